Background: an optimization exercise with open tools, aiming at small area. Do not read the settings as production practice. Only simulation tests tie the RTL to the original design; equivalence was not proved. The runs stand in the order in which they began. Some may have run side by side, so a run need not build on the results above it, and the first need not be the original design. Some runs may be left out. An edit can pass the tests and still lose a function that they never use. No activity file was given, so power comes from the tool's default toggle rates.

==> flow/design.v <==
module adder #(parameter WIDTH = 32) (
    input       [WIDTH-1:0] a, b,
    output      [WIDTH-1:0] sum
);
assign sum = a + b;
endmodule
module mux2 #(parameter WIDTH = 32) (
    input       [WIDTH-1:0] d0, d1,
    input       sel,
    output      [WIDTH-1:0] y
);
assign y = sel ? d1 : d0;
endmodule
module mux4 #(parameter WIDTH = 8) (
    input       [WIDTH-1:0] d0, d1, d2, d3,
    input       [1:0] sel,
    output      [WIDTH-1:0] y
);
assign y = sel[1] ? (sel[0] ? d3 : d2) : (sel[0] ? d1 : d0);
endmodule
module mux5 #(parameter WIDTH = 8) (
    input  [WIDTH-1:0] d0, d1, d2, d3, d4,
    input  [2:0]       sel,         
    output [WIDTH-1:0] y
);
assign y = (sel == 3'b000) ? d0 :
           (sel == 3'b001) ? d1 :
           (sel == 3'b010) ? d2 :
           (sel == 3'b011) ? d3 :
           (sel == 3'b100) ? d4 :
           {WIDTH{1'b0}};  
endmodule
module reset_ff #(parameter WIDTH = 32) (
    input       clk, rst,
    input       [WIDTH-1:0] d,
    output reg  [WIDTH-1:0] q
);
always @(posedge clk or posedge rst) begin
    if (rst) q <= 0;
    else     q <= d;
end
endmodule
module instr_fetch(
    input clk,
    input rst,FlushD,
    input  PCSrcE,
    input [31:0] PCTargetE,
    input  [31:0] InstrF,
    output [31:0] PCF_out,
    output  [31:0] InstrD,
    output  [31:0] PCD,
    output [31:0] PCPlus4D
);
  wire [31:0] PCPlus4F, PCF_1, PCF;
  reg  [31:0] PCF_reg, PCPlus4F_reg, InstrF_reg;
  adder pc_adder (
    .a(PCF), 
    .b(32'd4), 
    .sum(PCPlus4F)
  );
  mux2 pc_mux (
    .d0(PCPlus4F), 
    .d1(PCTargetE), 
    .sel(PCSrcE), 
    .y(PCF_1)
  );
  assign PCF_out = PCF;
reset_ff PC_update (
    .clk(clk),
    .rst(rst),
    .d(PCF_1),
    .q(PCF)
);
  always @(posedge clk or posedge rst) begin
    if (rst) begin
      PCF_reg <= 32'b0;
      PCPlus4F_reg <= 32'b0;
      InstrF_reg <= 32'b0;
    end else if(FlushD) begin
      InstrF_reg <= 32'b0;
      PCF_reg <= 32'b0; 
      PCPlus4F_reg <= 32'b0;
    end else begin
      PCF_reg <= PCF;
      PCPlus4F_reg <= PCPlus4F;
      InstrF_reg <= InstrF;
    end
  end
assign PCD       = PCF_reg;
assign PCPlus4D  =  PCPlus4F_reg;
assign InstrD    =  InstrF_reg;
endmodule
module main_decoder (
    input  [6:0] op,
    output [2:0] ResultSrc,
    output       MemWrite, Branch, ALUSrc,
    output       RegWrite,
    output [2:0] ImmSrc,
    output [1:0] ALUOp,
    output [1:0] Jump
);
reg [13:0] controls;  
always @(*) begin
    casez (op)
        7'b0000011: controls = 14'b1_000_1_0_001_00_00_0;  
        7'b0100011: controls = 14'b0_001_1_1_000_00_00_0;  
        7'b0110011: controls = 14'b1_000_0_0_000_10_00_0;  
        7'b0010011: controls = 14'b1_000_1_0_000_10_00_0;  
        7'b1100011: controls = 14'b0_010_0_0_000_01_00_1;  
        7'b0110111: controls = 14'b1_100_1_0_011_00_00_0;  
        7'b0010111: controls = 14'b1_100_1_0_011_00_00_0;  
        7'b1101111: controls = 14'b1_011_0_0_010_00_01_0;  
        7'b1100111: controls = 14'b1_000_1_0_010_00_10_0;  
        7'b1110011: controls = 14'b1_000_1_0_100_00_00_0;  
        default:    controls = 14'b0_000_0_0_000_00_00_0;  
    endcase
end
assign {RegWrite, ImmSrc, ALUSrc, MemWrite, ResultSrc, ALUOp, Jump, Branch} = controls;
endmodule
module alu_decoder (
    input            opb5,
    input [2:0]      funct3,
    input            funct7b5,
    input [1:0]      ALUOp,
    output reg [2:0] ALUControl
);
always @(*) begin
    case (ALUOp)
        2'b00: ALUControl = 3'b000;              
        2'b01: ALUControl = 3'b001;              
        default:
            case (funct3)  
                3'b000: begin
                    if   (funct7b5 & opb5) ALUControl = 3'b001;  
                    else ALUControl = 3'b000;  
                end
                3'b001:  ALUControl = 3'b100; 
                3'b010:  ALUControl = 3'b101;  
					 3'b011:  ALUControl = 3'b101;  
                3'b100:  ALUControl = 3'b111; 
					 3'b101:  ALUControl = 3'b110;  
                3'b110:  ALUControl = 3'b011;  
                3'b111:  ALUControl = 3'b010;  
                default: ALUControl = 3'b000;  
            endcase
    endcase
end
endmodule
module controller (
    input [6:0]  op,
    input [2:0]  funct3,
    input        funct7b5,
    output       [2:0] ResultSrc,
    output       MemWrite,
    output     ALUSrc,
    output       RegWrite,Branch,
    output [1:0] Jump,
    output [2:0] ALUControl,ImmSrc
);
wire [1:0] ALUOp;
main_decoder    md (.op(op),.ResultSrc(ResultSrc), .MemWrite(MemWrite),.Branch(Branch),
                    .ALUSrc(ALUSrc), .RegWrite(RegWrite), .Jump(Jump), .ImmSrc(ImmSrc), .ALUOp(ALUOp));
alu_decoder     ad (op[5], funct3, funct7b5, ALUOp, ALUControl);
endmodule
module reg_file #(parameter DATA_WIDTH = 32) (
    input       clk,
    input       wr_en,
    input       [4:0] rd_addr1, rd_addr2, wr_addr,
    input       [DATA_WIDTH-1:0] wr_data,
    output      [DATA_WIDTH-1:0] rd_data1, rd_data2
);
reg [DATA_WIDTH-1:0] reg_file_arr [0:31];
always @(posedge clk) begin
    if (wr_en) reg_file_arr[wr_addr] <= wr_data;
end
assign rd_data1 = ( rd_addr1 == 0 ) ? 0 : (wr_en && wr_addr == rd_addr1) ? wr_data : reg_file_arr[rd_addr1];
assign rd_data2 = ( rd_addr2 == 0 ) ? 0 : (wr_en && wr_addr == rd_addr2) ? wr_data : reg_file_arr[rd_addr2];
endmodule
module imm_extend (
    input  [31:0]  instr,      
    input  [2:0]   immsrc,
    output reg [31:0] immext
);
always @(*) begin
    case(immsrc)
        3'b000: immext = {{21{instr[31]}}, instr[30:20]};
        3'b001: immext = {{21{instr[31]}}, instr[30:25], instr[11:7]};
        3'b010: immext = {{20{instr[31]}}, instr[7], instr[30:25], instr[11:8], 1'b0};
        3'b011: immext = {{12{instr[31]}}, instr[19:12], instr[20], instr[30:21], 1'b0};
        3'b100: immext = {instr[31:12], 12'b0};
        3'b101:immext={27'b0,instr[19:15]};
        default: immext = 32'b0;  
    endcase
end
endmodule
module decode_cycle(
    input clk,rst,RegWriteW,FlushE,
    input [31:0] ResultW,
    input [4:0] RDW,
    input [31:0] InstrD,PCD,PCPlus4D,
    output RegWriteE,MemWriteE,BranchE,ALUSrcE,luiE,
    output [2:0] ALUControlE,ResultSrcE,
    output [1:0] JumpE,
    output [4:0] RdE,RS1E,RS2E,
    output [31:0] RD1E,RD2E,PCE,PCPlus4E,ImmExtE,InstrE
);
wire [2:0]ImmSrcD;
wire [1:0]JumpD;
wire [2:0]ResultSrcD;
reg [2:0] ResultSrc_r;
wire ALUSrcD,BranchD,MemWriteD;
reg RegWrite_r,MemWrite_r,Branch_r,ALUSrc_r;
wire lui_control_bit,Final_RegWrite,RegWriteD;
reg [1:0] Jump_r;
wire [31:0] RD1,RD2;
reg [31:0] RD1_r,RD2_r,InstrD_r;
wire [2:0] ALUControlD;
reg [2:0]ALUControl_r;
wire [4:0] RdD;
reg [4:0] Rd_r,RS1_r,RS2_r;
wire [31:0] ImmExtD;
reg [31:0] ImmExt_r;
reg lui_r;
reg [31:0]PC_r,PCPlus4_r;
assign RdD=InstrD[11:7];
assign Final_RegWrite=RdD!=5'b00000 ? RegWriteD : 1'b0;  
assign lui_control_bit=InstrD[5];
controller c(
 .op(InstrD[6:0]),
 .funct3(InstrD[14:12]),
 .funct7b5(InstrD[30]),
  .ResultSrc(ResultSrcD),
  .MemWrite(MemWriteD),
  .ALUSrc(ALUSrcD),
  .Branch(BranchD),
  .RegWrite(RegWriteD),
  .Jump(JumpD),
  .ImmSrc(ImmSrcD),
  .ALUControl(ALUControlD));
reg_file reg1(.clk(clk),.wr_en(RegWriteW),
              .rd_addr1(InstrD[19:15]),
              .rd_addr2(InstrD[24:20]),
               .wr_addr(RDW),
               .wr_data(ResultW),
               .rd_data1(RD1),
               .rd_data2(RD2));
imm_extend ext(InstrD,
               ImmSrcD,
               ImmExtD);
always @(posedge clk or posedge rst)begin
  if(rst)begin 
    RegWrite_r<=1'b0;
    ALUSrc_r<=1'b0;
    MemWrite_r<=1'b0;
    ResultSrc_r<=3'b0;
    Jump_r<=2'b0;
    Branch_r<=1'b0;
    RD1_r<=32'h00000000;
    RD2_r<=32'h00000000;
    Rd_r<=32'h00000000;
    ImmExt_r<=32'h00000000;
    PC_r<=32'h00000000;
    PCPlus4_r<=32'h00000000;
    ALUControl_r<=2'b0;
    ImmExt_r<=32'h00000000;
    InstrD_r<=32'h00000000;
    RS1_r<=5'b00000;
    RS2_r<=5'b00000;
    lui_r<=1'b0;
 end else if (FlushE) begin
    RegWrite_r   <= 1'b0;
    ALUSrc_r     <= 1'b0;
    MemWrite_r   <= 1'b0;
    ResultSrc_r  <= 3'b0;
    Jump_r       <= 2'b0;
    Branch_r     <= 1'b0;
    RD1_r        <= 32'h00000000;
    RD2_r        <= 32'h00000000;
    Rd_r         <= 5'b00000;
    ImmExt_r     <= 32'h00000000;
    ALUControl_r <= 3'b000;
    InstrD_r     <= 32'h00000000;  
    RS1_r        <= 5'b00000;
    RS2_r        <= 5'b00000;
    lui_r        <= 1'b0;
    PC_r<=32'b0;
    PCPlus4_r<=32'b0;
  end
 else begin 
    RegWrite_r<=Final_RegWrite;
    ALUSrc_r<=ALUSrcD;
    MemWrite_r<=MemWriteD;
    ResultSrc_r<=ResultSrcD;
    Jump_r<=JumpD;
    Branch_r<=BranchD;
    RD1_r<=RD1;
    RD2_r<=RD2;
    Rd_r<=RdD;
    PC_r<=PCD;
    PCPlus4_r<=PCPlus4D;
    ALUControl_r<=ALUControlD;
    ImmExt_r<=ImmExtD;
    InstrD_r<=InstrD;
    RS1_r<=InstrD[19:15];
    RS2_r<=InstrD[24:20];
    lui_r<=lui_control_bit;
 end
  end 
assign RegWriteE =RegWrite_r;
assign ALUSrcE =ALUSrc_r;
assign MemWriteE =MemWrite_r;
assign ResultSrcE =ResultSrc_r;
assign JumpE =Jump_r;
assign BranchE=Branch_r;
assign RD1E=RD1_r;
assign RD2E=RD2_r;
assign RdE=Rd_r;
assign PCE =PC_r;
assign PCPlus4E=PCPlus4_r;
assign ALUControlE=ALUControl_r;
assign ImmExtE=ImmExt_r;
assign InstrE=InstrD_r;
assign RS1E=RS1_r;
assign RS2E=RS2_r;
assign luiE=lui_r;
endmodule 
module hazard_detection_unit(
   input rst,RegWriteM,RegWriteW,Branch_or_Jump,
   input [4:0] RD_M,RD_W,Rs1_E,Rs2_E,
   output [1:0] ForwardOp1,ForwardOp2,
   output FlushD,FlushE     
);
assign ForwardOp1 = (RegWriteM && (RD_M != 0) && (RD_M == Rs1_E)) ? 2'b10 : 
                    (RegWriteW && (RD_W != 0) && (RD_W == Rs1_E)) ? 2'b01 : 2'b00;
assign ForwardOp2 = (RegWriteM && (RD_M != 0) && (RD_M == Rs2_E)) ? 2'b10 : 
                    (RegWriteW && (RD_W != 0) && (RD_W == Rs2_E)) ? 2'b01 : 2'b00;
assign FlushE=Branch_or_Jump;
assign FlushD= Branch_or_Jump;                                                                               
endmodule 
module alu #(parameter WIDTH = 32) (
    input [WIDTH-1:0] a, b,
    input [2:0] alu_ctrl,
    output reg [WIDTH-1:0] alu_out,
    output zero,
    input op7bit, funct3_bit
);
wire signed [31:0] a_s;
always @(*) begin
    case (alu_ctrl)
        3'b000: alu_out <= a + b;  
        3'b001: alu_out <= a - b;  
        3'b010: alu_out <= a & b;  
        3'b011: alu_out <= a | b;  
		  3'b100: alu_out <= a << b[4:0];  
        3'b101: begin 
            case (funct3_bit)
                1'b0: begin
                    if (a[31] != b[31])
                        alu_out <= a[31] ? 1 : 0; 
                    else
                        alu_out <= (a < b) ? 1 : 0; 
                end
                1'b1: alu_out <= (a < b) ? 1 : 0;  
            endcase
        end
        3'b110: begin  
            if (op7bit == 1'b0)
                alu_out <= (a >> b[4:0]);  
            else
                alu_out <= (a_s >>> b[4:0]);  
        end
        3'b111: alu_out <= a ^ b; 
        default: alu_out <= 0;
    endcase
end
assign zero = (alu_out == 0) ? 1'b1 : 1'b0;
assign a_s = a;
endmodule
module branching_unit (
    input  [2:0] funct3,
    input        zero,    
    input        lt,      
    input        ltu,     
    output reg   Branch   
); 
    always @(*) begin
        case (funct3)
            3'b000: Branch =  zero;      
            3'b001: Branch = !zero;      
            3'b100: Branch =  lt;        
            3'b101: Branch = !lt;        
            3'b110: Branch =  ltu;       
            3'b111: Branch = !ltu;       
            default: Branch = 0;
        endcase
    end
endmodule
module jump_mux (
    input  [31:0] pc,        
    input  [31:0] imm,       
    input  [31:0] rs1,       
    input  [1:0]  Jump,      
    output reg [31:0] next_pc
);
always @(*) begin
    case (Jump)
        2'b00: next_pc = pc + 4;                  
        2'b01: next_pc = pc + imm;                
        2'b10: next_pc = (rs1 + imm) & ~32'h1;    
        default: next_pc = 32'b0;                 
    endcase
end
endmodule
module csr_exec
(
  input  [31:0] csr_old,     
  input  [31:0] csr_wdata,   
  input  [2:0]  funct3,      
  output reg [31:0] csr_data,   
  output reg [31:0] csr_new     
);
always @(*) begin
  case(funct3)
    3'b001: begin  
      csr_data = csr_old;      
      csr_new  = csr_wdata;    
    end
    3'b010: begin  
      csr_data = csr_old;
      csr_new  = csr_old | csr_wdata;
    end
    3'b011: begin  
      csr_data = csr_old;
      csr_new  = csr_old & ~csr_wdata;
    end
    3'b101: begin  
      csr_data = csr_old;
      csr_new  = csr_wdata;
    end
    3'b110: begin  
      csr_data = csr_old;
      csr_new  = csr_old | csr_wdata;
    end
    3'b111: begin  
      csr_data = csr_old;
      csr_new  = csr_old & ~csr_wdata;
    end
    default: begin
      csr_data = 32'b0;
      csr_new  = csr_old;   
    end
  endcase
end
endmodule
module csr_reg_file (
    input         clk,
    input         reset,
    input  [11:0] csr_addr,    
    input  [31:0] wdata,       
    input         we,          
    output reg [31:0] rdata    
);
    reg [31:0] mrTEVi0, mrTEVi1, mrTEVi2, mrTEVi3;
    reg [31:0] mrWDEVi0, mrWDEVi1, mrWDEVi2, mrWDEVi3;
    reg [31:0] mrD1EVi0, mrD1EVi1, mrD1EVi2, mrD1EVi3;
    reg [31:0] mrD2EVi0, mrD2EVi1, mrD2EVi2, mrD2EVi3;
    reg [31:0] crTR0,crTR1,crTR2,crTR3;
    always @(*) begin
        case (csr_addr)
            12'h7E0: rdata = mrTEVi0;
            12'h7E1: rdata = mrWDEVi0;
            12'h7E2: rdata = mrD1EVi0;
            12'h7E3: rdata = mrD2EVi0;
            12'h7E4: rdata= crTR0;
            12'h7E5: rdata=32'b0;
            12'h7E6: rdata=32'b0;
            12'h7E7: rdata=32'b0;
            12'h7F0: rdata = mrTEVi1;
            12'h7F1: rdata = mrWDEVi1;
            12'h7F2: rdata = mrD1EVi1;
            12'h7F3: rdata = mrD2EVi1;
            12'h7F4: rdata = crTR1;
            12'h7F5: rdata = 32'b0;
            12'h7F6: rdata = 32'b0;
            12'h7F7: rdata = 32'b0;
            12'h800: rdata = mrTEVi2;
            12'h801: rdata = mrWDEVi2;
            12'h802: rdata = mrD1EVi2;
            12'h803: rdata = mrD2EVi2;
            12'h804: rdata = crTR2;
            12'h805: rdata = 32'b0;
            12'h806: rdata = 32'b0;
            12'h807: rdata = 32'b0;
            12'h900: rdata = mrTEVi3;
            12'h901: rdata = mrWDEVi3;
            12'h902: rdata = mrD1EVi3;
            12'h903: rdata = mrD2EVi3;
            12'h904: rdata = crTR3;
            12'h905: rdata = 32'b0;
            12'h906: rdata = 32'b0;
            12'h907: rdata = 32'b0;
            default: rdata = 32'b0;
        endcase
    end
    always @(posedge clk or posedge reset) begin
        if (reset) begin
            mrTEVi0  <= 32'b0; mrWDEVi0 <= 32'b0; mrD1EVi0 <= 32'b0; mrD2EVi0 <= 32'b0;
            mrTEVi1  <= 32'b0; mrWDEVi1 <= 32'b0; mrD1EVi1 <= 32'b0; mrD2EVi1 <= 32'b0;
            mrTEVi2  <= 32'b0; mrWDEVi2 <= 32'b0; mrD1EVi2 <= 32'b0; mrD2EVi2 <= 32'b0;
            mrTEVi3  <= 32'b0; mrWDEVi3 <= 32'b0; mrD1EVi3 <= 32'b0; mrD2EVi3 <= 32'b0;
            crTR0    <= 32'b0; crTR1    <= 32'b0; crTR2    <= 32'b0; crTR3    <= 32'b0;
        end else if (we) begin
            case (csr_addr)
                12'h7E0: mrTEVi0  <= wdata;
                12'h7E1: mrWDEVi0 <= wdata;
                12'h7E2: mrD1EVi0 <= wdata;
                12'h7E3: mrD2EVi0 <= wdata;
                12'h7E4: crTR0    <= wdata;
                12'h7F0: mrTEVi1  <= wdata;
                12'h7F1: mrWDEVi1 <= wdata;
                12'h7F2: mrD1EVi1 <= wdata;
                12'h7F3: mrD2EVi1 <= wdata;
                12'h7F4: crTR1    <= wdata;
                12'h800: mrTEVi2  <= wdata;
                12'h801: mrWDEVi2 <= wdata;
                12'h802: mrD1EVi2 <= wdata;
                12'h803: mrD2EVi2 <= wdata;
                12'h804: crTR2    <= wdata;
                12'h900: mrTEVi3  <= wdata;
                12'h901: mrWDEVi3 <= wdata;
                12'h902: mrD1EVi3 <= wdata;
                12'h903: mrD2EVi3 <= wdata;
                12'h904: crTR3    <= wdata;
                default: ;
            endcase
        end
    end
endmodule
module execute_cycle(
input clk,rst,
input RegWriteE, MemWriteE, BranchE, ALUSrcE, op7bit, luiE,
input [2:0] ALUControlE,funct3,ResultSrcE,
input [31:0]InstrE,
input [1:0] JumpE,ForwardOp1,ForwardOp2,
input [4:0] RdE,
input [31:0] RD1E, RD2E, PCE, PCPlus4E, ImmExtE,ResultW,
output PCSrcE,RegWriteM,MemWriteM,Branch_or_Jump,
output [2:0] ResultSrcM,
output [4:0] RdM,
output [31:0] PCTargetE,WriteDataM,ALUResultM,PCPlus4M,luAuiPCM,InstrM
);
wire [31:0] Result_Final;
reg RegWrite_mr,MemWrite_mr;
wire is_lui,is_auipc,is_csr;
reg [2:0] ResultSrc_mr;
wire [31:0] SrcA,SrcB,SrcB_Final,ALUResultE,csr_operand,new_csr,CSR_ResultE;
wire ZeroE, LtE, LtuE, Branch_type;
wire [31:0] BranchAddr,JumpTarget,WriteDataE,Auipc,lAuiPC;
assign WriteDataE=SrcB;
assign Branch_or_Jump=((JumpE!=2'b00)|BranchE)?1'b1:1'b0;
reg [31:0] WriteData_mr,PCPlus4_mr,ALUResult_mr,lAuiPC_r,InstrE_r;
reg[4:0] Rd_mr;
assign is_lui=(InstrE[6:0]==7'b0110111)?1'b1:1'b0;
assign is_auipc=(InstrE[6:0]==7'b0010111)?1'b1:1'b0;
assign is_csr=(ResultSrcE==3'b100)?1'b1:1'b0;
always @(posedge clk or posedge rst)begin
if(rst)begin
RegWrite_mr<=1'b0;
MemWrite_mr<=1'b0;
ResultSrc_mr<=3'b0;
WriteData_mr<=32'b0;
Rd_mr<=5'b0;
PCPlus4_mr<=32'b0;
ALUResult_mr<=32'b0;
lAuiPC_r<=32'b0;
InstrE_r<=32'b0;
end else begin
RegWrite_mr<=RegWriteE;
MemWrite_mr<=MemWriteE;
ResultSrc_mr<=ResultSrcE;
WriteData_mr<=WriteDataE;
Rd_mr<=RdE;
PCPlus4_mr<=PCPlus4E;
ALUResult_mr<=Result_Final;
lAuiPC_r<=lAuiPC;
InstrE_r<=InstrE;
end
end
mux4 #(32) ForwardOperand_1 (
.d0(RD1E),  
.d1(ResultW),  
.d2(ALUResultM),  
.d3(32'b0),  
.sel(ForwardOp1),
.y(SrcA)
);
mux4 #(32) ForwardOperand_2 (
.d0(RD2E),  
.d1(ResultW),  
.d2(ALUResultM),  
.d3(32'b0),
.sel(ForwardOp2),
.y(SrcB)
);
mux2 operand_select(
.d0(SrcB),
.d1(ImmExtE),
.sel(ALUSrcE),
.y(SrcB_Final)
);
adder#(32) auipcadder(PCE,ImmExtE,Auipc);
mux2 #(32) luipcmux( Auipc,ImmExtE, luiE,lAuiPC);
alu alu_unit(
.a(SrcA),
.b(SrcB_Final),
.alu_ctrl(ALUControlE),
.alu_out(ALUResultE),
.zero(ZeroE),
.op7bit(op7bit),
.funct3_bit(funct3[0])
);
assign Result_Final = (is_auipc|is_lui) ? lAuiPC :
                      (ResultSrcE==3'b010) ? PCPlus4E :
                      is_csr ? CSR_ResultE : ALUResultE;
assign LtE  = ($signed(SrcA) < $signed(SrcB_Final)) ? 1'b1 : 1'b0;
assign LtuE = (SrcA < SrcB_Final) ? 1'b1 : 1'b0;
branching_unit branch(
.zero(ZeroE),
.funct3(funct3),
.lt(LtE),
.ltu(LtuE),
.Branch(Branch_type)
);
adder#(32) pcaddbranch(PCE, ImmExtE, BranchAddr);
assign PCTargetE = (JumpE != 2'b00) ? JumpTarget : BranchAddr;
assign PCSrcE = (Branch_type & BranchE) | (JumpE!=2'b00) ;
jump_mux jump_selector (
.pc(PCE),
.imm(ImmExtE),
.rs1(SrcA),
.Jump(JumpE),
.next_pc(JumpTarget)
);
mux2 #(32) op_csr_select(.d0(SrcA),
                         .d1({27'b0,InstrE[19:15]}),
                         .sel(InstrE[14]),
                         .y(csr_operand));
csr_reg_file csr_reg(
    .clk(clk),
    .reset(rst),
    .csr_addr(InstrE[31:20]),
    .we(is_csr),
    .wdata(new_csr),
    .rdata(CSR_ResultE)
);
csr_exec csr_unit(
    .csr_old(CSR_ResultE),
    .csr_wdata(csr_operand),
    .funct3(InstrE[14:12]),
    .csr_data(),
    .csr_new(new_csr)
);
assign RegWriteM = RegWrite_mr;
assign ResultSrcM = ResultSrc_mr;
assign WriteDataM = WriteData_mr;
assign ALUResultM =  ALUResult_mr;
assign RdM =  Rd_mr;
assign PCPlus4M = PCPlus4_mr;
assign luAuiPCM =lAuiPC_r;
assign InstrM=InstrE_r;
assign MemWriteM=MemWrite_mr;
endmodule
module data_mem #(
    parameter DATA_WIDTH = 32,
    parameter ADDR_WIDTH = 32
) (
    input wire wr_en,
    input wire [2:0] funct3,
    input wire [ADDR_WIDTH-1:0] wr_addr,
    input wire [DATA_WIDTH-1:0] wr_data,
    input wire [DATA_WIDTH-1:0] mem_word,       
    output reg [3:0] mem_wstrb,                 
    output reg [DATA_WIDTH-1:0] mem_wdata,      
    output reg [DATA_WIDTH-1:0] rd_data_mem
);
    always @(*) begin
        mem_wstrb = 4'b0000;
        mem_wdata = wr_data;
        if (wr_en) begin
            case (funct3)
                3'b000: begin  
                    mem_wdata = {4{wr_data[7:0]}};
                    case (wr_addr[1:0])
                        2'b00: mem_wstrb = 4'b0001;
                        2'b01: mem_wstrb = 4'b0010;
                        2'b10: mem_wstrb = 4'b0100;
                        2'b11: mem_wstrb = 4'b1000;
                    endcase
                end
                3'b001: begin  
                    mem_wdata = {2{wr_data[15:0]}};
                    case (wr_addr[1:0])
                        2'b00: mem_wstrb = 4'b0011;  
                        2'b10: mem_wstrb = 4'b1100;  
                        default: mem_wstrb = 4'b0000;
                    endcase
                end
                3'b010: begin  
                    mem_wstrb = 4'b1111;
                end
                default: begin
                    mem_wstrb = 4'b0000;
                end
            endcase
        end
    end
    always @(*) begin
        rd_data_mem = 32'b0;
        case (funct3)
            3'b000: begin  
                case (wr_addr[1:0])
                    2'b00: rd_data_mem = {{24{mem_word[7]}}, mem_word[7:0]};
                    2'b01: rd_data_mem = {{24{mem_word[15]}}, mem_word[15:8]};
                    2'b10: rd_data_mem = {{24{mem_word[23]}}, mem_word[23:16]};
                    2'b11: rd_data_mem = {{24{mem_word[31]}}, mem_word[31:24]};
                endcase
            end
            3'b100: begin  
                case (wr_addr[1:0])
                    2'b00: rd_data_mem = {24'b0, mem_word[7:0]};
                    2'b01: rd_data_mem = {24'b0, mem_word[15:8]};
                    2'b10: rd_data_mem = {24'b0, mem_word[23:16]};
                    2'b11: rd_data_mem = {24'b0, mem_word[31:24]};
                endcase
            end
            3'b010: begin  
                rd_data_mem = mem_word;
            end
            3'b001: begin  
                case (wr_addr[1:0])
                    2'b00: rd_data_mem = {{16{mem_word[15]}}, mem_word[15:0]};  
                    2'b10: rd_data_mem = {{16{mem_word[31]}}, mem_word[31:16]};  
                    default: rd_data_mem = 32'b0;
                endcase
            end
            3'b101: begin  
                case (wr_addr[1:0])
                    2'b00: rd_data_mem = {16'b0, mem_word[15:0]};  
                    2'b10: rd_data_mem = {16'b0, mem_word[31:16]};  
                    default: rd_data_mem = 32'b0;
                endcase
            end
            default: begin
                rd_data_mem = 32'b0;
            end
        endcase
    end
endmodule
module memory_cycle(
input clk,rst,RegWriteM,MemWriteM,
input [2:0] ResultSrcM,funct3,
input [31:0] ALUResultM,WriteDataM,PCPlus4M,luAuiPCM,InstrM,
input [4:0] RdM,
output [31:0] mem_addr,mem_wdata,
output [3:0] mem_wstrb,
output mem_re,
input [31:0] mem_rdata,
output [4:0] RdW,
output [31:0]PCPlus4W,
output RegWriteW,
output [31:0] ReadDataW,ALUResultW,luAuiPCW,InstrW,
output [2:0] ResultSrcW
);
wire [31:0] ReadDataM;
reg [31:0] ReadDataw_r,PCPlus4W_r,ALUResultw_r,luAuiPCw_r,Instrw_r;
reg [4:0] Rdw_r;
reg RegWritew_r;
reg [2:0]ResultSrcw_r;
data_mem dmem( .wr_en(MemWriteM),
              .funct3(funct3),
              .wr_addr(ALUResultM),
              .wr_data(WriteDataM),
              .mem_word(mem_rdata),
              .mem_wstrb(mem_wstrb),
              .mem_wdata(mem_wdata),
              .rd_data_mem(ReadDataM));
assign mem_addr = ALUResultM;
assign mem_re = (ResultSrcM==3'b001) ? 1'b1 : 1'b0;
always @(posedge clk or posedge rst)begin
  if(rst)begin
    ReadDataw_r<=32'b0;
    PCPlus4W_r<=32'b0;
    Rdw_r<=5'b0;
    RegWritew_r<=1'b0;
    ResultSrcw_r<=3'b0;
    ALUResultw_r<=32'b0;
    luAuiPCw_r<=32'b0;
    Instrw_r<=32'b0;
  end else begin
    RegWritew_r<=RegWriteM;
    ReadDataw_r<=ReadDataM;
    ResultSrcw_r<=ResultSrcM;
    Rdw_r<=RdM;
    PCPlus4W_r<=PCPlus4M;
    ALUResultw_r<=ALUResultM;
    luAuiPCw_r<=luAuiPCM;
    Instrw_r<=InstrM;
  end
end 
assign ReadDataW=(rst==1'b1)?32'b0:ReadDataw_r;
assign PCPlus4W=(rst==1'b1)?32'b0:PCPlus4W_r;
assign RdW=(rst==1'b1)?5'b0:Rdw_r;
assign RegWriteW=(rst==1'b1)?1'b0: RegWritew_r;
assign ResultSrcW=(rst==1'b1)?3'b0:ResultSrcw_r;
assign ALUResultW=ALUResultw_r;
assign luAuiPCW=luAuiPCw_r;
assign InstrW=Instrw_r;
endmodule
module writeback_cycle(
  input [31:0]InstrM,
   input [2:0] ResultSrcW,
   input [31:0]ReadDataW,
   input [31:0]PCPlus4W,
   input [31:0]ALUResultW,
   input [31:0]luAuiPCW,
   output [31:0]ResultW);
mux5 #(32) resultmux (
        .d0(ALUResultW),
        .d1(ReadDataW),
        .d2(PCPlus4W),
        .d3(luAuiPCW),
        .d4(ALUResultW),  
        .sel(ResultSrcW),
        .y(ResultW)
    );
endmodule
module t1c_riscv_cpu(
    input clk,
    input rst,
    output [31:0] imem_addr,
    input  [31:0] imem_rdata,
    output [31:0] dmem_addr,
    output [31:0] dmem_wdata,
    output [3:0]  dmem_wstrb,
    output        dmem_re,
    input  [31:0] dmem_rdata,
    output        wb_we,
    output [4:0]  wb_rd,
    output [31:0] wb_data
);
    wire PCSrcE;
    wire FlushD,FlushE,Branch_or_Jump;
    wire [31:0] InstrD, PCD, PCPlus4D;
    wire RegWriteE, MemWriteE, BranchE, ALUSrcE, luiE;
    wire [2:0] ALUControlE,ResultSrcE;
    wire [1:0] JumpE;
    wire [4:0] RdE,RS1E,RS2E;
    wire [31:0] RD1E, RD2E, PCE, PCPlus4E, ImmExtE,InstrE;
    wire RegWriteM, MemWriteM;
    wire [1:0] ForwardOp1,ForwardOp2;
    wire [2:0] ResultSrcM;
    wire [4:0] RdM;
    wire [31:0] WriteDataM, ALUResultM, PCPlus4M, PCTargetE;
    wire [31:0] luAuiPCM,InstrM;
    wire RegWriteW;
    wire [2:0] ResultSrcW;
    wire [4:0] RdW;
    wire [31:0] ReadDataW, PCPlus4W, ALUResultW, luAuiPCW, ResultW,InstrW;
    instr_fetch fetch_stage (
        .clk(clk),
        .rst(rst),
        .PCSrcE(PCSrcE),
        .PCTargetE(PCTargetE),
        .InstrF(imem_rdata),
        .PCF_out(imem_addr),
        .InstrD(InstrD),
        .PCD(PCD),
        .PCPlus4D(PCPlus4D),
        .FlushD(FlushD)
    );
    decode_cycle decode_stage (
        .clk(clk),
        .rst(rst),
        .RegWriteW(RegWriteW),
        .RDW(RdW),
        .ResultW(ResultW),
        .InstrD(InstrD),
        .PCD(PCD),
        .PCPlus4D(PCPlus4D),
        .RegWriteE(RegWriteE),
        .MemWriteE(MemWriteE),
        .BranchE(BranchE),
        .ALUSrcE(ALUSrcE),
        .ALUControlE(ALUControlE),
        .JumpE(JumpE),
        .ResultSrcE(ResultSrcE),
        .RdE(RdE),
        .RD1E(RD1E),
        .RD2E(RD2E),
        .PCE(PCE),
        .PCPlus4E(PCPlus4E),
        .ImmExtE(ImmExtE),
        .InstrE(InstrE),
        .RS1E(RS1E),
        .RS2E(RS2E),
        .luiE(luiE),
        .FlushE(FlushE)
    );
    execute_cycle execute_stage (
        .clk(clk),
        .rst(rst),
        .InstrE(InstrE),
        .RegWriteE(RegWriteE),
        .MemWriteE(MemWriteE),
        .BranchE(BranchE),
        .ALUSrcE(ALUSrcE),
        .op7bit(InstrE[30]),
        .funct3(InstrE[14:12]),
        .ALUControlE(ALUControlE),
        .JumpE(JumpE),
        .ResultSrcE(ResultSrcE),
        .RdE(RdE),
        .RD1E(RD1E),
        .RD2E(RD2E),
        .PCE(PCE),
        .PCPlus4E(PCPlus4E),
        .ImmExtE(ImmExtE),
        .PCSrcE(PCSrcE),
        .PCTargetE(PCTargetE),
        .RegWriteM(RegWriteM),
        .ResultSrcM(ResultSrcM),
        .RdM(RdM),
        .luAuiPCM(luAuiPCM),
        .WriteDataM(WriteDataM),
        .ALUResultM(ALUResultM),
        .PCPlus4M(PCPlus4M),
        .InstrM(InstrM),
        .MemWriteM(MemWriteM),
        .ForwardOp1(ForwardOp1),
        .ForwardOp2(ForwardOp2),
        .ResultW(ResultW),
        .luiE(luiE),
        .Branch_or_Jump(Branch_or_Jump)
    );
    memory_cycle mem_cycle_inst (
        .InstrM(InstrM),
        .clk(clk),
        .rst(rst),
        .RegWriteM(RegWriteM),
        .MemWriteM(MemWriteM),
        .ResultSrcM(ResultSrcM),
        .funct3(InstrM[14:12]),
        .ALUResultM(ALUResultM),
        .WriteDataM(WriteDataM),
        .PCPlus4M(PCPlus4M),
        .luAuiPCM(luAuiPCM),
        .RdM(RdM),
        .mem_addr(dmem_addr),
        .mem_wdata(dmem_wdata),
        .mem_wstrb(dmem_wstrb),
        .mem_re(dmem_re),
        .mem_rdata(dmem_rdata),
        .RdW(RdW),
        .PCPlus4W(PCPlus4W),
        .RegWriteW(RegWriteW),
        .ReadDataW(ReadDataW),
        .ALUResultW(ALUResultW),
        .luAuiPCW(luAuiPCW),
        .ResultSrcW(ResultSrcW),
        .InstrW(InstrW)
    );
    writeback_cycle wb_stage (
        .ResultSrcW(ResultSrcW),
        .ReadDataW(ReadDataW),
        .PCPlus4W(PCPlus4W),
        .ALUResultW(ALUResultW),
        .luAuiPCW(luAuiPCW),
        .ResultW(ResultW),
        .InstrM(InstrW)
    );
    hazard_detection_unit hdu (
        .rst(rst),
        .RegWriteM(RegWriteM),
        .RegWriteW(RegWriteW),
        .RD_M(RdM),
        .RD_W(RdW),
        .Rs1_E(RS1E),
        .Rs2_E(RS2E),
        .Branch_or_Jump(PCSrcE),
        .ForwardOp1(ForwardOp1),
        .ForwardOp2(ForwardOp2),
        .FlushD(FlushD),
        .FlushE(FlushE)
    );
    assign wb_we   = RegWriteW;
    assign wb_rd   = RdW;
    assign wb_data = ResultW;
endmodule
==> flow/run.sh <==
#!/bin/bash
# synth_recipe.tcl (not shown) runs the flow's synth.tcl, then flattens the netlist and writes it again
# the make line also repeats each setting of config.mk as NAME=value (left out here)
make -C /OpenROAD-flow-scripts/flow DESIGN_CONFIG=/design/flow/config.mk WORK_HOME=/design/flow/orfs CLKGATE_MAP_FILE= SYNTH_SCRIPT=/design/flow/synth_recipe.tcl finish
==> flow/config.mk <==
export PLATFORM = sky130hd
export DESIGN_NAME = t1c_riscv_cpu
export DESIGN_NICKNAME = t1c_riscv_cpu
export VERILOG_FILES = /design/flow/design.v
export SDC_FILE = /design/flow/constraint.sdc
export NUM_CORES = 4
export LEC_CHECK = 0
export CAP_MARGIN = 20
export CORE_MARGIN = 2
export CORE_UTILIZATION = 40
export SLEW_MARGIN = 20
==> flow/constraint.sdc <==
create_clock -name core_clock -period 10.0 [get_ports {clk}]
set_input_delay 2.0000 -clock core_clock [delete_from_list [all_inputs] [get_ports {clk}]]
set_output_delay 2.0000 -clock core_clock [all_outputs]
set_load 0.01 [all_outputs]
==> results of run 1 <==
-- per-stage QoR --
step	total power [mW]	instance area (sq um)	util, %	cells	setup WS, ns
finish	28.09	126000	45.68	12820	1.243
global route	28.92	126000	45.68	12820	0.9496
CTS	27.95	125900	45.64	12810	1.501
detailed placement	18.97	118100	42.81	12380	0.6326
global placement	18.93	118000	42.80	12370	0.5852
floorplan	15.54	110600	-	8853	-18.88
-- cells in the final DEF, fill, tap and decap left out, types with 58 or more instances in the layout --
cell type	n
xnor2_1	81
clkbuf_16	244
inv_1	115
nor3_1	166
nor2_1	399
buf_4	306
and2_1	177
clkbuf_1	61
a22oi_1	150
a21oi_1	328
ha_1	159
o21ai_0	939
a222oi_1	64
nand2_1	1110
edfxtp_1	1024
mux2i_1	282
clkdlybuf4s50_1	203
nand3_1	89
mux2_2	58
nor2b_1	59
mux4_2	641
a221oi_1	97
dfrtp_1	1232
-- critical path: cells and delay by family --
family | cells | cell delay [ns]
compound gates | 11 | 2.47
mux | 3 | 0.83
buf+inv | 5 | 1.12
fa+ha+maj | 1 | 0.35
simple gates | 9 | 2.69
-- power groups by stage --
stage / Combinational [mW] / Sequential [mW] / Clock (mW)
floorplan: 3.71 / 11.8 / 0
CTS: 6.77 / 12.1 / 9.08
finish: 6.96 / 12.1 / 8.98
global placement: 6.66 / 12.3 / 0
detailed placement: 6.73 / 12.2 / 0
global route: 7.30 / 12.2 / 9.46
-- kinds of logic (layout without fill, tap and decap cells) --
family | Yosys count | in the layout | synth area share (%)
AND/OR/NAND/NOR | 2347 | 2347 | 9.597
AO/OA/AOI/OAI | 2115 | 2115 | 12.04
multiplexers | 987 | 987 | 16.26
adder cells (fa/ha/maj) | 163 | 163 | 1.871
other | 0 | 7 | 0
flip-flops | 2270 | 2270 | 55.99
XOR/XNOR | 137 | 137 | 1.085
buffers and inverters | 834 | 1091 | 3.155
-- layer usage --
| layer | track usage (%) | wire length (um) | vias up |
|---|---|---|---|
| met5 | 0 | 35 | - |
| met4 | 13.71 | 22400 | 6 |
| met3 | 6.581 | 43280 | 917 |
| met2 | 45.19 | 189400 | 4564 |
| met1 | 39.98 | 165000 | 41570 |
| li1 | - | - | 33470 |
-- Yosys cell counts (54+ instances only) --
cell	number	share of area (%)
and2_1	178	1.0
a21oi_1	328	1.5
a221oi_1	97	0.77
nand4_1	54	0.31
xnor2_1	81	0.64
a22oi_1	150	1.0
a222oi_1	64	0.58
ha_1	159	1.8
mux4_2	641	13
xor2_1	56	0.44
mux2_2	58	0.59
dfrtp_1	1246	28
nand3_1	91	0.41
clkbuf_1	538	1.8
edfxtp_1	1024	28
nor2_1	457	1.6
nand2_1	1132	3.8
nor3_1	169	0.76
inv_1	116	0.39
o21ai_0	947	4.3
buf_1	67	0.23
nor2b_1	62	0.35
mux2i_1	282	2.6
buf_2	61	0.28
-- worst paths after layout --
check,to,startpoint
min reg2reg,mem_cycle_inst.PCPlus4W_r[22],execute_stage.PCPlus4_mr[22]
min in group asynchronous,execute_stage.RegWrite_mr,rst
max reg2reg,fetch_stage.PC_update.q[8],mem_cycle_inst.ResultSrcw_r[2]
min,mem_cycle_inst.PCPlus4W_r[22],execute_stage.PCPlus4_mr[22]
max in group asynchronous,execute_stage.csr_reg.mrTEVi3[26],rst
max,fetch_stage.PC_update.q[8],rst
-- final cells by class --
| cell class | instances | area share (%) |
|---|---|---|
| Antenna cell | 7 | 0.01390 |
| Sequential cell | 2270 | 49.19 |
| Clock inverter | 111 | 0.9346 |
| Inverter | 121 | 0.3734 |
| Multi-Input combinational cell | 5749 | 36.78 |
| Timing Repair Buffer | 533 | 3.768 |
| Tap cell | 3705 | 3.680 |
| Clock buffer | 326 | 5.258 |
==> flow_summary.json, run 1 <==
{
  "cts_made_buffers": 242,
  "endpoint_kind": "register",
  "die_w_um": 529.8,
  "drc_errors": 0,
  "status": "no timing/DRC/antenna violations",
  "slowest_stage": "or4b_1",
  "multiInputGateArea_sq_mm": 0.04633,
  "top_register": "decode_stage.reg1.reg_file_arr",
  "hold_ws_ns": 0.2641,
  "hold_class": "reg -> reg",
  "post_cts_resize_count": 0,
  "fin_crit_ns": 8.757,
  "cts_tree": "yes",
  "syn_area_sq_mm": 0.1106,
  "pwr-share-clk_pct": 32.0,
  "cp_max_fo": 31,
  "num_io_pins": 205,
  "gr-total-overflow": 0,
  "period_share_pct": 87.57,
  "r2r_cells": 30,
  "start_util_pct": 40.11,
  "p_per_area_mw_per_mm2": 223.0,
  "antenna_found_initial": 22,
  "cts_max_level": 4,
  "grt_pass1_vias": 79770,
  "whs_path_depth": 0,
  "area_growth_pct": 13.90,
  "ys_ff_latch": 2270,
  "clockBufferDepth": 4,
  "final_nets": 9146,
  "clock.fmax_mhz": 114.2,
  "drtAntennaViolNets": 0,
  "skew_ns": 0.1134,
  "rsz0062_at_grt": "false",
  "routabilityCongestion": 1.066,
  "cap_violations": 0,
  "r2r_setup_slack_ns": 1.32,
  "largest_register_ffs": 1024,
  "slowest_delay_ns": 0.61,
  "grt_use_total_pct": 29.51,
  "synth_cell_type_count": 104,
  "yosys_warnings": 15,
  "vias": 80530,
  "switching_share_pct": 33.13,
  "hold_violations": 0,
  "tightest_slew_ns": 1.302,
  "power.switching_mw": 9.305,
  "grt_max_degree": 186,
  "worstPathArrival_ns": 9.53,
  "wirelength_um": 420100,
  "pwr-share-comb_pct": 24.8,
  "hpwl_um": 268700,
  "tns_ns": 0,
  "vias_per_cell": 6.281,
  "route.detailed.wl_per_inst_um": 32.76,
  "postCtsHoldBufs": 0,
  "cts_setup_buffers": 0,
  "power.internal_mw": 18.78,
  "synth_seq_area_share_pct": 55.99,
  "max-vdd-ir-drop_v": 0.0001573,
  "core_area_sq_mm": 0.2758,
  "worstSkewPairLatency_ns": 0.96,
  "ff_latch_area_sq_mm": 0.06197,
  "die_h_um": 529.8,
  "setup_viol_count_final": 0,
  "fill_cells": 24680,
  "drtIter0Drc": 10600,
  "synth_edf_count": 1024,
  "startpoint_type": "input port",
  "required_ns": 10.77,
  "grt_pass1_wl_um": 594500,
  "detail_route.first_pass.iterations": 10,
  "rows": 193,
  "clock-sinks": 2270,
  "seqPwrFrac_pct": 43.2,
  "leakage_nw": 48.48,
  "max_slew_margin_pct": 12.27,
  "async_flop_share_pct": 54.89,
  "netlist_instances": 8853,
  "syn_avg_cell_area_sq_um": 12.49,
  "path_clk_slew_ns": 0.07,
  "die_area_sq_mm": 0.2807,
  "synth-main-ff-cell": "dfrtp_1",
  "drive_above_1_share_pct": 17.38,
  "ctsRootBufferMaster": "clkbuf_16",
  "drv_slew": 0,
  "port-buffer-count": 204,
  "path_class": "in -> reg"
}
==> inputs of run 2 (changes only) <==
==> flow/design.v (replaced) <==
module t1c_riscv_cpu(
    input clk,
    input rst,
    output [31:0] imem_addr,
    input  [31:0] imem_rdata,
    output [31:0] dmem_addr,
    output [31:0] dmem_wdata,
    output [3:0]  dmem_wstrb,
    output        dmem_re,
    input  [31:0] dmem_rdata,
    output        wb_we,
    output [4:0]  wb_rd,
    output [31:0] wb_data
);
    localparam [3:0] C_NONE  = 4'd0,
                     C_LOAD  = 4'd1,
                     C_STORE = 4'd2,
                     C_BR    = 4'd3,
                     C_R     = 4'd4,
                     C_I     = 4'd5,
                     C_LUI   = 4'd6,
                     C_AUIPC = 4'd7,
                     C_JAL   = 4'd8,
                     C_JALR  = 4'd9,
                     C_CSR   = 4'd10;
    reg  [31:1] pc;
    wire        take;             
    wire [31:1] target;
    assign imem_addr = {pc, 1'b0};
    always @(posedge clk or posedge rst)
        if (rst) pc <= 31'd0;
        else     pc <= take ? target : pc + 31'd2;
    reg [3:0] fclass;
    always @(*) begin
        case (imem_rdata[6:0])
            7'b0000011: fclass = C_LOAD;
            7'b0100011: fclass = C_STORE;
            7'b1100011: fclass = C_BR;
            7'b0110011: fclass = C_R;
            7'b0010011: fclass = C_I;
            7'b0110111: fclass = C_LUI;
            7'b0010111: fclass = C_AUIPC;
            7'b1101111: fclass = C_JAL;
            7'b1100111: fclass = C_JALR;
            7'b1110011: fclass = C_CSR;
            default:    fclass = C_NONE;
        endcase
    end
    reg [3:0]  dclass;
    reg [31:7] dinstr;
    always @(posedge clk or posedge rst)
        if (rst)       dclass <= C_NONE;
        else if (take) dclass <= C_NONE;
        else           dclass <= fclass;
    always @(posedge clk) dinstr <= imem_rdata[31:7];
    reg [3:0]  eclass;
    reg [31:7] ei;
    always @(posedge clk or posedge rst)
        if (rst)       eclass <= C_NONE;
        else if (take) eclass <= C_NONE;
        else           eclass <= dclass;
    always @(posedge clk) ei <= dinstr;
    wire e_load  = eclass == C_LOAD;
    wire e_store = eclass == C_STORE;
    wire e_br    = eclass == C_BR;
    wire e_r     = eclass == C_R;
    wire e_i     = eclass == C_I;
    wire e_lui   = eclass == C_LUI;
    wire e_auipc = eclass == C_AUIPC;
    wire e_jal   = eclass == C_JAL;
    wire e_jalr  = eclass == C_JALR;
    wire e_csr   = eclass == C_CSR;
    wire [4:0] e_rd  = ei[11:7];
    wire [2:0] e_f3  = ei[14:12];
    wire [4:0] e_rs1 = ei[19:15];
    wire [4:0] e_rs2 = ei[24:20];
    wire e_wr = (e_load | e_r | e_i | e_lui | e_auipc | e_jal | e_jalr | e_csr) & (e_rd != 5'd0);
    reg  [31:0] m_res, m_wd;
    reg  [4:0]  m_rd;
    reg  [2:0]  m_f3;
    reg         m_wr, m_ld, m_st;
    reg  [31:0] w_res;
    reg  [4:0]  w_rd;
    reg         w_wr;
    wire fa_m = m_wr & (m_rd == e_rs1);
    wire fa_w = w_wr & (w_rd == e_rs1);
    wire fb_m = m_wr & (m_rd == e_rs2);
    wire fb_w = w_wr & (w_rd == e_rs2);
    wire [31:0] ra [0:31];
    wire [31:0] rb [0:31];
    assign ra[0] = ({32{fa_m}} & m_res) | ({32{~fa_m & fa_w}} & w_res);
    assign rb[0] = ({32{fb_m}} & m_res) | ({32{~fb_m & fb_w}} & w_res);
    genvar g;
    generate
        for (g = 1; g < 32; g = g + 1) begin : rf
            reg [31:0] q;
            always @(posedge clk)
                if (w_wr & (w_rd == g)) q <= w_res;
            assign ra[g] = ra[g-1] | ({32{~fa_m & ~fa_w & (e_rs1 == g)}} & q);
            assign rb[g] = rb[g-1] | ({32{~fb_m & ~fb_w & (e_rs2 == g)}} & q);
        end
    endgenerate
    wire [31:0] srca = ra[31];
    wire [31:0] srcb = rb[31];
    wire [31:0] imm_i = {{21{ei[31]}}, ei[30:20]};
    wire [31:0] imm_s = {{21{ei[31]}}, ei[30:25], ei[11:7]};
    wire [31:0] imm_b = {{20{ei[31]}}, ei[7], ei[30:25], ei[11:8], 1'b0};
    wire [31:0] imm_j = {{12{ei[31]}}, ei[19:12], ei[20], ei[30:21], 1'b0};
    wire [31:0] imm_u = {ei[31:12], 12'b0};
    wire [31:0] alu_imm = e_store ? imm_s : imm_i;
    wire [31:0] opb     = (e_r | e_br) ? srcb : alu_imm;
    wire        is_sub = e_br | ((e_r | e_i) & ((e_f3 == 3'b000 & e_r & ei[30]) | (e_f3[2:1] == 2'b01)));
    wire [32:0] sum    = {1'b0, srca} + {1'b0, opb ^ {32{is_sub}}} + {32'd0, is_sub};
    wire        ltu    = ~sum[32];
    wire        lts    = (srca[31] ^ opb[31]) ? srca[31] : sum[31];
    wire        eq     = (srca == opb);
    wire        sh_left = ~e_f3[2];
    reg  [31:0] sh_in, sh_rev;
    integer j;
    always @(*)
        for (j = 0; j < 32; j = j + 1)
            sh_in[j] = sh_left ? srca[31-j] : srca[j];
    wire        sh_fill = ei[30] & srca[31] & ~sh_left;
    wire [31:0] sh_out  = $signed({sh_fill, sh_in}) >>> opb[4:0];
    always @(*)
        for (j = 0; j < 32; j = j + 1)
            sh_rev[j] = sh_left ? sh_out[31-j] : sh_out[j];
    reg [31:0] alu;
    always @(*) begin
        if (e_r | e_i)
            case (e_f3)
                3'b000:  alu = sum[31:0];
                3'b001:  alu = sh_rev;
                3'b010:  alu = {31'd0, lts};
                3'b011:  alu = {31'd0, ltu};
                3'b100:  alu = srca ^ opb;
                3'b101:  alu = sh_rev;
                3'b110:  alu = srca | opb;
                default: alu = srca & opb;
            endcase
        else
            alu = sum[31:0];
    end
    reg cond;
    always @(*)
        case (e_f3)
            3'b000:  cond = eq;
            3'b001:  cond = ~eq;
            3'b100:  cond = lts;
            3'b101:  cond = ~lts;
            3'b110:  cond = ltu;
            3'b111:  cond = ~ltu;
            default: cond = 1'b0;
        endcase
    assign take = e_jal | e_jalr | (e_br & cond);
    wire [31:1] pc_e  = {pc[31:3] - 29'd1, pc[2:1]};
    wire [31:1] pc_e4 = {pc[31:2] - 30'd1, pc[1]};
    wire [31:0] tgt_imm = e_br ? imm_b : e_jal ? imm_j : imm_u;
    wire [31:0] tgt     = ({32{~e_lui}} & {pc_e, 1'b0}) + tgt_imm;
    assign target = e_jalr ? sum[31:1] : tgt[31:1];
    wire [11:0] csr_addr = ei[31:20];
    reg  [19:0] csr_sel;
    always @(*) begin
        csr_sel = 20'd0;
        case (csr_addr)
            12'h7E0: csr_sel[0]  = 1'b1;
            12'h7E1: csr_sel[1]  = 1'b1;
            12'h7E2: csr_sel[2]  = 1'b1;
            12'h7E3: csr_sel[3]  = 1'b1;
            12'h7E4: csr_sel[4]  = 1'b1;
            12'h7F0: csr_sel[5]  = 1'b1;
            12'h7F1: csr_sel[6]  = 1'b1;
            12'h7F2: csr_sel[7]  = 1'b1;
            12'h7F3: csr_sel[8]  = 1'b1;
            12'h7F4: csr_sel[9]  = 1'b1;
            12'h800: csr_sel[10] = 1'b1;
            12'h801: csr_sel[11] = 1'b1;
            12'h802: csr_sel[12] = 1'b1;
            12'h803: csr_sel[13] = 1'b1;
            12'h804: csr_sel[14] = 1'b1;
            12'h900: csr_sel[15] = 1'b1;
            12'h901: csr_sel[16] = 1'b1;
            12'h902: csr_sel[17] = 1'b1;
            12'h903: csr_sel[18] = 1'b1;
            12'h904: csr_sel[19] = 1'b1;
            default: ;
        endcase
    end
    reg  [19:0] csr_v;
    wire [31:0] cr [0:20];
    assign cr[0] = 32'd0;
    wire [31:0] csr_old = cr[20];
    reg  [31:0] csr_new;
    generate
        for (g = 0; g < 20; g = g + 1) begin : csrs
            reg [31:0] q;
            always @(posedge clk)
                if (e_csr & csr_sel[g]) q <= csr_new;
            assign cr[g+1] = cr[g] | ({32{csr_sel[g] & csr_v[g]}} & q);
        end
    endgenerate
    wire [31:0] csr_op = e_f3[2] ? {27'd0, e_rs1} : srca;
    always @(*)
        case (e_f3[1:0])
            2'b01:   csr_new = csr_op;
            2'b10:   csr_new = csr_old | csr_op;
            2'b11:   csr_new = csr_old & ~csr_op;
            default: csr_new = csr_old;
        endcase
    always @(posedge clk or posedge rst)
        if (rst)        csr_v <= 20'd0;
        else if (e_csr) csr_v <= csr_v | csr_sel;
    wire [31:0] e_res = (e_lui | e_auipc) ? tgt :
                        (e_jal | e_jalr)  ? {pc_e4, 1'b0} :
                        e_csr             ? csr_old : alu;
    always @(posedge clk or posedge rst)
        if (rst) begin
            m_wr <= 1'b0;
            m_ld <= 1'b0;
            m_st <= 1'b0;
        end else begin
            m_wr <= e_wr;
            m_ld <= e_load;
            m_st <= e_store;
        end
    always @(posedge clk) begin
        m_res <= e_res;
        m_wd  <= srcb;
        m_rd  <= e_rd;
        m_f3  <= e_f3;
    end
    assign dmem_addr = m_res;
    assign dmem_re   = m_ld;
    wire [1:0] ma = m_res[1:0];
    reg  [3:0] wstrb;
    always @(*) begin
        wstrb = 4'b0000;
        if (m_st)
            case (m_f3)
                3'b000:  wstrb = 4'b0001 << ma;
                3'b001:  wstrb = (ma == 2'b00) ? 4'b0011 : (ma == 2'b10) ? 4'b1100 : 4'b0000;
                3'b010:  wstrb = 4'b1111;
                default: wstrb = 4'b0000;
            endcase
    end
    assign dmem_wstrb = wstrb;
    assign dmem_wdata[7:0]   = m_wd[7:0];
    assign dmem_wdata[15:8]  = (m_f3[1:0] == 2'b00) ? m_wd[7:0] : m_wd[15:8];
    assign dmem_wdata[23:16] = m_f3[1] ? m_wd[23:16] : m_wd[7:0];
    assign dmem_wdata[31:24] = m_f3[1] ? m_wd[31:24] : m_f3[0] ? m_wd[15:8] : m_wd[7:0];
    reg [31:0] ld;
    reg [7:0]  lb;
    reg [15:0] lh;
    always @(*) begin
        case (ma)
            2'b00: lb = dmem_rdata[7:0];
            2'b01: lb = dmem_rdata[15:8];
            2'b10: lb = dmem_rdata[23:16];
            default: lb = dmem_rdata[31:24];
        endcase
        lh = ma[1] ? dmem_rdata[31:16] : dmem_rdata[15:0];
        case (m_f3)
            3'b000:  ld = {{24{lb[7]}}, lb};
            3'b100:  ld = {24'd0, lb};
            3'b010:  ld = dmem_rdata;
            3'b001:  ld = ma[0] ? 32'd0 : {{16{lh[15]}}, lh};
            3'b101:  ld = ma[0] ? 32'd0 : {16'd0, lh};
            default: ld = 32'd0;
        endcase
    end
    always @(posedge clk or posedge rst)
        if (rst) w_wr <= 1'b0;
        else     w_wr <= m_wr;
    always @(posedge clk) begin
        w_res <= m_ld ? ld : m_res;
        w_rd  <= m_rd;
    end
    assign wb_we   = w_wr;
    assign wb_rd   = w_rd;
    assign wb_data = w_res;
endmodule
==> run 2 against run 1 <==
Compared with the run above:
- final cell count shrank 17%
- routed wire length rose by 25%
- still clean on timing, DRC and antenna
- critical path type is now reg -> reg
- core utilization rose by 1.3 points
- via count fell by 0.96%
- clock skew up 0.011 ns
==> flow_summary.json, run 2 <==
{
  "status": "no timing/DRC/antenna violations",
  "leakage_nw": 36.30,
  "layout_common_cells": "1632 x edfxtp_1, 472 x a22oi_1, 456 x buf_4, 432 x nor2_1, 376 x nand2_1",
  "multiInputGateArea_sq_mm": 0.03332,
  "seqPwrFrac_pct": 43.0,
  "synth_top_area_share_pct": 55.06,
  "power.total_mw": 22.49,
  "die_w_um": 475.7,
  "cts_made_buffers": 196,
  "max_slew_margin_pct": 9.465,
  "worstPathArrival_ns": 9.46,
  "post-place-ws_ns": 1.673,
  "worstSkewPairLatency_ns": 0.95,
  "clockBufferDepth": 3,
  "largest_register_ffs": 992,
  "skew_ns": 0.1244,
  "startpoint_type": "register",
  "hold_ws_ns": 0.3254,
  "synth_cell_type_count": 112,
  "synthMuxAreaShare_pct": 4.730,
  "tightest_slew_ns": 1.348,
  "start_util_pct": 40.16,
  "fin_ws_ns": 1.285,
  "fin_crit_ns": 8.715,
  "synth-simple-area-share_pct": 10.25,
  "drc_errors": 0,
  "hold_class": "reg -> reg",
  "ys_ff_latch": 1854,
  "netlist_instances": 7143,
  "synth-compound-area-share_pct": 17.47,
  "vias": 79760,
  "cts_max_level": 4,
  "synth_xor_area_share_pct": 1.830,
  "ff_latch_area_sq_mm": 0.05380,
  "pwr-share-clk_pct": 34.6,
  "cts_tree": "yes",
  "max-vdd-ir-drop_v": 0.0001813,
  "post_cts_resize_count": 0,
  "synth_common_cells": "1632 x edfxtp_1, 518 x nor2_1, 472 x a22oi_1",
  "rsz0062_at_grt": "false",
  "cp_common_cell": "nor2_1",
  "path_class": "reg -> reg",
  "gr-total-overflow": 0,
  "detail_route.first_pass.iterations": 13,
  "top_register": "rf.q",
  "endpoint_kind": "register",
  "drtIter0Drc": 17300,
  "switching_share_pct": 32.89,
  "routabilityCongestion": 1.125,
  "power.switching_mw": 7.397,
  "final_nets": 7657,
  "reg_top3": "rf.q: 992 flops, csrs.q: 640 flops",
  "grt_max_degree": 64,
  "antenna_found_initial": 72,
  "grt_pass1_wl_um": 679100,
  "core_area_sq_mm": 0.2217,
  "drv_slew": 0,
  "tns_ns": 0,
  "synth_seq_area_share_pct": 60.40,
  "fill_cells": 19720,
  "setup_viol_count_final": 0,
  "ctsRootBufferMaster": "clkbuf_16",
  "slowest_delay_ns": 1.13,
  "power.internal_mw": 15.10,
  "port-buffer-count": 203,
  "rows": 173,
  "mostFrequentLayoutCell": "edfxtp_1",
  "syn_avg_cell_area_sq_um": 12.46,
  "cp_max_fo": 20,
  "async_flop_share_pct": 3.398,
  "yosys_warnings": 1,
  "grt_pass1_vias": 71030,
  "synth-main-ff-cell": "edfxtp_1",
  "grt_use_total_pct": 45.07,
  "synthAdderAreaFrac_pct": 1.872,
  "period_share_pct": 87.15,
  "drive_above_1_share_pct": 15.62,
  "synth.area.top_cells": "edfxtp_1 55%, a22oi_1 4.0%, dfxtp_1 3.6%",
  "required_ns": 10.74,
  "pwr-share-comb_pct": 22.4,
  "area_growth_pct": 16.95,
  "die_area_sq_mm": 0.2263,
  "die_h_um": 475.7,
  "postCtsHoldBufs": 0,
  "clock.fmax_mhz": 114.7,
  "route.detailed.wl_per_inst_um": 49.24,
  "cts_setup_buffers": 0,
  "synth_edf_count": 1632,
  "syn_area_sq_mm": 0.08901,
  "synth.most_common_cell": "edfxtp_1",
  "vias_per_cell": 7.473,
  "clock-sinks": 1854,
  "synth_top_family_by_area": "compound AO/OA/AOI/OAI gates",
  "hpwl_um": 348000,
  "path_clk_slew_ns": 0.06,
  "wirelength_um": 525500,
  "slowest_stage": "nor2_4",
  "drtAntennaViolNets": 0,
  "yosys.area.top_type": "edfxtp_1",
  "hold_violations": 0,
  "p_per_area_mw_per_mm2": 216.1,
  "num_io_pins": 205,
  "cap_violations": 0
}
[run 2: layer usage]
metal	vias up	GRT usage (%)	share of wire [%]
met3	2100	22.64	17
met5	-	0.7676	0.11
met2	8181	58.53	38
met4	48	29.15	8.2
li1	29220	-	-
met1	40200	58.36	37
[run 2: cells by family after synthesis]
logic type	after synthesis
other cells	1
xor+xnor	186
buf+inv	691
fa+ha+maj	132
compound gates	2092
mux	372
simple gates	1815
flops	1854
[run 2: path summary, 6_finish.rpt]
path,slack (ns),from,depth (start not counted),end
hold / removal,0.33,dinstr[30],0,ei[30]
setup / recovery,1.29,w_rd[4],30,pc[11]
setup reg to reg,1.29,w_rd[4],30,pc[11]
hold reg to reg,0.33,dinstr[30],0,ei[30]
max in group asynchronous,7.54,rst,3,pc[3]
min in group asynchronous,1.74,rst,3,eclass[3]
[run 2: stage by stage]
step | area [sq um] | cells | util (%)
2_1_floorplan | 89010 | 7143 | -
3_3_place_gp | 96890 | 10230 | 43.71
3_5_place_dp | 96970 | 10230 | 43.75
4_1_cts | 103800 | 10600 | 46.84
5_1_grt | 103900 | 10610 | 46.89
6_report | 104100 | 10670 | 46.97
[run 2: power by group through the flow]
| stage | combinational, mW | sequential [mW] | clock (mW) |
|---|---|---|---|
| 6_report | 5.04 | 9.68 | 7.77 |
| 5_1_grt | 5.10 | 9.67 | 8.07 |
| 4_1_cts | 4.76 | 9.64 | 7.78 |
| 3_5_place_dp | 4.74 | 9.80 | 0 |
| 3_3_place_gp | 4.75 | 9.80 | 0 |
| 2_1_floorplan | 1.95 | 9.89 | 0 |
[run 2: final cells by class]
type / count / area share [%]
well taps: 2975 / 3.576
inverters: 135 / 0.4880
multi-input cells: 4598 / 32.00
repair buffers: 674 / 5.507
flip-flops and latches: 1854 / 51.69
diodes: 70 / 0.1683
clock buffers: 233 / 4.974
clock inverters: 133 / 1.599
[run 2: critical path: cells and delay by family, from the launching register on]
kind | cells | cell delay, ns
AO/OA/AOI/OAI | 11 | 2.61
XOR/XNOR | 2 | 0.24
adder cells (fa/ha/maj) | 1 | 0.41
AND/OR/NAND/NOR | 12 | 3.72
buffers and inverters | 4 | 1.04
flip-flops | 1 | 0.52
==> inputs of run 3 (changes only) <==
--- a/flow/design.v
+++ b/flow/design.v
@@ -25,11 +25,11 @@
                      C_CSR   = 4'd10;
     reg  [31:1] pc;
     wire        take;             
-    wire [31:1] target;
+    wire [31:1] target;           
     assign imem_addr = {pc, 1'b0};
     always @(posedge clk or posedge rst)
         if (rst) pc <= 31'd0;
-        else     pc <= take ? target : pc + 31'd2;
+        else     pc <= target;
     reg [3:0] fclass;
     always @(*) begin
         case (imem_rdata[6:0])
@@ -82,65 +82,137 @@
     reg  [31:0] w_res;
     reg  [4:0]  w_rd;
     reg         w_wr;
+    wire [11:0] csr_addr = ei[31:20];
+    reg  [19:0] csr_sel;
+    always @(*) begin
+        csr_sel = 20'd0;
+        case (csr_addr)
+            12'h7E0: csr_sel[0]  = 1'b1;
+            12'h7E1: csr_sel[1]  = 1'b1;
+            12'h7E2: csr_sel[2]  = 1'b1;
+            12'h7E3: csr_sel[3]  = 1'b1;
+            12'h7E4: csr_sel[4]  = 1'b1;
+            12'h7F0: csr_sel[5]  = 1'b1;
+            12'h7F1: csr_sel[6]  = 1'b1;
+            12'h7F2: csr_sel[7]  = 1'b1;
+            12'h7F3: csr_sel[8]  = 1'b1;
+            12'h7F4: csr_sel[9]  = 1'b1;
+            12'h800: csr_sel[10] = 1'b1;
+            12'h801: csr_sel[11] = 1'b1;
+            12'h802: csr_sel[12] = 1'b1;
+            12'h803: csr_sel[13] = 1'b1;
+            12'h804: csr_sel[14] = 1'b1;
+            12'h900: csr_sel[15] = 1'b1;
+            12'h901: csr_sel[16] = 1'b1;
+            12'h902: csr_sel[17] = 1'b1;
+            12'h903: csr_sel[18] = 1'b1;
+            12'h904: csr_sel[19] = 1'b1;
+            default: ;
+        endcase
+    end
+    reg  [19:0] csr_v;
+    wire [31:0] lu;                  
+    always @(posedge clk or posedge rst)
+        if (rst)        csr_v <= 20'd0;
+        else if (e_csr) csr_v <= csr_v | csr_sel;
+    wire [639:0] csrq;
+    genvar g;
+    generate
+        for (g = 0; g < 20; g = g + 1) begin : csrs
+            reg  [31:0] q;
+            wire [31:0] nq;
+            wire        we = e_csr & csr_sel[g];
+            hold_mux hm (.d(lu), .q(q), .we(we), .wen(~we), .y(nq));
+            always @(posedge clk) q <= nq;
+            assign csrq[g*32 +: 32] = q;
+        end
+    endgenerate
+    wire zsel = e_csr & e_f3[2];
     wire fa_m = m_wr & (m_rd == e_rs1);
     wire fa_w = w_wr & (w_rd == e_rs1);
     wire fb_m = m_wr & (m_rd == e_rs2);
     wire fb_w = w_wr & (w_rd == e_rs2);
-    wire [31:0] ra [0:31];
-    wire [31:0] rb [0:31];
-    assign ra[0] = ({32{fa_m}} & m_res) | ({32{~fa_m & fa_w}} & w_res);
-    assign rb[0] = ({32{fb_m}} & m_res) | ({32{~fb_m & fb_w}} & w_res);
-    genvar g;
+    wire ra_rf = ~zsel & ~fa_m & ~fa_w;
+    wire rb_rf = ~e_csr & ~fb_m & ~fb_w;
+    wire [30:0]  sela, selb;
+    wire [991:0] rfq;
     generate
         for (g = 1; g < 32; g = g + 1) begin : rf
-            reg [31:0] q;
-            always @(posedge clk)
-                if (w_wr & (w_rd == g)) q <= w_res;
-            assign ra[g] = ra[g-1] | ({32{~fa_m & ~fa_w & (e_rs1 == g)}} & q);
-            assign rb[g] = rb[g-1] | ({32{~fb_m & ~fb_w & (e_rs2 == g)}} & q);
+            reg  [31:0] q;
+            wire [31:0] nq;
+            wire        we = w_wr & (w_rd == g);
+            hold_mux hm (.d(w_res), .q(q), .we(we), .wen(~we), .y(nq));
+            always @(posedge clk) q <= nq;
+            assign rfq[(g-1)*32 +: 32] = q;
+            assign sela[g-1] = ra_rf & (e_rs1 == g);
+            assign selb[g-1] = rb_rf & (e_rs2 == g);
         end
     endgenerate
-    wire [31:0] srca = ra[31];
-    wire [31:0] srcb = rb[31];
+    wire [31:0] rda, srcb;
+    sel_or #(.N(33)) rd_a (
+        .d({w_res, m_res, rfq}),
+        .sel({~zsel & ~fa_m & fa_w, ~zsel & fa_m, sela}),
+        .y(rda));
+    sel_or #(.N(53)) rd_b (
+        .d({csrq, w_res, m_res, rfq}),
+        .sel({csr_sel & csr_v & {20{e_csr}}, ~e_csr & ~fb_m & fb_w, ~e_csr & fb_m, selb}),
+        .y(srcb));
+    wire [31:0] srca = {rda[31:5], rda[4:0] | ({5{zsel}} & e_rs1)};
     wire [31:0] imm_i = {{21{ei[31]}}, ei[30:20]};
     wire [31:0] imm_s = {{21{ei[31]}}, ei[30:25], ei[11:7]};
     wire [31:0] imm_b = {{20{ei[31]}}, ei[7], ei[30:25], ei[11:8], 1'b0};
     wire [31:0] imm_j = {{12{ei[31]}}, ei[19:12], ei[20], ei[30:21], 1'b0};
     wire [31:0] imm_u = {ei[31:12], 12'b0};
     wire [31:0] alu_imm = e_store ? imm_s : imm_i;
-    wire [31:0] opb     = (e_r | e_br) ? srcb : alu_imm;
-    wire        is_sub = e_br | ((e_r | e_i) & ((e_f3 == 3'b000 & e_r & ei[30]) | (e_f3[2:1] == 2'b01)));
+    wire [31:0] nopb;
+    mux2iw #(.W(32)) opb_mux (.a(alu_imm), .b(srcb), .s(e_r | e_br | e_csr), .y(nopb));
+    wire [31:0] opb = ~nopb;
+    wire e_alu = e_r | e_i;
+    wire        is_sub = e_br | (e_alu & ((e_f3 == 3'b000 & e_r & ei[30]) | (e_f3[2:1] == 2'b01)));
     wire [32:0] sum    = {1'b0, srca} + {1'b0, opb ^ {32{is_sub}}} + {32'd0, is_sub};
     wire        ltu    = ~sum[32];
     wire        lts    = (srca[31] ^ opb[31]) ? srca[31] : sum[31];
-    wire        eq     = (srca == opb);
-    wire        sh_left = ~e_f3[2];
-    reg  [31:0] sh_in, sh_rev;
-    integer j;
-    always @(*)
-        for (j = 0; j < 32; j = j + 1)
-            sh_in[j] = sh_left ? srca[31-j] : srca[j];
-    wire        sh_fill = ei[30] & srca[31] & ~sh_left;
-    wire [31:0] sh_out  = $signed({sh_fill, sh_in}) >>> opb[4:0];
-    always @(*)
-        for (j = 0; j < 32; j = j + 1)
-            sh_rev[j] = sh_left ? sh_out[31-j] : sh_out[j];
-    reg [31:0] alu;
+    reg lt1, lt2, lt3;
     always @(*) begin
-        if (e_r | e_i)
-            case (e_f3)
-                3'b000:  alu = sum[31:0];
-                3'b001:  alu = sh_rev;
-                3'b010:  alu = {31'd0, lts};
-                3'b011:  alu = {31'd0, ltu};
-                3'b100:  alu = srca ^ opb;
-                3'b101:  alu = sh_rev;
-                3'b110:  alu = srca | opb;
-                default: alu = srca & opb;
+        if (e_csr)
+            case (e_f3[1:0])
+                2'b01:   {lt1, lt2, lt3} = 3'b011;
+                2'b10:   {lt1, lt2, lt3} = 3'b111;
+                2'b11:   {lt1, lt2, lt3} = 3'b100;
+                default: {lt1, lt2, lt3} = 3'b101;
             endcase
         else
-            alu = sum[31:0];
+            case (e_f3[1:0])
+                2'b10:   {lt1, lt2, lt3} = 3'b111;
+                2'b11:   {lt1, lt2, lt3} = 3'b001;
+                default: {lt1, lt2, lt3} = 3'b110;
+            endcase
     end
+    assign lu = (~srca & opb & {32{lt1}}) | (srca & ~opb & {32{lt2}}) | (srca & opb & {32{lt3}});
+    wire eq = ~|lu;
+    wire        sh_left = ~e_f3[2];
+    wire [31:0] srca_rev;
+    wire [31:0] sh0, sh1, sh2, sh3, sh4, sh5;
+    genvar b;
+    generate
+        for (b = 0; b < 32; b = b + 1) begin : rev
+            assign srca_rev[b] = srca[31-b];
+        end
+    endgenerate
+    wire sh_fill = ei[30] & srca[31] & ~sh_left;
+    wire nfill = ~sh_fill;
+    mux2iw #(.W(32)) sh_m0 (.a(srca), .b(srca_rev), .s(sh_left), .y(sh0));
+    mux2iw #(.W(32)) sh_m1 (.a(sh0), .b({nfill, sh0[31:1]}),            .s(opb[0]), .y(sh1));
+    mux2iw #(.W(32)) sh_m2 (.a(sh1), .b({{2{sh_fill}}, sh1[31:2]}),     .s(opb[1]), .y(sh2));
+    mux2iw #(.W(32)) sh_m3 (.a(sh2), .b({{4{nfill}}, sh2[31:4]}),       .s(opb[2]), .y(sh3));
+    mux2iw #(.W(32)) sh_m4 (.a(sh3), .b({{8{sh_fill}}, sh3[31:8]}),     .s(opb[3]), .y(sh4));
+    mux2iw #(.W(32)) sh_m5 (.a(sh4), .b({{16{nfill}}, sh4[31:16]}),     .s(opb[4]), .y(sh5));
+    wire [31:0] shl;
+    generate
+        for (b = 0; b < 32; b = b + 1) begin : revo
+            assign shl[b] = sh5[31-b];
+        end
+    endgenerate
     reg cond;
     always @(*)
         case (e_f3)
@@ -154,65 +226,28 @@
         endcase
     assign take = e_jal | e_jalr | (e_br & cond);
     wire [31:1] pc_e  = {pc[31:3] - 29'd1, pc[2:1]};
-    wire [31:1] pc_e4 = {pc[31:2] - 30'd1, pc[1]};
     wire [31:0] tgt_imm = e_br ? imm_b : e_jal ? imm_j : imm_u;
     wire [31:0] tgt     = ({32{~e_lui}} & {pc_e, 1'b0}) + tgt_imm;
-    assign target = e_jalr ? sum[31:1] : tgt[31:1];
-    wire [11:0] csr_addr = ei[31:20];
-    reg  [19:0] csr_sel;
-    always @(*) begin
-        csr_sel = 20'd0;
-        case (csr_addr)
-            12'h7E0: csr_sel[0]  = 1'b1;
-            12'h7E1: csr_sel[1]  = 1'b1;
-            12'h7E2: csr_sel[2]  = 1'b1;
-            12'h7E3: csr_sel[3]  = 1'b1;
-            12'h7E4: csr_sel[4]  = 1'b1;
-            12'h7F0: csr_sel[5]  = 1'b1;
-            12'h7F1: csr_sel[6]  = 1'b1;
-            12'h7F2: csr_sel[7]  = 1'b1;
-            12'h7F3: csr_sel[8]  = 1'b1;
-            12'h7F4: csr_sel[9]  = 1'b1;
-            12'h800: csr_sel[10] = 1'b1;
-            12'h801: csr_sel[11] = 1'b1;
-            12'h802: csr_sel[12] = 1'b1;
-            12'h803: csr_sel[13] = 1'b1;
-            12'h804: csr_sel[14] = 1'b1;
-            12'h900: csr_sel[15] = 1'b1;
-            12'h901: csr_sel[16] = 1'b1;
-            12'h902: csr_sel[17] = 1'b1;
-            12'h903: csr_sel[18] = 1'b1;
-            12'h904: csr_sel[19] = 1'b1;
-            default: ;
-        endcase
-    end
-    reg  [19:0] csr_v;
-    wire [31:0] cr [0:20];
-    assign cr[0] = 32'd0;
-    wire [31:0] csr_old = cr[20];
-    reg  [31:0] csr_new;
-    generate
-        for (g = 0; g < 20; g = g + 1) begin : csrs
-            reg [31:0] q;
-            always @(posedge clk)
-                if (e_csr & csr_sel[g]) q <= csr_new;
-            assign cr[g+1] = cr[g] | ({32{csr_sel[g] & csr_v[g]}} & q);
-        end
-    endgenerate
-    wire [31:0] csr_op = e_f3[2] ? {27'd0, e_rs1} : srca;
-    always @(*)
-        case (e_f3[1:0])
-            2'b01:   csr_new = csr_op;
-            2'b10:   csr_new = csr_old | csr_op;
-            2'b11:   csr_new = csr_old & ~csr_op;
-            default: csr_new = csr_old;
-        endcase
-    always @(posedge clk or posedge rst)
-        if (rst)        csr_v <= 20'd0;
-        else if (e_csr) csr_v <= csr_v | csr_sel;
-    wire [31:0] e_res = (e_lui | e_auipc) ? tgt :
-                        (e_jal | e_jalr)  ? {pc_e4, 1'b0} :
-                        e_csr             ? csr_old : alu;
+    wire [31:0] next_pc;
+    sel_or #(.N(3)) pc_mux (
+        .d({pc + 31'd2, 1'b0, tgt, sum[31:0]}),
+        .sel({~take, take & ~e_jalr, e_jalr}),
+        .y(next_pc));
+    assign target = next_pc[31:1];
+    wire r_lu   = e_alu & (e_f3 == 3'b100 | e_f3[2:1] == 2'b11);
+    wire r_shr  = e_alu & (e_f3 == 3'b101);
+    wire r_shl  = e_alu & (e_f3 == 3'b001);
+    wire r_tgt  = e_lui | e_auipc;
+    wire r_link = e_jal | e_jalr;
+    wire r_sum  = ~(r_lu | r_shr | r_shl | r_tgt | r_link | e_csr | (e_alu & e_f3[2:1] == 2'b01));
+    wire [31:0] res_w;
+    sel_or #(.N(8)) res_mux (
+        .d({srcb, pc[31:3], 1'b0, pc[1], 1'b0, pc_e[31:3], 1'b1, pc[1], 1'b0,
+            tgt, shl, sh5, lu, sum[31:0]}),
+        .sel({e_csr, r_link & pc[2], r_link & ~pc[2], r_tgt, r_shl, r_shr, r_lu, r_sum}),
+        .y(res_w));
+    wire slt = e_alu & (e_f3[2:1] == 2'b01) & (e_f3[0] ? ltu : lts);
+    wire [31:0] e_res = {res_w[31:1], res_w[0] | slt};
     always @(posedge clk or posedge rst)
         if (rst) begin
             m_wr <= 1'b0;
@@ -279,3 +314,95 @@
     assign wb_rd   = w_rd;
     assign wb_data = w_res;
 endmodule
+module sel_or #(parameter N = 2) (
+    input  [N*32-1:0] d,
+    input  [N-1:0]    sel,
+    output [31:0]     y
+);
+    localparam G3 = N / 3;
+    localparam R  = N - 3 * G3;
+    localparam G  = G3 + R;
+    localparam H  = (G + 3) / 4;        
+    localparam L2 = (H + 2) / 3;        
+    genvar i, k;
+    generate
+        for (i = 0; i < 32; i = i + 1) begin : gb
+            wire [G-1:0] lo;
+            for (k = 0; k < G; k = k + 1) begin : ga
+                localparam W = (k < G3) ? 3 : 1;
+                localparam B = (k < G3) ? 3 * k : 3 * G3 + (k - G3);
+                wire [W-1:0] dd, ss;
+                genvar j;
+                for (j = 0; j < W; j = j + 1) begin : gj
+                    assign dd[j] = d[(B+j)*32 + i];
+                    assign ss[j] = sel[B+j];
+                end
+                aoi_n #(.W(W)) u (.a(dd), .b(ss), .y(lo[k]));
+            end
+            if (H == 1) begin : h1
+                nand_n #(.W(G)) u (.a(lo), .y(y[i]));
+            end else begin : hn
+                wire [H-1:0] hi;
+                for (k = 0; k < H; k = k + 1) begin : gn
+                    localparam W = (4 * k + 4 <= G) ? 4 : G - 4 * k;
+                    nand_n #(.W(W)) u (.a(lo[4*k +: W]), .y(hi[k]));
+                end
+                if (H <= 4) begin : h4
+                    or_n #(.W(H)) u (.a(hi), .y(y[i]));
+                end else begin : h9
+                    wire [L2-1:0] l2;
+                    for (k = 0; k < L2; k = k + 1) begin : gr
+                        localparam W = (3 * k + 3 <= H) ? 3 : H - 3 * k;
+                        nor_n #(.W(W)) u (.a(hi[3*k +: W]), .y(l2[k]));
+                    end
+                    nand_n #(.W(L2)) u (.a(l2), .y(y[i]));
+                end
+            end
+        end
+    endgenerate
+endmodule
+module aoi_n #(parameter W = 3) (
+    input  [W-1:0] a, b,
+    output         y
+);
+    assign y = ~|(a & b);
+endmodule
+module nand_n #(parameter W = 4) (
+    input  [W-1:0] a,
+    output         y
+);
+    assign y = ~&a;
+endmodule
+module nor_n #(parameter W = 4) (
+    input  [W-1:0] a,
+    output         y
+);
+    assign y = ~|a;
+endmodule
+module or_n #(parameter W = 4) (
+    input  [W-1:0] a,
+    output         y
+);
+    assign y = |a;
+endmodule
+module mux2w #(parameter W = 32) (
+    input  [W-1:0] a, b,
+    input          s,
+    output [W-1:0] y
+);
+    assign y = s ? b : a;
+endmodule
+module mux2iw #(parameter W = 32) (
+    input  [W-1:0] a, b,
+    input          s,
+    output [W-1:0] y
+);
+    assign y = ~(s ? b : a);
+endmodule
+module hold_mux #(parameter W = 32) (
+    input  [W-1:0] d, q,
+    input          we, wen,
+    output [W-1:0] y
+);
+    assign y = (d & {W{we}}) | (q & {W{wen}});
+endmodule
--- a/flow/config.mk
+++ b/flow/config.mk
@@ -7,5 +7,9 @@
 export LEC_CHECK = 0
 export CAP_MARGIN = 20
 export CORE_MARGIN = 2
-export CORE_UTILIZATION = 40
+export CORE_UTILIZATION = 45
+export CTS_BUF_LIST = sky130_fd_sc_hd__clkbuf_16
+export CTS_CLUSTER_DIAMETER = 100
+export CTS_CLUSTER_SIZE = 20
 export SLEW_MARGIN = 20
+export SYNTH_HIERARCHICAL = 1
==> run 3 against run 2 <==
Compared with the run above:
- die area fell by 19%
- cell area decreased by 16%
- final cell count down 8.3%
- non-clock buffer count down 143
- synthesized cell count increased by 0.70%
- critical path depth down 7
- fmax shrank 10%
==> flow_summary.json, run 3 <==
{
  "cp_max_fo": 31,
  "routabilityCongestion": 1.031,
  "path_class": "reg -> reg",
  "stdcell_area_sq_mm": 0.08778,
  "slowest_delay_ns": 0.97,
  "rsz0062_at_grt": "false",
  "regToRegStartpoint": "eclass[2]",
  "route.detailed.wl_per_inst_um": 40.75,
  "holdPathEnd": "ei[22]",
  "min_from": "dinstr[22]",
  "r2r_cells": 23,
  "syn_avg_cell_area_sq_um": 11.25,
  "layout_common_cells": "1769 x dfxtp_1, 1530 x a22o_1, 991 x a222oi_1, 361 x nand2_1, 322 x buf_4",
  "max_slew_margin_pct": 4.463,
  "drv_slew": 0,
  "cts_setup_buffers": 0,
  "period_share_pct": 96.83,
  "drtIter0Drc": 20190,
  "core_area_sq_mm": 0.1786,
  "mostFrequentLayoutCell": "dfxtp_1",
  "leakage_nw": 33.68,
  "path_clk_slew_ns": 0.08,
  "clockBufferDepth": 3,
  "setup_viol_count_final": 0,
  "antenna_found_initial": 46,
  "p_per_area_mw_per_mm2": 189.6,
  "grt_pass1_vias": 68730,
  "hold_violations": 0,
  "max-vdd-ir-drop_v": 0.0001417,
  "slowest_stage": "nor2_4",
  "ctsRootBufferMaster": "clkbuf_16",
  "grt_pass1_wl_um": 547600,
  "whs_path_depth": 0,
  "hold_class": "reg -> reg",
  "die_area_sq_mm": 0.1832,
  "worstPathArrival_ns": 10.37,
  "cts_max_level": 3,
  "yosys_warnings": 7,
  "cts_tree": "yes",
  "vias_per_cell": 7.738,
  "syn_area_sq_mm": 0.08090,
  "reg_top3": "rf.q: 992 flops, csrs.q: 640 flops",
  "netlist_instances": 7193,
  "worstSkewPairLatency_ns": 0.83,
  "drive_above_1_share_pct": 11.03,
  "final_nets": 7534,
  "rows": 155,
  "required_ns": 10.69,
  "cts_made_buffers": 104,
  "placed_area_sq_mm": 0.08478,
  "num_io_pins": 205,
  "path_cells": "nand4bb_1, o21ai_0, nor3_2, nand3_1, nor2_4, buf_4, a222oi_1, nand4_1, or3_1, a21o_1, ha_1, o21a_1, o31a_1, o22a_1, o211a_1, nor3_1, a211oi_1, nor3_1, a31oi_4, o21bai_2, buf_4, a222oi_1, inv_1",
  "gr-total-overflow": 0,
  "grt_use_total_pct": 41.01,
  "skew_ns": 0.05185,
  "start_util_pct": 45.29,
  "regToRegEndpoint": "pc[3]",
  "cap_violations": 0,
  "wirelength_um": 398700,
  "drc_errors": 0,
  "tns_ns": 0,
  "fin_crit_ns": 9.683,
  "largest_register_ffs": 992,
  "die_w_um": 428.0,
  "clock.fmax_mhz": 103.3,
  "top_register": "rf.q",
  "die_h_um": 428.0,
  "postCtsHoldBufs": 0,
  "grt_max_degree": 54,
  "r2r_setup_slack_ns": 0.32,
  "tightest_slew_ns": 1.422,
  "port-buffer-count": 203,
  "status": "no timing/DRC/antenna violations",
  "vias": 75720,
  "clock-sinks": 1854,
  "post_cts_resize_count": 0,
  "endpoint_kind": "register",
  "drtAntennaViolNets": 0,
  "detail_route.first_pass.iterations": 22,
  "area_growth_pct": 8.502,
  "startpoint_type": "register",
  "hpwl_um": 264800
}
run 3: stage by stage:
step           utilization, %  setup WS [ns]  hold slack [ns]  power [mW]  instances
2_1_floorplan               -          2.428           0.3096       10.15       7197
3_3_place_gp            47.43          1.032           0.3102       11.95       9639
3_5_place_dp            47.46         0.9361           0.3121       11.97       9641
4_1_cts                 49.10         0.9283           0.3268       16.43       9771
5_1_grt                 49.13         0.4590           0.3326       17.01       9773
6_report                49.14         0.3170           0.3250       16.64       9785
run 3: area by class of cell:
class                      count  area (sq um)
tap                         2355          2947
multi-input combinational   4752         39280
fill                       16130         90840
timing repair buffer         531          4579
inverter                     150         566.8
sequential                  1854         37460
clock inverter                25         287.8
antenna                       13         32.53
clock buffer                 105          2628
run 3: where the power goes:
group | leakage (nW) | switching (mW) | internal [mW]
Clock | 1.46 | 2.66 | 1.96
Sequential | 15.4 | 0.715 | 7.85
Combinational | 16.8 | 2.29 | 1.17
run 3: per-layer routing:
metal | part of all wire, % | global-route usage (%) | up-vias
li1 | - | - | 30580
met1 | 37 | 53.96 | 37430
met2 | 39 | 56.43 | 6471
met3 | 15 | 13.99 | 1204
met4 | 8.2 | 27.18 | 34
met5 | 0.11 | 0.8847 | -
run 3: how the worst max path moves through the flow:
stage	startpoint	to	cells past startpoint
after floorplan	w_rd[2]	pc[10]	26
after global placement	eclass[2]	pc[22]	23
after detailed placement	eclass[2]	pc[3]	25
after CTS	eclass[2]	pc[3]	25
after global routing	ei[22]	pc[3]	25
final	eclass[2]	pc[3]	23
run 3: worst max-delay path, delay by kind of cell (launching register included):
| family | cells | cell delay (ns) |
|---|---|---|
| AND/OR/NAND/NOR | 8 | 5.10 |
| adder cells (fa/ha/maj) | 1 | 0.34 |
| AO/OA/AOI/OAI | 11 | 2.73 |
| flip-flops | 1 | 0.62 |
| buffers and inverters | 3 | 0.69 |
==> inputs of run 4 (changes only) <==
--- a/flow/design.v
+++ b/flow/design.v
@@ -323,7 +323,6 @@
     localparam R  = N - 3 * G3;
     localparam G  = G3 + R;
     localparam H  = (G + 3) / 4;        
-    localparam L2 = (H + 2) / 3;        
     genvar i, k;
     generate
         for (i = 0; i < 32; i = i + 1) begin : gb
@@ -349,13 +348,15 @@
                 end
                 if (H <= 4) begin : h4
                     or_n #(.W(H)) u (.a(hi), .y(y[i]));
-                end else begin : h9
-                    wire [L2-1:0] l2;
-                    for (k = 0; k < L2; k = k + 1) begin : gr
-                        localparam W = (3 * k + 3 <= H) ? 3 : H - 3 * k;
-                        nor_n #(.W(W)) u (.a(hi[3*k +: W]), .y(l2[k]));
+                end else begin : h8
+                    wire [1:0] h2;
+                    or_n #(.W(4)) u0 (.a(hi[3:0]), .y(h2[0]));
+                    if (H == 5) begin : h5
+                        assign h2[1] = hi[4];
+                    end else begin : h6
+                        or_n #(.W(H-4)) u1 (.a(hi[H-1:4]), .y(h2[1]));
                     end
-                    nand_n #(.W(L2)) u (.a(l2), .y(y[i]));
+                    or_n #(.W(2)) u (.a(h2), .y(y[i]));
                 end
             end
         end
@@ -373,25 +374,12 @@
 );
     assign y = ~&a;
 endmodule
-module nor_n #(parameter W = 4) (
-    input  [W-1:0] a,
-    output         y
-);
-    assign y = ~|a;
-endmodule
 module or_n #(parameter W = 4) (
     input  [W-1:0] a,
     output         y
 );
     assign y = |a;
 endmodule
-module mux2w #(parameter W = 32) (
-    input  [W-1:0] a, b,
-    input          s,
-    output [W-1:0] y
-);
-    assign y = s ? b : a;
-endmodule
 module mux2iw #(parameter W = 32) (
     input  [W-1:0] a, b,
     input          s,
==> flow/flow/run.sh (new file) <==
#!/bin/bash
# The standard layout (standard.sh) with two changes:
#  - the buffers placed on the input and output ports are the smallest
#    buffer, sky130_fd_sc_hd__buf_1, rather than clkdlybuf4s50_1;
#  - clock tree synthesis inserts no dummy loads, with leaf clusters of up
#    to 20 sinks within 100 um, built from clkbuf_16.
# make's full output goes to flow.log here; each ORFS step keeps its own log
# under orfs/logs.
set -euo pipefail
bash standard.sh \
  "BUFFER_PORTS_ARGS=-buffer_cell sky130_fd_sc_hd__buf_1" \
  "CTS_ARGS=-sink_clustering_enable -repair_clock_nets -sink_clustering_size 20 -sink_clustering_max_diameter 100 -buf_list sky130_fd_sc_hd__clkbuf_16 -dont_use_dummy_load" \
  finish > flow.log 2>&1
==> flow/standard.sh (new file) <==
#!/bin/bash
# synth_recipe.tcl (not shown) runs the flow's synth.tcl, then flattens the netlist and writes it again
# the make line also repeats each setting of config.mk as NAME=value (left out here)
make -C /OpenROAD-flow-scripts/flow DESIGN_CONFIG=/design/flow/config.mk WORK_HOME=/design/flow/orfs CLKGATE_MAP_FILE= SYNTH_SCRIPT=/design/flow/synth_recipe.tcl "${@:-finish}"
--- a/flow/config.mk
+++ b/flow/config.mk
@@ -7,9 +7,6 @@
 export LEC_CHECK = 0
 export CAP_MARGIN = 20
 export CORE_MARGIN = 2
-export CORE_UTILIZATION = 45
-export CTS_BUF_LIST = sky130_fd_sc_hd__clkbuf_16
-export CTS_CLUSTER_DIAMETER = 100
-export CTS_CLUSTER_SIZE = 20
+export CORE_UTILIZATION = 40
 export SLEW_MARGIN = 20
 export SYNTH_HIERARCHICAL = 1
removed: flow/run.sh
==> run 4 against run 3 <==
Compared with the run above:
- still clean
- combinational power decreased by 4%
- global-route usage shrank 4.2 points
- via count rose by 0.22%
- flip-flop and latch count stayed put
- core utilization is 6.0 points lower
- critical path type unchanged
==> flow_summary.json, run 4 <==
{
  "port-buffer-count": 203,
  "leakage_nw": 33.08,
  "wirelength_um": 400100,
  "clock.fmax_mhz": 104.0,
  "p_per_area_mw_per_mm2": 188.1,
  "multiInputGateArea_sq_mm": 0.03914,
  "detail_route.first_pass.iterations": 23,
  "gr-total-overflow": 0,
  "die_area_sq_mm": 0.2056,
  "num_io_pins": 205,
  "drive_above_1_share_pct": 10.43,
  "fin_crit_ns": 9.618,
  "r2r_setup_slack_ns": 0.38,
  "hpwl_um": 262600,
  "grt_use_met1_pct": 46.82,
  "antenna_found_initial": 50,
  "postCtsHoldBufs": 0,
  "cts_made_buffers": 106,
  "top_register": "rf.q",
  "rows": 164,
  "setup_viol_count_final": 0,
  "max_slew_margin_pct": 10.62,
  "die_w_um": 453.4,
  "grt_pass1_vias": 68470,
  "required_ns": 10.68,
  "holdPathEnd": "ei[16]",
  "start_util_pct": 40.33,
  "drc_errors": 0,
  "route.detailed.wl_per_inst_um": 39.83,
  "final_cells": 10050,
  "cap_violations": 0,
  "use_met3_pct": 12.47,
  "startpoint_type": "register",
  "grt-busiest-layer": "met2",
  "syn_area_sq_mm": 0.08078,
  "yosys_warnings": 7,
  "routabilityCongestion": 1.048,
  "area_growth_pct": 7.085,
  "netlist_instances": 7161,
  "layout_common_cells": "1772 x dfxtp_1, 1530 x a22o_1, 991 x a222oi_1, 328 x nand2_1, 324 x buf_4",
  "mostFrequentLayoutCell": "dfxtp_1",
  "endpoint_kind": "register",
  "min_from": "dinstr[16]",
  "max-vdd-ir-drop_v": 0.0001527,
  "path_clk_slew_ns": 0.08,
  "fill_cells": 18910,
  "tns_ns": 0,
  "vias_per_cell": 7.553,
  "post_cts_resize_count": 0,
  "worstSkewPairLatency_ns": 0.84,
  "whs_path_depth": 0,
  "worstPathArrival_ns": 10.30,
  "skew_ns": 0.1100,
  "die_h_um": 453.4,
  "dp_cells": 9909,
  "period_share_pct": 96.18,
  "hold_class": "reg -> reg",
  "clockBufferDepth": 3,
  "grt_use_total_pct": 36.85,
  "cp_max_fo": 32,
  "cts_setup_buffers": 0,
  "ff_latch_area_sq_mm": 0.03745,
  "status": "no timing/DRC/antenna violations",
  "syn_avg_cell_area_sq_um": 11.28,
  "core_area_sq_mm": 0.2003,
  "met2_usage_pct": 50.95,
  "grt_pass1_wl_um": 547700,
  "hold_violations": 0,
  "reg_top3": "rf.q: 992 flops, csrs.q: 640 flops",
  "ctsRootBufferMaster": "clkbuf_16",
  "r2r_cells": 22,
  "grt_max_degree": 64,
  "path_class": "reg -> reg",
  "final_nets": 7504,
  "clock-sinks": 1854,
  "rsz0062_at_grt": "false",
  "drv_slew": 0,
  "regToRegStartpoint": "eclass[2]",
  "cts_tree": "yes",
  "vias": 75890,
  "tightest_slew_ns": 1.331,
  "largest_register_ffs": 992,
  "drtAntennaViolNets": 0,
  "regToRegEndpoint": "pc[23]",
  "drtIter0Drc": 19680,
  "cts_max_level": 3
}
-- run 4: stage by stage --
stage / total power, mW / worst slack [ns] / hold slack, ns / util (%) / instance area, sq um
floorplan: 10.15 / 2.380 / 0.3096 / - / 80790
global placement: 11.72 / 1.303 / 0.3112 / 41.78 / 83680
detailed placement: 11.77 / 1.107 / 0.3135 / 41.80 / 83710
CTS: 16.04 / 1.053 / 0.3320 / 43.12 / 86370
global route: 16.64 / 0.5006 / 0.3366 / 43.17 / 86460
finish: 16.27 / 0.3817 / 0.3313 / 43.19 / 86500
-- run 4: worst max-delay path, cell delays in order, from the launching register on --
cell	delay [ns]
dfrtp_1	0.56
nand4bb_1	0.82
and3_1	0.46
nand4b_1	0.60
nor2_4	0.41
a222oi_1	0.71
nand4_1	0.38
or4_1	0.79
or2_1	0.32
mux2i_1	0.47
xnor2_1	0.17
ha_1	0.28
a211o_1	0.32
or3b_2	0.48
o211a_1	0.23
nor3_1	0.65
a211oi_1	0.17
nor3_1	0.38
a31oi_4	0.29
o21bai_2	0.28
buf_4	0.24
a222oi_1	0.30
inv_1	0.08
-- run 4: worst max path at each step --
stage | from | to | slack (ns) | cells past startpoint
finish | eclass[2] | pc[23] | 0.38 | 22
global route | eclass[2] | pc[24] | 0.50 | 23
CTS | eclass[2] | pc[27] | 1.05 | 23
detailed placement | eclass[2] | pc[27] | 1.11 | 23
global placement | eclass[2] | pc[23] | 1.30 | 24
floorplan | w_rd[2] | pc[10] | 2.38 | 26
-- run 4: routing by layer --
layer  routed length (um)  share of wire (%)  vias to the layer above
met5                  336              0.084                        -
met4                37520                9.4                       26
met3                58070                 15                     1219
met2               158400                 40                     6551
met1               145900                 36                    37560
li1                     -                  -                    30540
-- run 4: area by class of cell --
class | instances | share of cell area (%)
Tap cell | 2656 | 3.842
Multi-Input combinational cell | 4720 | 45.25
Clock buffer | 106 | 3.067
Antenna cell | 30 | 0.08679
Inverter | 150 | 0.6552
Timing Repair Buffer | 531 | 3.803
Sequential cell | 1854 | 43.30
-- run 4: power by group --
part | internal (mW) | switching, mW | leakage, nW | total [mW]
clock network | 1.87 | 2.56 | 1.31 | 4.43
logic | 0.998 | 2.33 | 16.4 | 3.33
registers | 7.85 | 0.663 | 15.4 | 8.51
total | 10.7 | 5.55 | 33.1 | 16.3

==> port drivers added, routing unchanged <==
Ports are ideal in the flow. The routed layouts listed here were re-timed in OpenROAD. Step 1, drivers: a clkbuf_16 drives clk and a buf_2 each remaining input, both assumed. Step 2 also shifts input and output timing later by t, the mid clock arrival at the registers, as if the neighbouring blocks saw the same clock. a / b / c = ideal ports / drivers / drivers and shift; a / b = the first two.
run | t (ns) | slack for setup (ns) | worst slew at a driven data input, ns
run 1 | 0.984 | 1.243 / 1.303 / 0.320 | 0.05
run 2 | 0.980 | 1.285 / 1.285 / 1.285 | 0.12
run 3 | 0.893 | 0.317 / 0.317 / 0.317 | 0.06
run 4 | 0.886 | 0.382 / 0.382 / 0.382 | 0.18
After both steps setup and hold are still met in every run listed. For run 1, which loses most, drivers alone change the setup slack by +0.060 ns; drivers and shift together by -0.923 ns.
